Background: an optimization exercise with open tools, aiming at small area. Do not read the settings as production practice.
In this exercise RTL edits were held to simulation tests only and were not proved equivalent to the original.
Order is by start time. A run may have started before the one above it ended, and the first run may already hold edits.
The series may have gaps, and a smaller design here may also do less where the tests do not look.
The flow treats the clock pin as an ideal source, which a real chip does not have.

==> design/flow/design.v <==
`timescale 1ns/1ps
  module small_fifo
    #(parameter WIDTH = 72,
      parameter MAX_DEPTH_BITS = 3,
      parameter PROG_FULL_THRESHOLD = 2**MAX_DEPTH_BITS - 1
      )
    (
     input [WIDTH-1:0] din,      
     input          wr_en,    
     input          rd_en,    
     output reg [WIDTH-1:0]  dout,     
     output         full,
     output         nearly_full,
     output         prog_full,
     output         empty,
     input          reset,
     input          clk
     );
parameter MAX_DEPTH        = 2 ** MAX_DEPTH_BITS;
reg [WIDTH-1:0] queue [MAX_DEPTH - 1 : 0];
reg [MAX_DEPTH_BITS - 1 : 0] rd_ptr;
reg [MAX_DEPTH_BITS - 1 : 0] wr_ptr;
reg [MAX_DEPTH_BITS : 0] depth;
always @(posedge clk)
begin
   if (wr_en)
      queue[wr_ptr] <= din;
   if (rd_en)
      dout <=
	      queue[rd_ptr];
end
always @(posedge clk)
begin
   if (reset) begin
      rd_ptr <= 'h0;
      wr_ptr <= 'h0;
      depth  <= 'h0;
   end
   else begin
      if (wr_en) wr_ptr <= wr_ptr + 'h1;
      if (rd_en) rd_ptr <= rd_ptr + 'h1;
      if (wr_en & ~rd_en) depth <=
				   depth + 'h1;
      else if (~wr_en & rd_en) depth <=
				   depth - 'h1;
   end
end
assign full = depth == MAX_DEPTH;
assign prog_full = (depth >= PROG_FULL_THRESHOLD);
assign nearly_full = depth >= MAX_DEPTH-1;
assign empty = depth == 'h0;
always @(posedge clk)
begin
   if (wr_en && depth == MAX_DEPTH && !rd_en)
      $display($time, " ERROR: Attempt to write to full FIFO: %m");
   if (rd_en && depth == 'h0)
      $display($time, " ERROR: Attempt to read an empty FIFO: %m");
end
endmodule  
`timescale 1ns/1ps
  module fallthrough_small_fifo
    #(parameter WIDTH = 72,
      parameter MAX_DEPTH_BITS = 3,
      parameter PROG_FULL_THRESHOLD = 2**MAX_DEPTH_BITS - 1)
    (
     input [WIDTH-1:0] din,      
     input          wr_en,    
     input          rd_en,    
     output [WIDTH-1:0]  dout,     
     output         full,
     output         nearly_full,
     output         prog_full,
     output reg     empty,
     input          reset,
     input          clk
     );
   reg  fifo_rd_en, empty_nxt;
   small_fifo
     #(.WIDTH (WIDTH),
       .MAX_DEPTH_BITS (MAX_DEPTH_BITS),
       .PROG_FULL_THRESHOLD (PROG_FULL_THRESHOLD))
       fifo
        (.din           (din),
         .wr_en         (wr_en),
         .rd_en         (fifo_rd_en),
         .dout          (dout),
         .full          (full),
         .nearly_full   (nearly_full),
         .prog_full     (prog_full),
         .empty         (fifo_empty),
         .reset         (reset),
         .clk           (clk)
         );
   always @(*) begin
      empty_nxt  = empty;
      fifo_rd_en = 0;
      case (empty)
         1'b1: begin
            if(!fifo_empty) begin
               fifo_rd_en = 1;
               empty_nxt  = 0;
            end
         end
         1'b0: begin
            if(rd_en) begin
               if(fifo_empty) begin
                  empty_nxt = 1;
               end
               else begin
                  fifo_rd_en = 1;
               end
            end
         end
      endcase  
   end  
   always @(posedge clk) begin
      if(reset) begin
         empty <= 1'b1;
      end
      else begin
         empty <= empty_nxt;
      end
   end
   always @(posedge clk)
   begin
      if (wr_en && full) begin
         $display("%t ERROR: Attempt to write to full FIFO: %m", $time);
      end
      if (rd_en && empty) begin
         $display("%t ERROR: Attempt to read an empty FIFO: %m", $time);
      end
   end  
endmodule  
module bram_output_queues
#(
    parameter C_M_AXIS_DATA_WIDTH=64,
    parameter C_S_AXIS_DATA_WIDTH=64,
    parameter C_M_AXIS_TUSER_WIDTH=32,
    parameter C_S_AXIS_TUSER_WIDTH=32,
    parameter C_S_AXI_DATA_WIDTH=32,
    parameter NUM_QUEUES=5
)
(
    input axi_aclk,
    input axi_resetn,
    input [C_S_AXIS_DATA_WIDTH - 1:0] s_axis_tdata,
    input [((C_S_AXIS_DATA_WIDTH / 8)) - 1:0] s_axis_tstrb,
    input [C_S_AXIS_TUSER_WIDTH-1:0] s_axis_tuser,
    input s_axis_tvalid,
    output reg s_axis_tready,
    input s_axis_tlast,
    output [C_M_AXIS_DATA_WIDTH - 1:0] m_axis_tdata_0,
    output [((C_M_AXIS_DATA_WIDTH / 8)) - 1:0] m_axis_tstrb_0,
    output [C_M_AXIS_TUSER_WIDTH-1:0] m_axis_tuser_0,
    output  m_axis_tvalid_0,
    input m_axis_tready_0,
    output  m_axis_tlast_0,
    output [C_M_AXIS_DATA_WIDTH - 1:0] m_axis_tdata_1,
    output [((C_M_AXIS_DATA_WIDTH / 8)) - 1:0] m_axis_tstrb_1,
    output [C_M_AXIS_TUSER_WIDTH-1:0] m_axis_tuser_1,
    output  m_axis_tvalid_1,
    input m_axis_tready_1,
    output  m_axis_tlast_1,
    output [C_M_AXIS_DATA_WIDTH - 1:0] m_axis_tdata_2,
    output [((C_M_AXIS_DATA_WIDTH / 8)) - 1:0] m_axis_tstrb_2,
    output [C_M_AXIS_TUSER_WIDTH-1:0] m_axis_tuser_2,
    output  m_axis_tvalid_2,
    input m_axis_tready_2,
    output  m_axis_tlast_2,
    output [C_M_AXIS_DATA_WIDTH - 1:0] m_axis_tdata_3,
    output [((C_M_AXIS_DATA_WIDTH / 8)) - 1:0] m_axis_tstrb_3,
    output [C_M_AXIS_TUSER_WIDTH-1:0] m_axis_tuser_3,
    output  m_axis_tvalid_3,
    input m_axis_tready_3,
    output  m_axis_tlast_3,
    output [C_M_AXIS_DATA_WIDTH - 1:0] m_axis_tdata_4,
    output [((C_M_AXIS_DATA_WIDTH / 8)) - 1:0] m_axis_tstrb_4,
    output [C_M_AXIS_TUSER_WIDTH-1:0] m_axis_tuser_4,
    output  m_axis_tvalid_4,
    input m_axis_tready_4,
    output  m_axis_tlast_4,
    output reg  [C_S_AXI_DATA_WIDTH-1:0] bytes_stored,
    output reg  [NUM_QUEUES-1:0]         pkt_stored,
    output [C_S_AXI_DATA_WIDTH-1:0]  bytes_removed_0,
    output [C_S_AXI_DATA_WIDTH-1:0]  bytes_removed_1,
    output [C_S_AXI_DATA_WIDTH-1:0]  bytes_removed_2,
    output [C_S_AXI_DATA_WIDTH-1:0]  bytes_removed_3,
    output [C_S_AXI_DATA_WIDTH-1:0]  bytes_removed_4,
    output                           pkt_removed_0,
    output                           pkt_removed_1,
    output                           pkt_removed_2,
    output                           pkt_removed_3,
    output                           pkt_removed_4,
    output reg [C_S_AXI_DATA_WIDTH-1:0]  bytes_dropped,
    output reg [NUM_QUEUES-1:0]          pkt_dropped
);
   function integer log2;
      input integer number;
      begin
         log2=0;
         while(2**log2<number) begin
            log2=log2+1;
         end
      end
   endfunction  
   localparam NUM_QUEUES_WIDTH = log2(NUM_QUEUES);
   localparam BUFFER_SIZE         = 128;  
   localparam BUFFER_SIZE_WIDTH   = log2(BUFFER_SIZE/(C_M_AXIS_DATA_WIDTH/8));
   localparam MAX_PACKET_SIZE = 64;
   localparam BUFFER_THRESHOLD = (BUFFER_SIZE-MAX_PACKET_SIZE)/(C_M_AXIS_DATA_WIDTH/8);
   localparam NUM_STATES = 3;
   localparam IDLE = 0;
   localparam WR_PKT = 1;
   localparam DROP = 2;
   localparam NUM_METADATA_STATES = 2;
   localparam WAIT_HEADER = 0;
   localparam WAIT_EOP = 1;
   reg [NUM_QUEUES-1:0]                nearly_full;
   wire [NUM_QUEUES-1:0]               nearly_full_fifo;
   wire [NUM_QUEUES-1:0]               empty;
   reg [NUM_QUEUES-1:0]                metadata_nearly_full;
   wire [NUM_QUEUES-1:0]               metadata_nearly_full_fifo;
   wire [NUM_QUEUES-1:0]               metadata_empty;
   wire [C_M_AXIS_TUSER_WIDTH-1:0]             fifo_out_tuser[NUM_QUEUES-1:0];
   wire [C_M_AXIS_DATA_WIDTH-1:0]        fifo_out_tdata[NUM_QUEUES-1:0];
   wire [((C_M_AXIS_DATA_WIDTH/8))-1:0]  fifo_out_tstrb[NUM_QUEUES-1:0];
   wire [NUM_QUEUES-1:0] 	           fifo_out_tlast;
   wire [NUM_QUEUES-1:0]               rd_en;
   reg [NUM_QUEUES-1:0]                wr_en;
   reg [NUM_QUEUES-1:0]                metadata_rd_en;
   reg [NUM_QUEUES-1:0]                metadata_wr_en;
   reg [NUM_QUEUES-1:0]          cur_queue;
   reg [NUM_QUEUES-1:0]          cur_queue_next;
   wire [NUM_QUEUES-1:0]         oq;
   reg [NUM_STATES-1:0]                state;
   reg [NUM_STATES-1:0]                state_next;
   reg [NUM_METADATA_STATES-1:0]       metadata_state[NUM_QUEUES-1:0];
   reg [NUM_METADATA_STATES-1:0]       metadata_state_next[NUM_QUEUES-1:0];
   reg								   first_word, first_word_next;
   reg [NUM_QUEUES-1:0] pkt_stored_next;
   reg [C_S_AXI_DATA_WIDTH-1:0] bytes_stored_next;
   reg [NUM_QUEUES-1:0] pkt_dropped_next;
   reg [C_S_AXI_DATA_WIDTH-1:0] bytes_dropped_next;
   reg [NUM_QUEUES-1:0] pkt_removed;
   reg [C_S_AXI_DATA_WIDTH-1:0] bytes_removed[NUM_QUEUES-1:0];
   generate
   genvar i;
   for(i=0; i<NUM_QUEUES; i=i+1) begin: output_queues
      fallthrough_small_fifo
        #( .WIDTH(C_M_AXIS_DATA_WIDTH+C_M_AXIS_DATA_WIDTH/8+1),
           .MAX_DEPTH_BITS(BUFFER_SIZE_WIDTH),
           .PROG_FULL_THRESHOLD(BUFFER_THRESHOLD))
      output_fifo
        ( 
         .dout                           ({fifo_out_tlast[i], fifo_out_tstrb[i], fifo_out_tdata[i]}),
         .full                           (),
         .nearly_full                    (),
	 	 .prog_full                      (nearly_full_fifo[i]),
         .empty                          (empty[i]),
         .din                            ({s_axis_tlast, s_axis_tstrb, s_axis_tdata}),
         .wr_en                          (wr_en[i]),
         .rd_en                          (rd_en[i]),
         .reset                          (~axi_resetn),
         .clk                            (axi_aclk));
      fallthrough_small_fifo
        #( .WIDTH(C_M_AXIS_TUSER_WIDTH),
           .MAX_DEPTH_BITS(2))
      metadata_fifo
        ( 
         .dout                           (fifo_out_tuser[i]),
         .full                           (),
         .nearly_full                    (metadata_nearly_full_fifo[i]),
	 	 .prog_full                      (),
         .empty                          (metadata_empty[i]),
         .din                            (s_axis_tuser),
         .wr_en                          (metadata_wr_en[i]),
         .rd_en                          (metadata_rd_en[i]),
         .reset                          (~axi_resetn),
         .clk                            (axi_aclk));
   always @(*) begin
        metadata_rd_en[i] = 1'b0;
        pkt_removed[i]= 1'b0;
	bytes_removed[i]=32'b0;
	metadata_state_next[i] = metadata_state[i];
      	case(metadata_state[i])
      		WAIT_HEADER: begin
      			if(rd_en[i]) begin
      				metadata_state_next[i] = fifo_out_tlast[i] ? WAIT_HEADER : WAIT_EOP;
      				metadata_rd_en[i] = 1'b1;
				pkt_removed[i]= 1'b1;
				bytes_removed[i]=fifo_out_tuser[i][15:0];
      			end
      		end
      		WAIT_EOP: begin
      			if(rd_en[i] & fifo_out_tlast[i]) begin
      				metadata_state_next[i] = WAIT_HEADER;
      			end
      		end
        endcase
      end
      always @(posedge axi_aclk) begin
      	if(~axi_resetn) begin
         	metadata_state[i] <= WAIT_HEADER;
      	end
      	else begin
         	metadata_state[i] <= metadata_state_next[i];
      	end
      end
   end 
   endgenerate
   localparam DST_POS = 24;
   assign oq = s_axis_tuser[DST_POS] |
   			   (s_axis_tuser[DST_POS + 2] << 1) |
   			   (s_axis_tuser[DST_POS + 4] << 2) |
   			   (s_axis_tuser[DST_POS + 6] << 3) |
   			   ((s_axis_tuser[DST_POS + 1] | s_axis_tuser[DST_POS + 3] | s_axis_tuser[DST_POS + 5] | s_axis_tuser[DST_POS + 7]) << 4);
   always @(*) begin
      state_next     = state;
      cur_queue_next = cur_queue;
      wr_en          = 0;
      metadata_wr_en = 0;
      s_axis_tready  = 0;
      first_word_next = first_word;
      bytes_stored_next = 0;
      pkt_stored_next = 0;
      pkt_dropped_next = 0;
      bytes_dropped_next = 0;
      case(state)
        IDLE: begin
           cur_queue_next = oq;
           if(s_axis_tvalid) begin
              if(~|((nearly_full | metadata_nearly_full) & oq)) begin  
                  state_next = WR_PKT;
                  first_word_next = 1'b1;
		  pkt_stored_next = oq;
		  bytes_stored_next = s_axis_tuser[15:0];
              end
              else begin
              	  state_next = DROP;
	          pkt_dropped_next = oq;
		  bytes_dropped_next = s_axis_tuser[15:0];
              end
           end
        end
        WR_PKT: begin
           s_axis_tready = 1;
           if(s_axis_tvalid) begin
           		first_word_next = 1'b0;
				wr_en = cur_queue;
				if(first_word) begin
					metadata_wr_en = cur_queue;
				end
				if(s_axis_tlast) begin
					state_next = IDLE;
				end
           end
        end  
        DROP: begin
           s_axis_tready = 1;
           if(s_axis_tvalid & s_axis_tlast) begin
           	  state_next = IDLE;
           end
        end
      endcase  
   end  
   always @(posedge axi_aclk) begin
      if(~axi_resetn) begin
         state <= IDLE;
         cur_queue <= 0;
         first_word <= 0;
 	 bytes_stored <= 0;
         pkt_stored <= 0;
         pkt_dropped <=0;
         bytes_dropped <=0;
      end
      else begin
         state <= state_next;
         cur_queue <= cur_queue_next;
         first_word <= first_word_next;
	 bytes_stored <= bytes_stored_next;
         pkt_stored <= pkt_stored_next;
         pkt_dropped<= pkt_dropped_next;
         bytes_dropped<= bytes_dropped_next;
      end
      nearly_full <= nearly_full_fifo;
      metadata_nearly_full <= metadata_nearly_full_fifo;
   end
   assign m_axis_tdata_0	 = fifo_out_tdata[0];
   assign m_axis_tstrb_0	 = fifo_out_tstrb[0];
   assign m_axis_tuser_0	 = fifo_out_tuser[0];
   assign m_axis_tlast_0	 = fifo_out_tlast[0];
   assign m_axis_tvalid_0	 = ~empty[0];
   assign rd_en[0]		 = m_axis_tready_0 & ~empty[0];
   assign pkt_removed_0		 = pkt_removed[0];
   assign bytes_removed_0          = bytes_removed[0];
   assign m_axis_tdata_1	 = fifo_out_tdata[1];
   assign m_axis_tstrb_1	 = fifo_out_tstrb[1];
   assign m_axis_tuser_1	 = fifo_out_tuser[1];
   assign m_axis_tlast_1	 = fifo_out_tlast[1];
   assign m_axis_tvalid_1	 = ~empty[1];
   assign rd_en[1]		 = m_axis_tready_1 & ~empty[1];
   assign pkt_removed_1          = pkt_removed[1];
   assign bytes_removed_1          = bytes_removed[1];
   assign m_axis_tdata_2	 = fifo_out_tdata[2];
   assign m_axis_tstrb_2	 = fifo_out_tstrb[2];
   assign m_axis_tuser_2	 = fifo_out_tuser[2];
   assign m_axis_tlast_2	 = fifo_out_tlast[2];
   assign m_axis_tvalid_2	 = ~empty[2];
   assign rd_en[2]		 = m_axis_tready_2 & ~empty[2];
   assign pkt_removed_2          = pkt_removed[2];
   assign bytes_removed_2          = bytes_removed[2];
   assign m_axis_tdata_3	 = fifo_out_tdata[3];
   assign m_axis_tstrb_3	 = fifo_out_tstrb[3];
   assign m_axis_tuser_3	 = fifo_out_tuser[3];
   assign m_axis_tlast_3	 = fifo_out_tlast[3];
   assign m_axis_tvalid_3	 = ~empty[3];
   assign rd_en[3]		 = m_axis_tready_3 & ~empty[3];
   assign pkt_removed_3          = pkt_removed[3];
   assign bytes_removed_3          = bytes_removed[3];
   assign m_axis_tdata_4	 = fifo_out_tdata[4];
   assign m_axis_tstrb_4	 = fifo_out_tstrb[4];
   assign m_axis_tuser_4	 = fifo_out_tuser[4];
   assign m_axis_tlast_4	 = fifo_out_tlast[4];
   assign m_axis_tvalid_4	 = ~empty[4];
   assign rd_en[4]		 = m_axis_tready_4 & ~empty[4];
   assign pkt_removed_4          = pkt_removed[4];
   assign bytes_removed_4          = bytes_removed[4];
endmodule
==> design/flow/run.sh <==
#!/bin/bash
# synth_recipe.tcl (not shown) runs the flow's synth.tcl, then flattens the netlist and writes it again
# the make line also repeats each setting of config.mk as NAME=value (left out here)
make -C /OpenROAD-flow-scripts/flow DESIGN_CONFIG=/design/flow/config.mk WORK_HOME=/design/flow/orfs CLKGATE_MAP_FILE= SYNTH_SCRIPT=/design/flow/synth_recipe.tcl finish
==> design/flow/config.mk <==
export PLATFORM = sky130hd
export DESIGN_NAME = bram_output_queues
export DESIGN_NICKNAME = bram_output_queues
export VERILOG_FILES = /design/flow/design.v
export SDC_FILE = /design/flow/constraint.sdc
export NUM_CORES = 4
export LEC_CHECK = 0
export CAP_MARGIN = 20
export CORE_MARGIN = 2
export CORE_UTILIZATION = 45
export SLEW_MARGIN = 20
==> design/flow/constraint.sdc <==
create_clock -name core_clock -period 5.0 [get_ports {axi_aclk}]
set_input_delay 1.0000 -clock core_clock [delete_from_list [all_inputs] [get_ports {axi_aclk}]]
set_output_delay 1.0000 -clock core_clock [all_outputs]
set_load 0.01 [all_outputs]
==> flow_metrics.tcl, run 1 <==
set metrics [dict create \
    synth-compound-area-share_pct 0.2697 \
    cap_violations 0 \
    groute.usage.overall_pct 23.21 \
    clock_tree.htree_level_count 6 \
    period_needed_ns 3.978 \
    pin_count_of_the_biggest_net_entering_global_routing 88 \
    max_transition_viols_final 0 \
    setup_viol_count_final 0 \
    timing.critical_path.to_type "output port" \
    timing.critical_path.fanout_max 4 \
    detail-route-antenna-nets 0 \
    layout.nets 12200 \
    grt_setup_unrepaired "false" \
    relative_area_change_from_synthesis_to_final_layout_pct 15.88 \
    fraction_of_layout_cells_with_a_size_suffix_above_1_pct 28.25 \
    worst_pin_slew_ns 1.205 \
    cp-endpoint "s_axis_tready" \
    rrSetupSlack_ns 1.58 \
    worstPathArrival_ns 2.98 \
    ys.warnings.count 13 \
    worst-setup-path-type "reg2out" \
    synth_adder_area_share_pct 0.4254 \
    route.final.wire_length_mm 707.0 \
    first_pass_grt_wire_length_mm 983.3 \
    reg2regPathDepth 11 \
    ctsHoldBuffers 0 \
    post_drt_via_cell_ratio 5.896 \
    initial_antenna_violation_count 57 \
    place.detailed.hpwl_mm 425.6 \
    post_syn_area_sq_mm 0.2677 \
    chipHeight_um 775.3 \
    die_area_sq_mm 0.6010 \
    multiplexer_share_of_the_synthesized_area_pct 16.73 \
    min-delay-start "s_axis_tdata[31]" \
    timing.final.hold_violations 0 \
    worst_path_largest_cell_delay_ns 0.71 \
    synth_top_family_by_area "multiplexers" \
    cts_inserted_buffers 715 \
    synthDistinctLibCells 49 \
    io_buffers 770 \
    die_x_um 775.3 \
    timing.critical_path.from "state[1]$_SDFFE_PN0P_" \
    cts_num_sinks 7180 \
    syn_inst 10640 \
    leading_cell_type_in_the_layout_fill_and_taps_excluded "sky130_fd_sc_hd__edfxtp_1" \
    grt_pass1_vias 122900 \
    start_util_pct 45.11 \
    cts_root_buffer "sky130_fd_sc_hd__clkbuf_16" \
    dpl-instance-area_sq_mm 0.2868 \
    slew_headroom_pct 19.65 \
    cts_setup_buffers 0 \
    yosys.area_share.simple_pct 0.9208 \
    detail_route.iter0.violations 13820 \
    timing.critical_path.from_type "register" \
    worst-endpoint-required_ns 4.00 \
    final_cell_mix "7,005 x sky130_fd_sc_hd__edfxtp_1, 1,973 x sky130_fd_sc_hd__mux4_2, 723 x sky130_fd_sc_hd__clkbuf_16" \
    gp_routability_congestion 0.8740 \
    routedWlPerCell_um 34.58 \
    clk_pin_slew_ns 0.06 \
    route.vias.total 120600 \
    drtPass1Iterations 6 \
    final_cell_area_sq_mm 0.3102 \
    clock_latency_of_the_later_clocked_register_in_the_worst_skew_pair_ns 1.16 \
    maxClockFrequency_mhz 251.4 \
    run_status "finished clean" \
    grt_overflow 0 \
    floorplan.rows 283 \
    clock_path_buffers 4 \
    ys_seq_area_share_pct 79.89 \
    drcViolationCount 0 \
    ys_seq_elements 7180 \
    core_region_area_sq_mm 0.5935 \
    final.hold.worst_slack_ns 0.2901 \
    cpMaxStageDelayCell "sky130_fd_sc_hd__clkdlybuf4s50_1" \
    cp_cell_instances "inv_1, ha_1, clkdlybuf4s50_1" \
    worstReg2RegStart "state[1]$_SDFFE_PN0P_" \
    synthFlopType "sky130_fd_sc_hd__edfxtp_1" \
    worstReg2RegEnd "output_queues[1].output_fifo.fifo.depth[4]$_SDFFE_PN0P_" \
    hp-class "in2reg" \
    io-pin-count 883 \
    cts_repair_resize_count 0 \
    cts_tree "done" \
    finalCritPeriodShare_pct 79.57 \
    async_reset_ff_share_pct 0 \
    worst_clock_skew_ns 0.06341 \
    hold_path_depth 1 \
    number_of_enable_type_register_cells_in_the_synthesized_netlist 7005 \
    synth_area_per_cell_sq_um 25.17 \
    synth-xor-area-share_pct 0.2356 \
]
==> metal layers <==
metal / wire, um / share of wire [%] / global-route usage (%) / vias up
met5: 13 / 0.0018 / 0 / -
met4: 22460 / 3.2 / 6.384 / 2
met3: 49220 / 7.0 / 3.662 / 870
met2: 361100 / 51 / 39.77 / 5136
met1: 274200 / 39 / 31.18 / 66410
li1: - / - / - / 48140
==> state kept, by name, summed over array words and instances (netlist names), 10 cells and up <==
name                                     cells
output_queues.metadata_fifo.fifo.queue     640
output_queues.metadata_fifo.fifo.depth      15
output_queues.metadata_fifo.fifo.wr_ptr     10
output_queues.output_fifo.fifo.wr_ptr       20
output_queues.output_fifo.fifo.dout        365
output_queues.metadata_fifo.fifo.dout      160
bytes_dropped                               16
output_queues.metadata_fifo.fifo.rd_ptr     10
output_queues.output_fifo.fifo.depth        25
bytes_stored                                16
output_queues.output_fifo.fifo.queue      5840
output_queues.output_fifo.fifo.rd_ptr       20
==> Yosys cell counts, drive strengths merged, types with 5 or more instances <==
| cell | n | area share, % |
|---|---|---|
| edfxtp | 7005 | 79 |
| mux4 | 1973 | 17 |
| buf | 401 | 1.1 |
| clkbuf | 213 | 0.30 |
| dfxtp | 175 | 1.3 |
| nor2 | 166 | 0.23 |
| and2 | 138 | 0.32 |
| ha | 75 | 0.35 |
| nand2 | 75 | 0.11 |
| inv | 64 | 0.090 |
| xor2 | 47 | 0.15 |
| a21oi | 45 | 0.084 |
| mux2i | 30 | 0.11 |
| o21ai | 27 | 0.050 |
| and3 | 25 | 0.058 |
| xnor2 | 25 | 0.082 |
| nor3 | 21 | 0.041 |
| a21o | 14 | 0.039 |
| or3 | 12 | 0.028 |
| nand2b | 11 | 0.026 |
| fa | 10 | 0.075 |
| nand3 | 9 | 0.017 |
| nand4 | 9 | 0.021 |
| o31ai | 8 | 0.022 |
| nor2b | 7 | 0.016 |
| a211oi | 6 | 0.017 |
| nor3b | 6 | 0.017 |
| or2 | 5 | 0.012 |
==> critical path: cells and delay by family, from the launching register on <==
| kind | cells | cell delay (ns) |
|---|---|---|
| flip-flops | 1 | 0.40 |
| adder cells (fa/ha/maj) | 1 | 0.66 |
| buffers and inverters | 2 | 0.81 |
==> cell families after synthesis <==
family,count (synthesis)
buffers and inverters,678
XOR/XNOR,72
other,1
AND/OR/NAND/NOR,492
AO/OA/AOI/OAI,120
adder cells (fa/ha/maj),85
multiplexers,2007
flip-flops,7180
==> through the flow <==
| step | std cells | utilization [%] | setup TNS (ns) | worst slack, ns |
|---|---|---|---|---|
| after global routing | 20430 | 52.26 | 0 | 0.9071 |
| after global placement | 19110 | 48.33 | 0 | 0.8394 |
| after detailed placement | 19110 | 48.33 | 0 | 0.8287 |
| final | 20450 | 52.27 | 0 | 1.022 |
| after floorplan | 10750 | - | -1966.35 | -0.5649 |
| after CTS | 20420 | 52.24 | 0 | 0.8035 |
==> worst min-delay path by stage <==
| stage | end |
|---|---|
| 5_1_grt | output_queues[3].output_fifo.fifo.queue[14][31]$_DFFE_PP_ |
| 6_report | output_queues[3].output_fifo.fifo.queue[15][31]$_DFFE_PP_ |
| 4_1_cts | output_queues[3].output_fifo.fifo.queue[12][31]$_DFFE_PP_ |
| 3_3_place_gp | metadata_nearly_full[2]$_DFF_P_ |
| 2_1_floorplan | nearly_full[1]$_DFF_P_ |
| 3_5_place_dp | metadata_nearly_full[2]$_DFF_P_ |
==> layout make-up <==
class	count	area, sq um
Sequential cell	7180	213900
Fill cell	44860	283300
Multi-Input combinational cell	2888	50790
Clock buffer	920	18960
Timing Repair Buffer	1149	12130
Inverter	64	257.7
Antenna cell	22	55.05
Tap cell	7837	9806
Clock inverter	388	4240
Power of run 1 is not shown: the default activity estimate is doubtful for this run.
==> run 2, diff against run 1 <==
==> design/flow/design.v (replaced) <==
`timescale 1ns/1ps
module oq_queue
  #(parameter Q = 0)
   (
    input             clk,
    input             reset,
    input             wr_en,       
    input             mwr_en,      
    input [63:0]      din_data,
    input [2:0]       din_nb,      
    input             din_last,
    input [31:0]      din_user,
    input             tready,
    output [63:0]     tdata,
    output [7:0]      tstrb,
    output            tlast,
    output [31:0]     tuser,
    output            tvalid,
    output            prog_full,   
    output            meta_nf,     
    output            pkt_removed,
    output [31:0]     bytes_removed
    );
   localparam DROWS = 17;
   localparam MROWS = 5;
   reg [4:0] depth;     
   reg       empty;     
   reg [4:0] wptr, rptr;
   wire      inner_empty = (depth == 5'd0);
   wire      rd_en = tready & ~empty;
   wire      fifo_rd = ~inner_empty & (empty | rd_en);
   always @(posedge clk) begin
      if (reset) begin
         depth <= 5'd0;
         empty <= 1'b1;
         wptr  <= 5'd0;
         rptr  <= 5'd0;
      end
      else begin
         depth <= depth + {4'd0, wr_en} - {4'd0, fifo_rd};
         if (empty | rd_en) empty <= inner_empty;
         if (wr_en) wptr <= (wptr == DROWS-1) ? 5'd0 : wptr + 5'd1;
         if (rd_en) rptr <= (rptr == DROWS-1) ? 5'd0 : rptr + 5'd1;
      end
   end
   assign prog_full = depth[4] | depth[3];
   assign tvalid = ~empty;
   reg [67:0] dmem [0:DROWS-1];
   reg [67:0] drd;
   integer r;
   always @(posedge clk)
      for (r = 0; r < DROWS; r = r + 1)
         if (wr_en && wptr == r) dmem[r] <= {din_last, din_nb, din_data};
   always @(*) begin
      drd = 68'd0;
      for (r = 0; r < DROWS; r = r + 1)
         drd = drd | (dmem[r] & {68{rptr == r}});
   end
   wire [2:0]  nb = drd[66:64];
   assign tdata = drd[63:0];
   assign tlast = drd[67];
   assign tstrb = {nb == 3'd7, nb >= 3'd6, nb >= 3'd5, nb >= 3'd4,
                   nb >= 3'd3, nb >= 3'd2, nb >= 3'd1, 1'b1};
   reg [2:0] mdepth;    
   reg       mempty;
   reg [2:0] mwptr;
   reg [2:0] mhead;     
   reg       in_pkt;    
   wire      mrd_en = rd_en & ~in_pkt;
   wire      minner_empty = (mdepth == 3'd0);
   wire      mfifo_rd = ~minner_empty & (mempty | mrd_en);
   always @(posedge clk) begin
      if (reset) begin
         mdepth <= 3'd0;
         mempty <= 1'b1;
         mwptr  <= 3'd0;
         mhead  <= MROWS-1;
         in_pkt <= 1'b0;
      end
      else begin
         mdepth <= mdepth + {2'd0, mwr_en} - {2'd0, mfifo_rd};
         if (mempty | mrd_en) mempty <= minner_empty;
         if (mwr_en) mwptr <= (mwptr == MROWS-1) ? 3'd0 : mwptr + 3'd1;
         if (mfifo_rd) mhead <= (mhead == MROWS-1) ? 3'd0 : mhead + 3'd1;
         if (rd_en) in_pkt <= ~tlast;
      end
   end
   assign meta_nf = (mdepth >= 3'd3);
   reg [31:0] mmem [0:MROWS-1];
   reg [31:0] mrd;
   integer k;
   always @(posedge clk)
      for (k = 0; k < MROWS; k = k + 1)
         if (mwr_en && mwptr == k) mmem[k] <= din_user;
   always @(*) begin
      mrd = 32'd0;
      for (k = 0; k < MROWS; k = k + 1)
         mrd = mrd | (mmem[k] & {32{mhead == k}});
   end
   generate
      if (Q < 4) begin : known_dst
         assign tuser = mrd | (32'd1 << (24 + 2*Q));
      end
      else begin : any_dst
         assign tuser = mrd;
      end
   endgenerate
   assign pkt_removed = mrd_en;
   assign bytes_removed = {16'd0, mrd[15:0] & {16{mrd_en}}};
endmodule
module bram_output_queues
#(
    parameter C_M_AXIS_DATA_WIDTH=64,
    parameter C_S_AXIS_DATA_WIDTH=64,
    parameter C_M_AXIS_TUSER_WIDTH=32,
    parameter C_S_AXIS_TUSER_WIDTH=32,
    parameter C_S_AXI_DATA_WIDTH=32,
    parameter NUM_QUEUES=5
)
(
    input axi_aclk,
    input axi_resetn,
    input [C_S_AXIS_DATA_WIDTH - 1:0] s_axis_tdata,
    input [((C_S_AXIS_DATA_WIDTH / 8)) - 1:0] s_axis_tstrb,
    input [C_S_AXIS_TUSER_WIDTH-1:0] s_axis_tuser,
    input s_axis_tvalid,
    output reg s_axis_tready,
    input s_axis_tlast,
    output [C_M_AXIS_DATA_WIDTH - 1:0] m_axis_tdata_0,
    output [((C_M_AXIS_DATA_WIDTH / 8)) - 1:0] m_axis_tstrb_0,
    output [C_M_AXIS_TUSER_WIDTH-1:0] m_axis_tuser_0,
    output  m_axis_tvalid_0,
    input m_axis_tready_0,
    output  m_axis_tlast_0,
    output [C_M_AXIS_DATA_WIDTH - 1:0] m_axis_tdata_1,
    output [((C_M_AXIS_DATA_WIDTH / 8)) - 1:0] m_axis_tstrb_1,
    output [C_M_AXIS_TUSER_WIDTH-1:0] m_axis_tuser_1,
    output  m_axis_tvalid_1,
    input m_axis_tready_1,
    output  m_axis_tlast_1,
    output [C_M_AXIS_DATA_WIDTH - 1:0] m_axis_tdata_2,
    output [((C_M_AXIS_DATA_WIDTH / 8)) - 1:0] m_axis_tstrb_2,
    output [C_M_AXIS_TUSER_WIDTH-1:0] m_axis_tuser_2,
    output  m_axis_tvalid_2,
    input m_axis_tready_2,
    output  m_axis_tlast_2,
    output [C_M_AXIS_DATA_WIDTH - 1:0] m_axis_tdata_3,
    output [((C_M_AXIS_DATA_WIDTH / 8)) - 1:0] m_axis_tstrb_3,
    output [C_M_AXIS_TUSER_WIDTH-1:0] m_axis_tuser_3,
    output  m_axis_tvalid_3,
    input m_axis_tready_3,
    output  m_axis_tlast_3,
    output [C_M_AXIS_DATA_WIDTH - 1:0] m_axis_tdata_4,
    output [((C_M_AXIS_DATA_WIDTH / 8)) - 1:0] m_axis_tstrb_4,
    output [C_M_AXIS_TUSER_WIDTH-1:0] m_axis_tuser_4,
    output  m_axis_tvalid_4,
    input m_axis_tready_4,
    output  m_axis_tlast_4,
    output reg  [C_S_AXI_DATA_WIDTH-1:0] bytes_stored,
    output reg  [NUM_QUEUES-1:0]         pkt_stored,
    output [C_S_AXI_DATA_WIDTH-1:0]  bytes_removed_0,
    output [C_S_AXI_DATA_WIDTH-1:0]  bytes_removed_1,
    output [C_S_AXI_DATA_WIDTH-1:0]  bytes_removed_2,
    output [C_S_AXI_DATA_WIDTH-1:0]  bytes_removed_3,
    output [C_S_AXI_DATA_WIDTH-1:0]  bytes_removed_4,
    output                           pkt_removed_0,
    output                           pkt_removed_1,
    output                           pkt_removed_2,
    output                           pkt_removed_3,
    output                           pkt_removed_4,
    output reg [C_S_AXI_DATA_WIDTH-1:0]  bytes_dropped,
    output reg [NUM_QUEUES-1:0]          pkt_dropped
);
   localparam IDLE   = 2'd0;
   localparam WR_PKT = 2'd1;
   localparam DROP   = 2'd2;
   reg [NUM_QUEUES-1:0]          nearly_full;
   wire [NUM_QUEUES-1:0]         prog_full;
   reg [NUM_QUEUES-1:0]          metadata_nearly_full;
   wire [NUM_QUEUES-1:0]         meta_nf;
   reg [NUM_QUEUES-1:0]          wr_en;
   reg [NUM_QUEUES-1:0]          metadata_wr_en;
   reg [NUM_QUEUES-1:0]          cur_queue;
   wire [NUM_QUEUES-1:0]         oq;
   reg [1:0]                     state;
   reg                           first_word;
   wire [C_M_AXIS_DATA_WIDTH-1:0]     q_tdata [NUM_QUEUES-1:0];
   wire [C_M_AXIS_DATA_WIDTH/8-1:0]   q_tstrb [NUM_QUEUES-1:0];
   wire [C_M_AXIS_TUSER_WIDTH-1:0]    q_tuser [NUM_QUEUES-1:0];
   wire [NUM_QUEUES-1:0]              q_tlast, q_tvalid, q_tready, q_removed;
   wire [C_S_AXI_DATA_WIDTH-1:0]      q_bytes_removed [NUM_QUEUES-1:0];
   wire [2:0] in_nb;
   assign in_nb[2] = s_axis_tstrb[4];
   assign in_nb[1] = s_axis_tstrb[6] | (~s_axis_tstrb[4] & s_axis_tstrb[2]);
   assign in_nb[0] = s_axis_tstrb[7] | (~s_axis_tstrb[6] & s_axis_tstrb[5]) |
                     (~s_axis_tstrb[4] & s_axis_tstrb[3]) | (~s_axis_tstrb[2] & s_axis_tstrb[1]);
   assign q_tready = {m_axis_tready_4, m_axis_tready_3, m_axis_tready_2,
                      m_axis_tready_1, m_axis_tready_0};
   generate
   genvar i;
   for(i=0; i<NUM_QUEUES; i=i+1) begin: output_queues
      oq_queue #(.Q(i)) queue
        (.clk           (axi_aclk),
         .reset         (~axi_resetn),
         .wr_en         (wr_en[i]),
         .mwr_en        (metadata_wr_en[i]),
         .din_data      (s_axis_tdata),
         .din_nb        (in_nb),
         .din_last      (s_axis_tlast),
         .din_user      (s_axis_tuser),
         .tready        (q_tready[i]),
         .tdata         (q_tdata[i]),
         .tstrb         (q_tstrb[i]),
         .tlast         (q_tlast[i]),
         .tuser         (q_tuser[i]),
         .tvalid        (q_tvalid[i]),
         .prog_full     (prog_full[i]),
         .meta_nf       (meta_nf[i]),
         .pkt_removed   (q_removed[i]),
         .bytes_removed (q_bytes_removed[i]));
   end
   endgenerate
   localparam DST_POS = 24;
   assign oq = {s_axis_tuser[DST_POS + 1] | s_axis_tuser[DST_POS + 3] |
                s_axis_tuser[DST_POS + 5] | s_axis_tuser[DST_POS + 7],
                s_axis_tuser[DST_POS + 6], s_axis_tuser[DST_POS + 4],
                s_axis_tuser[DST_POS + 2], s_axis_tuser[DST_POS]};
   wire admit = ~|((nearly_full | metadata_nearly_full) & oq);
   wire idle_start = (state == IDLE) & s_axis_tvalid;
   always @(*) begin
      s_axis_tready  = (state != IDLE);
      wr_en          = (state == WR_PKT && s_axis_tvalid) ? cur_queue : {NUM_QUEUES{1'b0}};
      metadata_wr_en = first_word ? wr_en : {NUM_QUEUES{1'b0}};
   end
   always @(posedge axi_aclk) begin
      if(~axi_resetn) begin
         state <= IDLE;
         cur_queue <= 0;
         first_word <= 0;
         bytes_stored <= 0;
         pkt_stored <= 0;
         pkt_dropped <= 0;
         bytes_dropped <= 0;
      end
      else begin
         bytes_stored  <= 0;
         pkt_stored    <= 0;
         pkt_dropped   <= 0;
         bytes_dropped <= 0;
         case (state)
           IDLE: begin
              cur_queue <= oq;
              if (s_axis_tvalid) begin
                 if (admit) begin
                    state <= WR_PKT;
                    first_word <= 1'b1;
                    pkt_stored <= oq;
                    bytes_stored <= {16'd0, s_axis_tuser[15:0]};
                 end
                 else begin
                    state <= DROP;
                    pkt_dropped <= oq;
                    bytes_dropped <= {16'd0, s_axis_tuser[15:0]};
                 end
              end
           end
           WR_PKT: begin
              if (s_axis_tvalid) begin
                 first_word <= 1'b0;
                 if (s_axis_tlast) state <= IDLE;
              end
           end
           default: begin
              if (s_axis_tvalid & s_axis_tlast) state <= IDLE;
           end
         endcase
      end
      nearly_full <= prog_full;
      metadata_nearly_full <= meta_nf;
   end
   assign m_axis_tdata_0  = q_tdata[0];
   assign m_axis_tstrb_0  = q_tstrb[0];
   assign m_axis_tuser_0  = q_tuser[0];
   assign m_axis_tlast_0  = q_tlast[0];
   assign m_axis_tvalid_0 = q_tvalid[0];
   assign pkt_removed_0   = q_removed[0];
   assign bytes_removed_0 = q_bytes_removed[0];
   assign m_axis_tdata_1  = q_tdata[1];
   assign m_axis_tstrb_1  = q_tstrb[1];
   assign m_axis_tuser_1  = q_tuser[1];
   assign m_axis_tlast_1  = q_tlast[1];
   assign m_axis_tvalid_1 = q_tvalid[1];
   assign pkt_removed_1   = q_removed[1];
   assign bytes_removed_1 = q_bytes_removed[1];
   assign m_axis_tdata_2  = q_tdata[2];
   assign m_axis_tstrb_2  = q_tstrb[2];
   assign m_axis_tuser_2  = q_tuser[2];
   assign m_axis_tlast_2  = q_tlast[2];
   assign m_axis_tvalid_2 = q_tvalid[2];
   assign pkt_removed_2   = q_removed[2];
   assign bytes_removed_2 = q_bytes_removed[2];
   assign m_axis_tdata_3  = q_tdata[3];
   assign m_axis_tstrb_3  = q_tstrb[3];
   assign m_axis_tuser_3  = q_tuser[3];
   assign m_axis_tlast_3  = q_tlast[3];
   assign m_axis_tvalid_3 = q_tvalid[3];
   assign pkt_removed_3   = q_removed[3];
   assign bytes_removed_3 = q_bytes_removed[3];
   assign m_axis_tdata_4  = q_tdata[4];
   assign m_axis_tstrb_4  = q_tstrb[4];
   assign m_axis_tuser_4  = q_tuser[4];
   assign m_axis_tlast_4  = q_tlast[4];
   assign m_axis_tvalid_4 = q_tvalid[4];
   assign pkt_removed_4   = q_removed[4];
   assign bytes_removed_4 = q_bytes_removed[4];
endmodule
==> flow_metrics.tcl, run 2 <==
set metrics [dict create \
    slew_headroom_pct 22.48 \
    gp_routability_congestion 0.8064 \
    start_util_pct 45.11 \
    synth_most_common_cell "sky130_fd_sc_hd__edfxtp_1" \
    chipHeight_um 745.2 \
    ys_seq_area_share_pct 81.27 \
    max_transition_viols_final 0 \
    hp-class "in2reg" \
    die_x_um 745.2 \
    worstPathArrival_ns 3.95 \
    synthFlopType "sky130_fd_sc_hd__edfxtp_1" \
    groute.usage.overall_pct 28.43 \
    drtPass1Iterations 9 \
    clock_tree.htree_level_count 6 \
    ys_seq_elements 6755 \
    non_filler_instance_count_after_layout 22950 \
    worst_pin_slew_ns 1.163 \
    detail-route-antenna-nets 0 \
    largest_register_ffs 5780 \
    cts_root_buffer "sky130_fd_sc_hd__clkbuf_16" \
    layout.nets 15380 \
    first_pass_grt_wire_length_mm 1105 \
    clock_latency_of_the_later_clocked_register_in_the_worst_skew_pair_ns 1.14 \
    synth_top_area_cell "sky130_fd_sc_hd__edfxtp_1" \
    io_buffers 760 \
    syn_inst 13440 \
    grt_pass1_vias 136900 \
    run_status "finished clean" \
    grt_overflow 0 \
    timing.critical_path.from_type "register" \
    floorplan.rows 272 \
    yosys.area.top_type_share_pct 79.69 \
    grt_setup_unrepaired "true" \
    synthDistinctLibCells 76 \
    core_region_area_sq_mm 0.5479 \
    timing.critical_path.fanout_max 19 \
    place_worst_setup_slack_ns -0.1258 \
    finalCritPeriodShare_pct 99.10 \
    pin_count_of_the_biggest_net_entering_global_routing 74 \
    cts_tree "done" \
    max_flop_register "output_queues.queue.dmem" \
    route.vias.total 146500 \
    setup_viol_count_final 0 \
    synth_area_per_cell_sq_um 18.39 \
    clk_pin_slew_ns 0.06 \
    io-pin-count 883 \
    post_syn_area_sq_mm 0.2472 \
    worst-setup-path-type "reg2out" \
    async_reset_ff_share_pct 0 \
    cap_violations 0 \
    cpMaxStageDelayCell "sky130_fd_sc_hd__nor4bb_4" \
    initial_antenna_violation_count 69 \
    netlist_top_cells_area "sky130_fd_sc_hd__edfxtp_1 80%, sky130_fd_sc_hd__a22oi_1 4.2%, sky130_fd_sc_hd__a222oi_1 1.8%" \
    leading_cell_type_in_the_layout_fill_and_taps_excluded "sky130_fd_sc_hd__edfxtp_1" \
    place.detailed.hpwl_mm 453.4 \
    drcViolationCount 0 \
    worst-endpoint-required_ns 4.00 \
    synth.top_cells.by_count "6,560 x sky130_fd_sc_hd__edfxtp_1, 1,369 x sky130_fd_sc_hd__a22oi_1, 520 x sky130_fd_sc_hd__nand2_1" \
    timing.critical_path.to_type "output port" \
    cts_num_sinks 6755 \
    timing.final.hold_violations 0 \
    worstReg2RegStart "state[1]$_SDFFE_PN0P_" \
    cts_inserted_buffers 678 \
    routedWlPerCell_um 35.88 \
    number_of_enable_type_register_cells_in_the_synthesized_netlist 6560 \
    setup-tns-final_ns 0 \
    route.final.wire_length_mm 823.2 \
    clock_path_buffers 4 \
    setup_ws_final_ns 0.04516 \
    final_cell_mix "6,560 x sky130_fd_sc_hd__edfxtp_1, 1,369 x sky130_fd_sc_hd__a22oi_1, 700 x sky130_fd_sc_hd__clkbuf_16" \
    post_drt_via_cell_ratio 6.382 \
    die_area_sq_mm 0.5552 \
    relative_area_change_from_synthesis_to_final_layout_pct 20.07 \
    timing.critical_path.from "output_queues[1].queue.rptr[0]$_SDFFE_PN0P_" \
    ys.warnings.count 16 \
    place_inst 21410 \
    fraction_of_layout_cells_with_a_size_suffix_above_1_pct 16.19 \
    cp_cell_instances "inv_1, ha_4, nor4bb_4, buf_4, buf_6, a222oi_1, nand2_1, dlygate4sd2_1" \
    layout_top_registers "output_queues.queue.dmem (5780), output_queues.queue.mmem (780)" \
    worst_path_largest_cell_delay_ns 0.54 \
    final.hold.worst_slack_ns 0.1433 \
    min-delay-start "s_axis_tdata[16]" \
    ctsHoldBuffers 0 \
    period_needed_ns 4.955 \
    maxClockFrequency_mhz 201.8 \
    worst_clock_skew_ns 0.06668 \
    detail_route.iter0.violations 22250 \
]
-- run 2: routing by layer --
layer	routed length (um)	track usage [%]
met5	84	0
met4	33390	9.891
met3	90900	5.230
met2	380900	45.35
met1	317900	39.53
-- run 2: worst max-delay path: cells and delay by family (launching register included) --
family	cells	cell delay [ns]
buf+inv	4	1.10
simple gates	2	0.89
flops	1	0.37
fa+ha+maj	1	0.28
compound gates	1	0.19
-- run 2: worst paths after layout --
path	to	slack [ns]	cells after the start
setup reg to reg	output_queues[3].queue.mdepth[2]$_SDFF_PN0_	1.23	10
setup / recovery	m_axis_tdata_1[58]	0.05	8
hold reg to reg	metadata_nearly_full[1]$_DFF_P_	0.45	2
hold / removal	output_queues[4].queue.dmem[11][16]$_DFFE_PP_	0.14	1
-- run 2: area by class of cell --
type                            count  area [sq um]
Antenna cell                       47         117.6
Sequential cell                  6755        201000
Clock buffer                      892         17980
Tap cell                         7261          9085
Fill cell                       42440        251100
Inverter                          162         608.1
Multi-Input combinational cell   5743         45080
Clock inverter                    316          3234
Timing Repair Buffer             1771         19720
-- run 2: cells by family (layout without fill, tap and decap cells) --
| kind of cell | Yosys count | count (layout) | share of synthesized area, % |
|---|---|---|---|
| AO/OA/AOI/OAI | 3174 | 3174 | 10.31 |
| XOR/XNOR | 32 | 32 | 0.1134 |
| adder cells (fa/ha/maj) | 160 | 160 | 0.8403 |
| buffers and inverters | 1075 | 3141 | 1.962 |
| flip-flops | 6755 | 6755 | 81.27 |
| multiplexers | 303 | 303 | 1.282 |
| other | 2 | 168 | 0.003038 |
| AND/OR/NAND/NOR | 1939 | 1953 | 4.216 |
-- run 2: through the flow --
step	instance area [sq um]	utilization, %
floorplan	247800	-
global placement	270200	49.31
detailed placement	270200	49.31
CTS	295700	53.96
global route	296700	54.15
finish	296800	54.17
-- run 2: what timing repair did --
item / 4_1_cts / 5_1_grt
gates cloned: 42 / 18
pin swaps: 117 / 48
endpoints found under the setup margin: 382 / 158
buffers inserted: 184 / 40
gates resized for setup: 518 / 131
Power of run 2 is not shown: the default activity estimate is doubtful for this run.
==> run 3, diff against run 2 <==
--- a/design/flow/design.v
+++ b/design/flow/design.v
@@ -25,7 +25,6 @@
    localparam MROWS = 5;
    reg [4:0] depth;     
    reg       empty;     
-   reg [4:0] wptr, rptr;
    wire      inner_empty = (depth == 5'd0);
    wire      rd_en = tready & ~empty;
    wire      fifo_rd = ~inner_empty & (empty | rd_en);
@@ -33,38 +32,56 @@
       if (reset) begin
          depth <= 5'd0;
          empty <= 1'b1;
-         wptr  <= 5'd0;
-         rptr  <= 5'd0;
       end
       else begin
          depth <= depth + {4'd0, wr_en} - {4'd0, fifo_rd};
          if (empty | rd_en) empty <= inner_empty;
-         if (wr_en) wptr <= (wptr == DROWS-1) ? 5'd0 : wptr + 5'd1;
-         if (rd_en) rptr <= (rptr == DROWS-1) ? 5'd0 : rptr + 5'd1;
       end
    end
    assign prog_full = depth[4] | depth[3];
    assign tvalid = ~empty;
-   reg [67:0] dmem [0:DROWS-1];
-   reg [67:0] drd;
+   reg [64:0] dmem [0:DROWS-1];
+   reg [64:0] drd;
    integer r;
    always @(posedge clk)
-      for (r = 0; r < DROWS; r = r + 1)
-         if (wr_en && wptr == r) dmem[r] <= {din_last, din_nb, din_data};
+      if (wr_en) begin
+         dmem[0] <= {din_last, din_data};
+         for (r = 1; r < DROWS; r = r + 1)
+            dmem[r] <= dmem[r-1];
+      end
    always @(*) begin
-      drd = 68'd0;
+      drd = 65'd0;
       for (r = 0; r < DROWS; r = r + 1)
-         drd = drd | (dmem[r] & {68{rptr == r}});
+         drd = drd | (dmem[r] & {65{depth == r}});
    end
-   wire [2:0]  nb = drd[66:64];
    assign tdata = drd[63:0];
-   assign tlast = drd[67];
-   assign tstrb = {nb == 3'd7, nb >= 3'd6, nb >= 3'd5, nb >= 3'd4,
-                   nb >= 3'd3, nb >= 3'd2, nb >= 3'd1, 1'b1};
+   assign tlast = drd[64];
+   localparam NROWS = 6;
+   reg [2:0] nbmem [0:NROWS-1];
+   reg [2:0] pkts;
+   reg [2:0] nb;
+   wire      last_wr = wr_en & din_last;
+   always @(posedge clk) begin
+      if (last_wr) begin
+         nbmem[0] <= din_nb;
+         for (r = 1; r < NROWS; r = r + 1)
+            nbmem[r] <= nbmem[r-1];
+      end
+      if (reset)
+         pkts <= 3'd0;
+      else
+         pkts <= pkts + {2'd0, last_wr} - {2'd0, rd_en & tlast};
+   end
+   always @(*) begin
+      nb = 3'd0;
+      for (r = 0; r < NROWS; r = r + 1)
+         nb = nb | (nbmem[r] & {3{pkts == r + 1}});
+   end
+   assign tstrb = tlast ? {nb == 3'd7, nb >= 3'd6, nb >= 3'd5, nb >= 3'd4,
+                           nb >= 3'd3, nb >= 3'd2, nb >= 3'd1, 1'b1}
+                        : 8'hff;
    reg [2:0] mdepth;    
    reg       mempty;
-   reg [2:0] mwptr;
-   reg [2:0] mhead;     
    reg       in_pkt;    
    wire      mrd_en = rd_en & ~in_pkt;
    wire      minner_empty = (mdepth == 3'd0);
@@ -73,15 +90,11 @@
       if (reset) begin
          mdepth <= 3'd0;
          mempty <= 1'b1;
-         mwptr  <= 3'd0;
-         mhead  <= MROWS-1;
          in_pkt <= 1'b0;
       end
       else begin
          mdepth <= mdepth + {2'd0, mwr_en} - {2'd0, mfifo_rd};
          if (mempty | mrd_en) mempty <= minner_empty;
-         if (mwr_en) mwptr <= (mwptr == MROWS-1) ? 3'd0 : mwptr + 3'd1;
-         if (mfifo_rd) mhead <= (mhead == MROWS-1) ? 3'd0 : mhead + 3'd1;
          if (rd_en) in_pkt <= ~tlast;
       end
    end
@@ -90,12 +103,15 @@
    reg [31:0] mrd;
    integer k;
    always @(posedge clk)
-      for (k = 0; k < MROWS; k = k + 1)
-         if (mwr_en && mwptr == k) mmem[k] <= din_user;
+      if (mwr_en) begin
+         mmem[0] <= din_user;
+         for (k = 1; k < MROWS; k = k + 1)
+            mmem[k] <= mmem[k-1];
+      end
    always @(*) begin
       mrd = 32'd0;
       for (k = 0; k < MROWS; k = k + 1)
-         mrd = mrd | (mmem[k] & {32{mhead == k}});
+         mrd = mrd | (mmem[k] & {32{mdepth == k}});
    end
    generate
       if (Q < 4) begin : known_dst
==> design/flow/flow/run.sh (new file) <==
#!/bin/bash
# Standard layout, unchanged.
bash standard.sh > standard.log 2>&1
==> design/flow/standard.sh (new file) <==
#!/bin/bash
# synth_recipe.tcl (not shown) runs the flow's synth.tcl, then flattens the netlist and writes it again
# the make line also repeats each setting of config.mk as NAME=value (left out here)
make -C /OpenROAD-flow-scripts/flow DESIGN_CONFIG=/design/flow/config.mk WORK_HOME=/design/flow/orfs CLKGATE_MAP_FILE= SYNTH_SCRIPT=/design/flow/synth_recipe.tcl "${@:-finish}"
removed: design/flow/run.sh
==> flow_metrics.tcl, run 3 <==
set metrics [dict create \
    run_status "finished clean" \
    final_cell_area_sq_mm 0.2873 \
    final_core_util_pct 53.45 \
    timing.critical_path.to_type "output port" \
    netlist_top_cells_area "sky130_fd_sc_hd__edfxtp_1 79%, sky130_fd_sc_hd__mux2i_1 4.5%, sky130_fd_sc_hd__a22oi_1 2.2%" \
    route.vias.total 139300 \
    timing.critical_path.from_type "register" \
    timing.critical_path.from "output_queues[3].queue.depth[1]$_SDFF_PN0_" \
    core_region_area_sq_mm 0.5375 \
    worst_pin_slew_ns 1.240 \
    reg2regPathDepth 20 \
    finalCritPeriodShare_pct 99.33 \
    crit_family "simple AND/OR/NAND/NOR gates" \
    clock_path_buffers 4 \
    cts_root_buffer "sky130_fd_sc_hd__clkbuf_16" \
    cpMaxStageDelayCell "sky130_fd_sc_hd__nor2b_2" \
    worst_path_largest_cell_delay_ns 0.94 \
    syn_inst 13260 \
    chipHeight_um 739.0 \
    place.detailed.hpwl_mm 453.2 \
    worst-endpoint-required_ns 4.00 \
    leading_cell_type_in_the_layout_fill_and_taps_excluded "sky130_fd_sc_hd__edfxtp_1" \
    clock_latency_of_the_later_clocked_register_in_the_worst_skew_pair_ns 1.14 \
    cp-endpoint "m_axis_tdata_3[35]" \
    slew_headroom_pct 17.31 \
    worst_path_depth 6 \
    synth_area_per_cell_sq_um 18.34 \
    final_cell_mix "6,395 x sky130_fd_sc_hd__edfxtp_1, 1,095 x sky130_fd_sc_hd__mux2i_1, 718 x sky130_fd_sc_hd__a22oi_1" \
    cp_cell_instances "buf_4, nor2b_2, a22oi_1, o221ai_1, or3_1, clkdlybuf4s50_1" \
    rrSetupSlack_ns 1.04 \
    ys_seq_elements 6525 \
    die_area_sq_mm 0.5461 \
    cp_num_buf_inv 2 \
    cts_tree "done" \
    yosys.area.top_type_share_pct 79.00 \
    fill_cells 42460 \
    drcViolationCount 0 \
    grt_pass1_vias 130600 \
    first_pass_grt_wire_length_mm 1003 \
    worst_clock_skew_ns 0.07729 \
    start_util_pct 45.22 \
    die_x_um 739.0 \
    synth_top_area_cell "sky130_fd_sc_hd__edfxtp_1" \
    detail_route.iter0.violations 20940 \
    final.hold.worst_slack_ns 0.3958 \
    relative_area_change_from_synthesis_to_final_layout_pct 18.18 \
    grt_setup_unrepaired "true" \
    io-pin-count 883 \
    io_buffers 760 \
    clock_tree.htree_level_count 6 \
    dpl-instance-area_sq_mm 0.2628 \
    detail-route-antenna-nets 0 \
    ys.warnings.count 21 \
    synthDistinctLibCells 84 \
    gp_routability_congestion 0.8261 \
    worst-setup-path-type "reg2out" \
    initial_antenna_violation_count 101 \
    hp-class "reg2reg" \
    timing.final.hold_violations 0 \
    worstReg2RegStart "output_queues[0].queue.depth[2]$_SDFF_PN0_" \
    worstReg2RegEnd "output_queues[0].queue.depth[4]$_SDFF_PN0_" \
    worstPathArrival_ns 3.97 \
    multi_input_comb_area_sq_mm 0.04597 \
    drtPass1Iterations 9 \
    route.final.wire_length_mm 728.0 \
    groute.usage.overall_pct 25.53 \
    maxClockFrequency_mhz 201.3 \
    post_syn_area_sq_mm 0.2431 \
    floorplan.rows 269 \
    max_transition_viols_final 0 \
    period_needed_ns 4.967 \
    layout_top_registers "output_queues.queue.dmem (5525), output_queues.queue.mmem (780), output_queues.queue.nbmem (90)" \
    synth_most_common_cell "sky130_fd_sc_hd__edfxtp_1" \
    number_of_enable_type_register_cells_in_the_synthesized_netlist 6395 \
    synthFlopType "sky130_fd_sc_hd__edfxtp_1" \
    max_flop_register "output_queues.queue.dmem" \
    ys_seq_area_share_pct 80.07 \
    fraction_of_layout_cells_with_a_size_suffix_above_1_pct 14.50 \
    async_reset_ff_share_pct 0 \
    routedWlPerCell_um 32.21 \
    setup_viol_count_final 0 \
    clk_pin_slew_ns 0.06 \
    pin_count_of_the_biggest_net_entering_global_routing 173 \
    timing.critical_path.fanout_max 14 \
    seq_area_sq_mm 0.1947 \
    cap_violations 0 \
    cts_inserted_buffers 664 \
    layout.nets 14970 \
    largest_register_ffs 5525 \
    post_drt_via_cell_ratio 6.161 \
    synth.top_cells.by_count "6,395 x sky130_fd_sc_hd__edfxtp_1, 1,095 x sky130_fd_sc_hd__mux2i_1, 718 x sky130_fd_sc_hd__a22oi_1" \
    cts_num_sinks 6525 \
    grt_overflow 0 \
]
run 3: changes by cell type after synthesis, sizes merged, moves of 121 or more:
cell / before / now
a21oi: 57 / 178
nand3: 305 / 153
o22ai: 42 / 287
nor2: 274 / 569
edfxtp: 6560 / 6395
mux2i: 204 / 1095
a221oi: 442 / 274
a222oi: 452 / 155
clkbuf: 464 / 328
a22oi: 1369 / 718
run 3: what timing repair did:
action,4_1_cts,5_1_grt
setup buffers,141,13
resized for setup,371,109
cloned,14,2
endpoints found under the hold margin,0,0
pin swaps,111,38
setup endpoints to repair,378,116
hold buffers,0,0
run 3: through the flow:
stage                     setup TNS (ns)  worst slack, ns  cells
after floorplan                        -           -5.612  13370
after global placement                 0           0.4855  21120
after detailed placement               0           0.4414  21120
after CTS                        -0.2657         -0.08423  22490
after global routing             -0.1178         -0.03813  22530
final                                  0          0.03339  22610
run 3: kinds of logic after synthesis:
family | share of synthesized area [%]
xor gates and xnor gates | 0.08287
and+or+nand+nor | 3.687
DFF | 80.07
other | 0.003089
buffers and inverters | 1.873
adders and majority gates | 0.4838
muxes | 5.514
AOI/OAI and AO/OA | 8.286
run 3: metal layers:
layer	GRT usage (%)	vias to the layer above	routed length, um
li1	-	57300	-
met1	37.26	72670	301300
met2	37.82	8245	323000
met3	6.015	1054	78590
met4	8.698	10	25030
met5	0	-	69
run 3: cell type report:
cell class | count | share of cell area (%)
antenna | 102 | 0.08885
clock buffer | 822 | 6.070
clock inverter | 393 | 1.302
inverter | 99 | 0.1307
multi-input combinational | 5928 | 16.00
sequential | 6525 | 67.77
tap | 7181 | 3.128
timing repair buffer | 1555 | 5.503
run 3: worst min-delay path by stage:
stage / from / endpoint / slack (ns) / depth (start not counted)
2_1_floorplan: output_queues[4].queue.dmem[6][13]$_DFFE_PP_ / output_queues[4].queue.dmem[7][13]$_DFFE_PP_ / 0.42 / 0
3_3_place_gp: output_queues[1].queue.mmem[2][9]$_DFFE_PP_ / output_queues[1].queue.mmem[3][9]$_DFFE_PP_ / 0.42 / 0
3_5_place_dp: output_queues[3].queue.dmem[11][16]$_DFFE_PP_ / output_queues[3].queue.dmem[12][16]$_DFFE_PP_ / 0.43 / 0
4_1_cts: axi_resetn / output_queues[0].queue.empty$_SDFFE_PN1N_ / 0.32 / 2
5_1_grt: axi_resetn / output_queues[0].queue.empty$_SDFFE_PN1N_ / 0.35 / 2
6_report: output_queues[0].queue.dmem[2][32]$_DFFE_PP_ / output_queues[0].queue.dmem[3][32]$_DFFE_PP_ / 0.40 / 0
Power of run 3 is not shown: the default activity estimate is doubtful for this run.
==> run 4, diff against run 3 <==
==> design/flow/flow/run.sh (replaced) <==
#!/bin/bash
# Layout flow: the standard ORFS flow (standard.sh) with two changes.
#  * Synthesis: the standard flow's synthesis script (synth_recipe.tcl) unchanged, except
#    that the final ABC technology mapping uses an area-oriented script
#    (flow/area.abc) instead of ORFS's speed script. Registers are mapped by
#    dfflibmap before ABC runs, so they are the standard synthesis's.
#  * CTS: ORFS's default clock_tree_synthesis arguments plus
#    -dont_use_dummy_load.
# Each tool's output goes to the ORFS logs under orfs/logs; make's output goes
# to flow.log in this folder.
set -euo pipefail
HERE=$(pwd)
sed -e "s#@ABC_SCRIPT@#$HERE/flow/area.abc#" flow/synth.tcl > synth_area.tcl
bash standard.sh SYNTH_SCRIPT=$HERE/synth_area.tcl \
  CTS_ARGS="-sink_clustering_enable -repair_clock_nets -dont_use_dummy_load" \
  finish > flow.log 2>&1
==> design/flow/flow/area.abc (new file) <==
&get -n
&st
&dch
&nf -R 1000 -F 8 -A 8 -C 32
&put
==> design/flow/flow/synth.tcl (new file) <==
# synth_recipe.tcl with the ABC mapping script replaced.
proc synth {args} { yosys synth -nofsm -noshare {*}$args }
proc abc {args} {
  set i [lsearch -exact $args -script]
  if {$i >= 0} { lset args [expr {$i + 1}] @ABC_SCRIPT@ }
  yosys abc {*}$args
}
source $::env(SCRIPTS_DIR)/synth.tcl
# left out here: clear keep_hierarchy, flatten, clean up, hide names made inside functions, write 1_2_yosys.v
==> flow_metrics.tcl, run 4 <==
set metrics [dict create \
    drtPass1Iterations 13 \
    core_region_area_sq_mm 0.5045 \
    worst_path_largest_cell_delay_ns 0.81 \
    cp_cell_instances "clkinv_1, ha_1, nand2_1, nor3_2, buf_12, a222oi_1, and4_1, nand4_1, clkdlybuf4s50_1" \
    timing.final.hold_violations 0 \
    worstPathArrival_ns 3.91 \
    cts_num_sinks 6525 \
    chipHeight_um 715.2 \
    clk_pin_slew_ns 0.06 \
    leading_cell_type_in_the_layout_fill_and_taps_excluded "sky130_fd_sc_hd__edfxtp_1" \
    io_buffers 760 \
    dpl-instance-area_sq_mm 0.2483 \
    worst-endpoint-required_ns 4.00 \
    worst_pin_slew_ns 1.123 \
    die_area_sq_mm 0.5115 \
    period_needed_ns 4.908 \
    syn_inst 10760 \
    worst-setup-path-type "reg2out" \
    routedWlPerCell_um 34.43 \
    final_cell_area_sq_mm 0.2662 \
    yosys.area.top_type_share_pct 84.38 \
    hp-class "reg2reg" \
    synth.top_cells.by_count "6,395 x sky130_fd_sc_hd__edfxtp_1, 1,601 x sky130_fd_sc_hd__a222oi_1, 659 x sky130_fd_sc_hd__a22oi_1" \
    cts_inserted_buffers 655 \
    timing.critical_path.fanout_max 52 \
    cts_tree "done" \
    initial_antenna_violation_count 83 \
    route.vias.total 129500 \
    grt_setup_unrepaired "true" \
    finalCritPeriodShare_pct 98.16 \
    final.hold.worst_slack_ns 0.3732 \
    maxClockFrequency_mhz 203.7 \
    non_filler_instance_count_after_layout 19410 \
    worstReg2RegStart "output_queues[0].queue.depth[3]$_SDFF_PN0_" \
    netlist_top_cells_area "sky130_fd_sc_hd__edfxtp_1 84%, sky130_fd_sc_hd__a222oi_1 7.0%, sky130_fd_sc_hd__a22oi_1 2.2%" \
    synthDistinctLibCells 36 \
    run_status "finished clean" \
    worst_clock_skew_ns 0.09879 \
    pin_count_of_the_biggest_net_entering_global_routing 178 \
    setup_viol_count_final 0 \
    synthFlopType "sky130_fd_sc_hd__edfxtp_1" \
    fraction_of_layout_cells_with_a_size_suffix_above_1_pct 10.66 \
    ys.warnings.count 21 \
    route.final.wire_length_mm 668.5 \
    first_pass_grt_wire_length_mm 922.9 \
    largest_register_ffs 5525 \
    place_inst 18600 \
    final_core_util_pct 52.75 \
    die_x_um 715.2 \
    io-pin-count 883 \
    fill_cells 38550 \
    layout.nets 12810 \
    slew_headroom_pct 25.15 \
    ctsHoldBuffers 0 \
    cpMaxStageDelayCell "sky130_fd_sc_hd__clkdlybuf4s50_1" \
    clock_latency_of_the_later_clocked_register_in_the_worst_skew_pair_ns 1.09 \
    synth_top_area_cell "sky130_fd_sc_hd__edfxtp_1" \
    detail-route-antenna-nets 0 \
    place.detailed.hpwl_mm 366.4 \
    layout_top_registers "output_queues.queue.dmem (5525), output_queues.queue.mmem (780), output_queues.queue.nbmem (90)" \
    gp_routability_congestion 0.8282 \
    cp-endpoint "m_axis_tdata_0[26]" \
    ys_seq_area_share_pct 85.52 \
    synth_area_per_cell_sq_um 21.16 \
    ys_seq_elements 6525 \
    reg2regPathDepth 18 \
    start_util_pct 45.11 \
    grt_overflow 0 \
    max_transition_viols_final 0 \
    number_of_enable_type_register_cells_in_the_synthesized_netlist 6395 \
    post_drt_via_cell_ratio 6.669 \
    final_cell_mix "6,395 x sky130_fd_sc_hd__edfxtp_1, 1,601 x sky130_fd_sc_hd__a222oi_1, 660 x sky130_fd_sc_hd__clkbuf_16" \
    floorplan.rows 261 \
    worstReg2RegEnd "output_queues[0].queue.pkts[2]$_SDFF_PN0_" \
    drcViolationCount 0 \
    synth_most_common_cell "sky130_fd_sc_hd__edfxtp_1" \
    async_reset_ff_share_pct 0 \
    groute.usage.overall_pct 24.88 \
    max_flop_register "output_queues.queue.dmem" \
    detail_route.iter0.violations 26590 \
    timing.critical_path.from_type "register" \
    cap_violations 0 \
    timing.critical_path.to_type "output port" \
    rrSetupSlack_ns 1.34 \
    grt_pass1_vias 124600 \
    post_syn_area_sq_mm 0.2276 \
    timing.critical_path.from "output_queues[0].queue.depth[2]$_SDFF_PN0_" \
    relative_area_change_from_synthesis_to_final_layout_pct 16.94 \
]
run 4: cell types whose count changed after synthesis, moves of 263 or more:
cell                       change
sky130_fd_sc_hd__a222oi_1   +1446
sky130_fd_sc_hd__mux2i_1    -1095
sky130_fd_sc_hd__nor2_1      -443
sky130_fd_sc_hd__clkbuf_1    -328
sky130_fd_sc_hd__and4_1      +327
sky130_fd_sc_hd__o22ai_1     -287
sky130_fd_sc_hd__buf_2       -276
sky130_fd_sc_hd__a22o_1      -263
run 4: what timing repair did:
item                       CTS  global route
buffers inserted            45            10
cloned                       7             4
setup endpoints to repair  342           110
pin swaps                   27            15
resized for setup          198            73
run 4: cell families (layout without fill, tap and decap cells):
family	after synthesis	after routing	share of synthesized area (%)
AOI/OAI and AO/OA	2426	2426	9.655
xor gates and xnor gates	5	5	0.01924
adders and majority gates	85	85	0.5168
DFF	6525	6525	85.52
buffers and inverters	238	1972	0.5921
and+or+nand+nor	1477	1479	3.693
other	2	216	0.003300
run 4: metal layers:
metal  part of all wire, %  track usage, %  vias to the layer above  routed length, um
met1                    37           33.50                    66760             246700
met4                   3.9           10.30                       16              26020
met2                    46           38.65                     9802             310200
met5                 0.016               0                        -                105
met3                    13           6.571                     1079              85550
li1                      -               -                    51810                  -
run 4: metrics by stage:
stage	TNS, ns	setup WS [ns]
global route	-0.02929	-0.02792
detailed placement	0	0.4157
floorplan	-	-5.691
finish	0	0.09192
global placement	0	0.4820
CTS	-0.05106	-0.03178
run 4: cell type report:
class	instances	area, sq um	area share, %
antenna	95	237.7	0.08932
timing repair buffer	1200	12830	4.821
multi-input combinational	4116	33180	12.47
clock buffer	655	16390	6.158
sequential	6525	194700	73.14
inverter	117	461.7	0.1735
tap	6706	8391	3.153
run 4: how the worst min path moves through the flow:
stage	to	cells past startpoint	startpoint	slack (ns)
CTS	output_queues[4].queue.empty$_SDFFE_PN1N_	2	axi_resetn	0.29
finish	output_queues[1].queue.dmem[16][32]$_DFFE_PP_	0	output_queues[1].queue.dmem[15][32]$_DFFE_PP_	0.37
detailed placement	output_queues[0].queue.dmem[10][30]$_DFFE_PP_	0	output_queues[0].queue.dmem[9][30]$_DFFE_PP_	0.43
global route	output_queues[4].queue.empty$_SDFFE_PN1N_	2	axi_resetn	0.35
global placement	output_queues[2].queue.dmem[1][11]$_DFFE_PP_	0	output_queues[2].queue.dmem[0][11]$_DFFE_PP_	0.43
floorplan	output_queues[0].queue.dmem[11][0]$_DFFE_PP_	0	output_queues[0].queue.dmem[10][0]$_DFFE_PP_	0.43
run 4: worst max-delay path, delay by kind of cell, from the launching register on:
kind / cells / cell delay [ns]
AOI/OAI and AO/OA: 1 / 0.16
and+or+nand+nor: 4 / 0.80
DFF: 1 / 0.34
adders and majority gates: 1 / 0.21
buffers and inverters: 3 / 1.32
Power of run 4 is not shown: the default activity estimate is doubtful for this run.
==> run 5, diff against run 4 <==
--- a/design/flow/design.v
+++ b/design/flow/design.v
@@ -172,8 +172,8 @@
     output  m_axis_tvalid_4,
     input m_axis_tready_4,
     output  m_axis_tlast_4,
-    output reg  [C_S_AXI_DATA_WIDTH-1:0] bytes_stored,
-    output reg  [NUM_QUEUES-1:0]         pkt_stored,
+    output      [C_S_AXI_DATA_WIDTH-1:0] bytes_stored,
+    output      [NUM_QUEUES-1:0]         pkt_stored,
     output [C_S_AXI_DATA_WIDTH-1:0]  bytes_removed_0,
     output [C_S_AXI_DATA_WIDTH-1:0]  bytes_removed_1,
     output [C_S_AXI_DATA_WIDTH-1:0]  bytes_removed_2,
@@ -184,8 +184,8 @@
     output                           pkt_removed_2,
     output                           pkt_removed_3,
     output                           pkt_removed_4,
-    output reg [C_S_AXI_DATA_WIDTH-1:0]  bytes_dropped,
-    output reg [NUM_QUEUES-1:0]          pkt_dropped
+    output     [C_S_AXI_DATA_WIDTH-1:0]  bytes_dropped,
+    output     [NUM_QUEUES-1:0]          pkt_dropped
 );
    localparam IDLE   = 2'd0;
    localparam WR_PKT = 2'd1;
@@ -248,21 +248,23 @@
       wr_en          = (state == WR_PKT && s_axis_tvalid) ? cur_queue : {NUM_QUEUES{1'b0}};
       metadata_wr_en = first_word ? wr_en : {NUM_QUEUES{1'b0}};
    end
+   reg        stored_flag, dropped_flag;
+   reg [15:0] last_bytes;
+   assign pkt_stored    = cur_queue & {NUM_QUEUES{stored_flag}};
+   assign pkt_dropped   = cur_queue & {NUM_QUEUES{dropped_flag}};
+   assign bytes_stored  = {16'd0, last_bytes & {16{stored_flag}}};
+   assign bytes_dropped = {16'd0, last_bytes & {16{dropped_flag}}};
    always @(posedge axi_aclk) begin
       if(~axi_resetn) begin
          state <= IDLE;
          cur_queue <= 0;
          first_word <= 0;
-         bytes_stored <= 0;
-         pkt_stored <= 0;
-         pkt_dropped <= 0;
-         bytes_dropped <= 0;
+         stored_flag <= 0;
+         dropped_flag <= 0;
       end
       else begin
-         bytes_stored  <= 0;
-         pkt_stored    <= 0;
-         pkt_dropped   <= 0;
-         bytes_dropped <= 0;
+         stored_flag  <= idle_start & admit;
+         dropped_flag <= idle_start & ~admit;
          case (state)
            IDLE: begin
               cur_queue <= oq;
@@ -270,13 +272,9 @@
                  if (admit) begin
                     state <= WR_PKT;
                     first_word <= 1'b1;
-                    pkt_stored <= oq;
-                    bytes_stored <= {16'd0, s_axis_tuser[15:0]};
                  end
                  else begin
                     state <= DROP;
-                    pkt_dropped <= oq;
-                    bytes_dropped <= {16'd0, s_axis_tuser[15:0]};
                  end
               end
            end
@@ -291,6 +289,7 @@
            end
          endcase
       end
+      last_bytes <= s_axis_tuser[15:0];
       nearly_full <= prog_full;
       metadata_nearly_full <= meta_nf;
    end
==> design/flow/flow/run.sh (replaced) <==
#!/bin/bash
# Layout flow: the standard ORFS flow (standard.sh) with these changes.
#  * Synthesis: the standard flow's synthesis script (synth_recipe.tcl) unchanged, except
#    that the final ABC technology mapping uses an area-oriented script
#    (flow/area.abc) instead of ORFS's speed script. Registers are mapped by
#    dfflibmap before ABC runs, so they are the standard synthesis's.
#  * Port buffers: every input and output port still gets a buffer, but a
#    buf_1 rather than the cell buffer_ports picks by itself.
#  * CTS: no dummy loads; clusters of at most 18 sinks driven by clkbuf_8.
# Each tool's output goes to the ORFS logs under orfs/logs; make's output goes
# to flow.log in this folder.
set -euo pipefail
HERE=$(pwd)
sed -e "s#@ABC_SCRIPT@#$HERE/flow/area.abc#" flow/synth.tcl > synth_area.tcl
bash standard.sh SYNTH_SCRIPT=$HERE/synth_area.tcl \
  "BUFFER_PORTS_ARGS=-buffer_cell sky130_fd_sc_hd__buf_1" \
  "CTS_ARGS=-sink_clustering_enable -repair_clock_nets -dont_use_dummy_load -sink_clustering_size 18 -sink_clustering_max_diameter 50 -buf_list {sky130_fd_sc_hd__clkbuf_8}" \
  finish > flow.log 2>&1
--- a/design/flow/config.mk
+++ b/design/flow/config.mk
@@ -5,7 +5,7 @@
 export SDC_FILE = /design/flow/constraint.sdc
 export NUM_CORES = 4
 export LEC_CHECK = 0
-export CAP_MARGIN = 20
+export CAP_MARGIN = 0
 export CORE_MARGIN = 2
 export CORE_UTILIZATION = 45
-export SLEW_MARGIN = 20
+export SLEW_MARGIN = 0
==> flow_metrics.tcl, run 5 <==
set metrics [dict create \
    largest_register_ffs 5525 \
    gp_routability_congestion 0.8306 \
    fraction_of_layout_cells_with_a_size_suffix_above_1_pct 9.227 \
    max_transition_viols_final 0 \
    detail_route.iter0.violations 26040 \
    grt_overflow 0 \
    route.final.wire_length_mm 659.0 \
    worst_pin_slew_ns 1.412 \
    final_cell_area_sq_mm 0.2511 \
    synth_area_per_cell_sq_um 21.11 \
    run_status "finished clean" \
    clock_latency_of_the_later_clocked_register_in_the_worst_skew_pair_ns 1.29 \
    clock_path_buffers 4 \
    die_x_um 714.6 \
    floorplan.rows 260 \
    relative_area_change_from_synthesis_to_final_layout_pct 10.53 \
    io-pin-count 883 \
    cts_num_sinks 6501 \
    route.vias.total 127900 \
    cts_tree "done" \
    cts_inserted_buffers 560 \
    timing.critical_path.fanout_max 32 \
    syn_inst 10770 \
    maxClockFrequency_mhz 204.9 \
    routedWlPerCell_um 34.29 \
    final_cell_mix "6,395 x sky130_fd_sc_hd__edfxtp_1, 1,555 x sky130_fd_sc_hd__a222oi_1, 705 x sky130_fd_sc_hd__buf_1" \
    hp-class "in2reg" \
    layout_top_registers "output_queues.queue.dmem (5525), output_queues.queue.mmem (780), output_queues.queue.nbmem (90)" \
    grt_setup_unrepaired "true" \
    worst-setup-path-type "reg2out" \
    setup_viol_count_final 0 \
    post_drt_via_cell_ratio 6.655 \
    ys_seq_area_share_pct 85.45 \
    finalCritPeriodShare_pct 97.59 \
    start_util_pct 45.23 \
    core_region_area_sq_mm 0.5023 \
    grt_pass1_vias 123100 \
    pin_count_of_the_biggest_net_entering_global_routing 223 \
    async_reset_ff_share_pct 0 \
    place.detailed.hpwl_mm 359.8 \
    timing.critical_path.from_type "register" \
    initial_antenna_violation_count 79 \
    chipHeight_um 714.6 \
    synthDistinctLibCells 32 \
    dpl-instance-area_sq_mm 0.2425 \
    max_flop_register "output_queues.queue.dmem" \
    timing.critical_path.to_type "output port" \
    fill_cells 39940 \
    synth.top_cells.by_count "6,395 x sky130_fd_sc_hd__edfxtp_1, 1,555 x sky130_fd_sc_hd__a222oi_1, 692 x sky130_fd_sc_hd__a22oi_1" \
    worst-endpoint-required_ns 4.00 \
    synth_most_common_cell "sky130_fd_sc_hd__edfxtp_1" \
    detail-route-antenna-nets 0 \
    drcViolationCount 0 \
    rrSetupSlack_ns 1.32 \
    synth_top_area_cell "sky130_fd_sc_hd__edfxtp_1" \
    number_of_enable_type_register_cells_in_the_synthesized_netlist 6395 \
    timing.final.hold_violations 0 \
    synthFlopType "sky130_fd_sc_hd__edfxtp_1" \
    netlist_top_cells_area "sky130_fd_sc_hd__edfxtp_1 85%, sky130_fd_sc_hd__a222oi_1 6.9%, sky130_fd_sc_hd__a22oi_1 2.3%" \
    leading_cell_type_in_the_layout_fill_and_taps_excluded "sky130_fd_sc_hd__edfxtp_1" \
    cts_root_buffer "sky130_fd_sc_hd__clkbuf_8" \
    drtPass1Iterations 14 \
    cap_violations 0 \
    layout.nets 12610 \
    io_buffers 760 \
    die_area_sq_mm 0.5106 \
    worst_clock_skew_ns 0.1911 \
    slew_headroom_pct 5.897 \
    post_syn_area_sq_mm 0.2272 \
    yosys.area.top_type_share_pct 84.52 \
    groute.usage.overall_pct 24.59 \
    worstPathArrival_ns 3.88 \
    first_pass_grt_wire_length_mm 911.2 \
    clock_tree.htree_level_count 6 \
    period_needed_ns 4.880 \
    clk_pin_slew_ns 0.10 \
    ys_seq_elements 6501 \
    ys.warnings.count 21 \
]
run 5: cell types whose count changed after synthesis, sizes merged, moves of 27 or more:
cell and change:
nand3 +59, a222oi -46, a22oi +33, and2 -28, and4 -27
run 5: metrics by stage:
step	hold slack, ns	std cells	setup TNS [ns]	utilization (%)	setup slack (ns)
floorplan	0.4252	10880	-	-	-7.939
global placement	0.4287	18520	0	48.28	0.5443
detailed placement	0.4315	18520	0	48.28	0.5893
CTS	0.002391	19090	-0.001717	49.90	-0.001717
global route	0.08395	19120	-0.3061	49.95	-0.07043
finish	0.1458	19220	0	50.00	0.1203
run 5: layer usage:
layer / GRT usage (%) / vias to the layer above / wire length [um]
met5: 0 / - / 148
met4: 11.00 / 24 / 29780
met3: 6.750 / 1165 / 81260
met2: 38.69 / 9481 / 307000
met1: 32.15 / 65970 / 240800
li1: - / 51270 / -
run 5: cell families after synthesis:
| logic type | synth area share, % |
|---|---|
| buf+inv | 0.5799 |
| fa+ha+maj | 0.5176 |
| other cells | 0.003305 |
| compound gates | 9.775 |
| xor+xnor | 0.05782 |
| flops | 85.45 |
| simple gates | 3.613 |
run 5: path summary, 6_finish.rpt:
kind | from | endpoint | depth (start not counted)
hold / removal | s_axis_tvalid | dropped_flag$_SDFF_PN0_ | 3
hold reg to reg | output_queues[1].queue.dmem[12][57]$_DFFE_PP_ | output_queues[1].queue.dmem[13][57]$_DFFE_PP_ | 0
setup reg to reg | output_queues[1].queue.depth[3]$_SDFF_PN0_ | output_queues[1].queue.pkts[2]$_SDFF_PN0_ | 17
setup / recovery | output_queues[0].queue.depth[3]$_SDFF_PN0_ | m_axis_tdata_0[16] | 9
run 5: repair_timing:
action | 4_1_cts | 5_1_grt
endpoints found under the hold margin | 1 | 0
endpoints found under the setup margin | 219 | 43
hold buffers | 1 | 0
buffers inserted | 6 | 0
gates cloned | 4 | 2
pin swaps | 8 | 9
resized for setup | 80 | 43
run 5: final cells by class:
cell class / count / area, sq um / share of cell area (%)
inverter: 109 / 431.7 / 0.1719
timing repair buffer: 1086 / 6943 / 2.765
multi-input combinational: 4153 / 33170 / 13.21
clock buffer: 560 / 7707 / 3.069
tap: 6681 / 8359 / 3.329
sequential: 6501 / 194200 / 77.32
antenna: 132 / 330.3 / 0.1315
run 5: critical path: stages (launching register included):
cell and delay, ns:
sky130_fd_sc_hd__dfxtp_1 0.33, sky130_fd_sc_hd__inv_2 0.08, sky130_fd_sc_hd__ha_2 0.22, sky130_fd_sc_hd__nand2_1 0.10
sky130_fd_sc_hd__nor3_4 0.45, sky130_fd_sc_hd__buf_6 0.53, sky130_fd_sc_hd__a222oi_1 0.17, sky130_fd_sc_hd__and4_1 0.26
sky130_fd_sc_hd__nand4_1 0.10, sky130_fd_sc_hd__buf_1 0.44
Power of run 5 is not shown: the default activity estimate is doubtful for this run.
==> run 6, diff against run 5 <==
--- a/design/flow/design.v
+++ b/design/flow/design.v
@@ -28,13 +28,17 @@
    wire      inner_empty = (depth == 5'd0);
    wire      rd_en = tready & ~empty;
    wire      fifo_rd = ~inner_empty & (empty | rd_en);
+   wire [4:0]       depth_n = depth + {4'd0, wr_en} - {4'd0, fifo_rd};
+   reg [DROWS-1:0]  dsel;
    always @(posedge clk) begin
       if (reset) begin
          depth <= 5'd0;
+         dsel  <= {{DROWS-1{1'b0}}, 1'b1};
          empty <= 1'b1;
       end
       else begin
-         depth <= depth + {4'd0, wr_en} - {4'd0, fifo_rd};
+         depth <= depth_n;
+         dsel  <= {{DROWS-1{1'b0}}, 1'b1} << depth_n;
          if (empty | rd_en) empty <= inner_empty;
       end
    end
@@ -52,30 +56,37 @@
    always @(*) begin
       drd = 65'd0;
       for (r = 0; r < DROWS; r = r + 1)
-         drd = drd | (dmem[r] & {65{depth == r}});
+         drd = drd | (dmem[r] & {65{dsel[r]}});
    end
    assign tdata = drd[63:0];
    assign tlast = drd[64];
    localparam NROWS = 6;
    reg [2:0] nbmem [0:NROWS-1];
    reg [2:0] pkts;
+   reg [NROWS-1:0] psel;    
    reg [2:0] nb;
    wire      last_wr = wr_en & din_last;
+   wire [2:0] pkts_n = pkts + {2'd0, last_wr} - {2'd0, rd_en & tlast};
+   wire [NROWS:0] pkts_oh = {{NROWS{1'b0}}, 1'b1} << pkts_n;
    always @(posedge clk) begin
       if (last_wr) begin
          nbmem[0] <= din_nb;
          for (r = 1; r < NROWS; r = r + 1)
             nbmem[r] <= nbmem[r-1];
       end
-      if (reset)
+      if (reset) begin
          pkts <= 3'd0;
-      else
-         pkts <= pkts + {2'd0, last_wr} - {2'd0, rd_en & tlast};
+         psel <= {NROWS{1'b0}};
+      end
+      else begin
+         pkts <= pkts_n;
+         psel <= pkts_oh[NROWS:1];
+      end
    end
    always @(*) begin
       nb = 3'd0;
       for (r = 0; r < NROWS; r = r + 1)
-         nb = nb | (nbmem[r] & {3{pkts == r + 1}});
+         nb = nb | (nbmem[r] & {3{psel[r]}});
    end
    assign tstrb = tlast ? {nb == 3'd7, nb >= 3'd6, nb >= 3'd5, nb >= 3'd4,
                            nb >= 3'd3, nb >= 3'd2, nb >= 3'd1, 1'b1}
@@ -86,14 +97,18 @@
    wire      mrd_en = rd_en & ~in_pkt;
    wire      minner_empty = (mdepth == 3'd0);
    wire      mfifo_rd = ~minner_empty & (mempty | mrd_en);
+   wire [2:0]       mdepth_n = mdepth + {2'd0, mwr_en} - {2'd0, mfifo_rd};
+   reg [MROWS-1:0]  msel;    
    always @(posedge clk) begin
       if (reset) begin
          mdepth <= 3'd0;
+         msel   <= {{MROWS-1{1'b0}}, 1'b1};
          mempty <= 1'b1;
          in_pkt <= 1'b0;
       end
       else begin
-         mdepth <= mdepth + {2'd0, mwr_en} - {2'd0, mfifo_rd};
+         mdepth <= mdepth_n;
+         msel   <= {{MROWS-1{1'b0}}, 1'b1} << mdepth_n;
          if (mempty | mrd_en) mempty <= minner_empty;
          if (rd_en) in_pkt <= ~tlast;
       end
@@ -111,7 +126,7 @@
    always @(*) begin
       mrd = 32'd0;
       for (k = 0; k < MROWS; k = k + 1)
-         mrd = mrd | (mmem[k] & {32{mdepth == k}});
+         mrd = mrd | (mmem[k] & {32{msel[k]}});
    end
    generate
       if (Q < 4) begin : known_dst
==> flow_metrics.tcl, run 6 <==
set metrics [dict create \
    run_status "finished clean" \
    layout_top_registers "output_queues.queue.dmem (5525), output_queues.queue.mmem (780), output_queues.queue.nbmem (90)" \
    worstPathArrival_ns 3.86 \
    clock_path_buffers 4 \
    min-delay-start "s_axis_tuser[1]" \
    timing.critical_path.from_type "register" \
    clock_tree.htree_level_count 6 \
    async_reset_ff_share_pct 0 \
    largest_register_ffs 5525 \
    synthDistinctLibCells 35 \
    cts_num_sinks 6641 \
    timing.critical_path.to_type "output port" \
    rrSetupSlack_ns 1.02 \
    synth.top_cells.by_count "6,395 x sky130_fd_sc_hd__edfxtp_1, 1,686 x sky130_fd_sc_hd__a222oi_1, 596 x sky130_fd_sc_hd__a22oi_1" \
    ys.warnings.count 21 \
    fraction_of_layout_cells_with_a_size_suffix_above_1_pct 8.342 \
    synth_adder_area_share_pct 0.4570 \
    synth_top_family_by_area "compound AO/OA/AOI/OAI gates" \
    worst_clock_skew_ns 0.1335 \
    chipHeight_um 718.9 \
    hold_path_depth 1 \
    syn_inst 10810 \
    layout.nets 12600 \
    cts_tree "done" \
    netlist_top_cells_area "sky130_fd_sc_hd__edfxtp_1 84%, sky130_fd_sc_hd__a222oi_1 7.3%, sky130_fd_sc_hd__dfxtp_1 2.1%" \
    yosys.area.top_type_share_pct 83.51 \
    place.detailed.hpwl_mm 362.2 \
    worst_hold_path.endpoint "last_bytes[1]$_DFF_P_" \
    synthFlopType "sky130_fd_sc_hd__edfxtp_1" \
    post_drt_via_cell_ratio 6.614 \
    io_buffers 760 \
    core_region_area_sq_mm 0.5091 \
    cts_root_buffer "sky130_fd_sc_hd__clkbuf_8" \
    die_area_sq_mm 0.5167 \
    finalCritPeriodShare_pct 97.11 \
    grt_overflow 0 \
    initial_antenna_violation_count 98 \
    clock_latency_of_the_later_clocked_register_in_the_worst_skew_pair_ns 1.29 \
    route.vias.total 127300 \
    yosys.area_share.simple_pct 3.694 \
    grt_pass1_vias 122300 \
    synth_top_area_cell "sky130_fd_sc_hd__edfxtp_1" \
    hp-class "in2reg" \
    route.final.wire_length_mm 648.9 \
    leading_cell_type_in_the_layout_fill_and_taps_excluded "sky130_fd_sc_hd__edfxtp_1" \
    worstReg2RegStart "output_queues[3].queue.dsel[4]$_SDFF_PP0_" \
    fill_cells 40790 \
    worstReg2RegEnd "output_queues[3].queue.psel[3]$_SDFF_PP0_" \
    gp_routability_congestion 0.8118 \
    clk_pin_slew_ns 0.11 \
    reg2regPathDepth 17 \
    pin_count_of_the_biggest_net_entering_global_routing 226 \
    max_flop_register "output_queues.queue.dmem" \
    slew_headroom_pct 7.390 \
    detail_route.iter0.violations 27270 \
    place_inst 18570 \
    cap_violations 0 \
    floorplan.rows 262 \
    io-pin-count 883 \
    final_cell_mix "6,395 x sky130_fd_sc_hd__edfxtp_1, 1,686 x sky130_fd_sc_hd__a222oi_1, 708 x sky130_fd_sc_hd__buf_1" \
    seq_area_sq_mm 0.1972 \
    setup_viol_count_final 0 \
    ys_seq_area_share_pct 85.65 \
    worst_pin_slew_ns 1.389 \
    routedWlPerCell_um 33.71 \
    number_of_enable_type_register_cells_in_the_synthesized_netlist 6395 \
    worst-endpoint-required_ns 4.00 \
    synth-xor-area-share_pct 0.1333 \
    drcViolationCount 0 \
    worst-setup-path-type "reg2out" \
    cts_inserted_buffers 558 \
    dpl-instance-area_sq_mm 0.2440 \
    non_filler_instance_count_after_layout 19250 \
    ys_seq_elements 6641 \
    detail-route-antenna-nets 0 \
    final_cell_area_sq_mm 0.2522 \
    timing.final.hold_violations 0 \
    die_x_um 718.9 \
    timing.critical_path.fanout_max 41 \
    maxClockFrequency_mhz 205.9 \
    drtPass1Iterations 10 \
    multiplexer_share_of_the_synthesized_area_pct 0 \
    start_util_pct 45.17 \
    max_transition_viols_final 0 \
    groute.usage.overall_pct 23.94 \
    relative_area_change_from_synthesis_to_final_layout_pct 9.652 \
    synth-compound-area-share_pct 9.480 \
    multi_input_comb_area_sq_mm 0.03241 \
    first_pass_grt_wire_length_mm 905.0 \
    synth_area_per_cell_sq_um 21.27 \
    synth_most_common_cell "sky130_fd_sc_hd__edfxtp_1" \
    period_needed_ns 4.856 \
    post_syn_area_sq_mm 0.2300 \
]
==> run 6: cell types whose count changed in the layout (fill, tap and decap cells not counted), sizes merged, moves of 22 or more <==
cell    change
a21oi      -34
a221oi     -28
a222oi    +131
a22o       -36
a22oi      -96
a31oi      -37
and2       +64
and4       +26
buf        -67
dfxtp     +140
nand2      -47
nand4      -37
nor2       -45
or2        -22
==> run 6: routing by layer <==
| metal | vias up | GRT usage [%] | part of all wire, % |
|---|---|---|---|
| li1 | 51350 | - | - |
| met1 | 65670 | 32.78 | 38 |
| met2 | 9276 | 37.75 | 47 |
| met3 | 1013 | 5.658 | 12 |
| met4 | 14 | 8.504 | 3.5 |
| met5 | - | 0 | 0.012 |
==> run 6: critical path: stages, from the launching register on <==
cell and delay [ns]:
sky130_fd_sc_hd__dfxtp_2 0.35, sky130_fd_sc_hd__buf_4 0.42, sky130_fd_sc_hd__buf_4 0.81, sky130_fd_sc_hd__a222oi_1 0.24
sky130_fd_sc_hd__and4_1 0.26, sky130_fd_sc_hd__nand3_1 0.08, sky130_fd_sc_hd__buf_1 0.42
==> run 6: cells by family after synthesis <==
group,Yosys count
adders and majority gates,75
and+or+nand+nor,1464
other,2
DFF,6641
AOI/OAI and AO/OA,2357
xor gates and xnor gates,35
buffers and inverters,235
==> run 6: through the flow <==
step / setup WS (ns) / setup TNS, ns / util [%] / hold slack (ns)
after global placement: 0.9880 / 0 / 47.94 / 0.4269
after global routing: -0.0004574 / -0.0004574 / 49.50 / 0.03548
after floorplan: -5.899 / - / - / 0.4227
after detailed placement: 0.9264 / 0 / 47.94 / 0.4312
after CTS: 0.001588 / 0 / 49.47 / 0.004910
final: 0.1444 / 0 / 49.53 / 0.1552
==> run 6: area by class of cell <==
class | instances | area share, %
antenna | 112 | 0.1112
clock buffer | 558 | 3.046
inverter | 114 | 0.1697
multi-input combinational | 4052 | 12.85
sequential | 6641 | 78.22
tap | 6732 | 3.340
timing repair buffer | 1042 | 2.259
==> run 6: worst max path at each step <==
stage	startpoint	slack, ns	cells after the start	endpoint
after floorplan	s_axis_tvalid	-5.90	7	output_queues[3].queue.dsel[16]$_SDFF_PN0_
after global placement	m_axis_tready_1	0.99	13	output_queues[1].queue.msel[4]$_SDFF_PN0_
after detailed placement	s_axis_tvalid	0.93	5	output_queues[3].queue.dmem[0][36]$_DFFE_PP_
after CTS	output_queues[1].queue.dsel[2]$_SDFF_PP0_	0.002	6	m_axis_tstrb_1[7]
after global routing	output_queues[1].queue.dsel[1]$_SDFF_PP0_	-0.0005	6	m_axis_tstrb_1[7]
final	output_queues[1].queue.dsel[4]$_SDFF_PP0_	0.14	6	m_axis_tdata_1[32]
==> run 6: timing repair <==
action | CTS | global route
buffers inserted | 0 | 1
hold buffers | 12 | 0
pin swaps | 0 | 0
endpoints found under the setup margin | 6 | 1
gates resized for setup | 3 | 1
hold endpoints to repair | 17 | 0
Power of run 6 is not shown: the default activity estimate is doubtful for this run.

==> static timing again, ports no longer ideal <==
Ports are ideal in the flow. The routed layouts listed here were re-timed in OpenROAD. Step 1 (the two cells are an assumption about what drives the block):
set clk [get_ports {axi_aclk}]
set_driving_cell -lib_cell sky130_fd_sc_hd__clkbuf_16 $clk
set_driving_cell -lib_cell sky130_fd_sc_hd__buf_2 [delete_from_list [all_inputs] $clk]
Step 2, shift: input delay + t, output delay - t, t = (earliest + latest rising clock arrival at the registers) / 2. This alone moves slack from input paths to output paths. a / b / c = ideal / step 1 / step 2; a / b = the first two.
| run | t, ns | slack for setup (ns) | clock arrival spread, ns |
|---|---|---|---|
| run 1 | 1.244 | 1.022 / 0.864 / 0.626 | 0.090 / 0.089 |
| run 2 | 1.246 | 0.045 / -0.085 / -0.179 | 0.084 / 0.084 |
| run 3 | 1.205 | 0.033 / -0.080 / 0.728 | 0.103 / 0.103 |
| run 4 | 1.163 | 0.092 / -0.024 / 0.350 | 0.152 / 0.151 |
| run 5 | 1.308 | 0.120 / -0.005 / 0.275 | 0.211 / 0.211 |
| run 6 | 1.359 | 0.144 / 0.009 / 0.280 | 0.177 / 0.177 |
Met with ideal ports but missed after step 2: setup timing in run 2. For run 1, which loses most, drivers alone change the setup slack by -0.158 ns; drivers and shift together by -0.396 ns.
